What follows belongs to an exercise in optimizing a design on an open flow for small area, a short achievable clock period and few clock cycles; a production flow would make more cautious choices. Only simulation tests tie the RTL to the original design; equivalence was not proved. Runs are listed by start time; runs that overlapped did not see each other's results, and the first one shown may already differ from the original design. The series may have gaps, and a smaller design here may also do less where the tests do not look. No activity file was given, so power comes from the tool's default toggle rates.

==> flow/design.v <==
`default_nettype none
`timescale 1ns / 1ns
module alu (
  input  wire [31:0] operand1,
  input  wire [31:0] operand2,
  input  wire [ 3:0] operation,
  output reg  [31:0] result,
  output wire        zero
);
  localparam OP_ADD  = 4'b0000;
  localparam OP_SUB  = 4'b0001;
  localparam OP_AND  = 4'b0010;
  localparam OP_OR   = 4'b0011;
  localparam OP_XOR  = 4'b0100;
  localparam OP_SLL  = 4'b0101;
  localparam OP_SRL  = 4'b0110;
  localparam OP_SRA  = 4'b0111;
  localparam OP_SLT  = 4'b1000;
  localparam OP_SLTU = 4'b1001;
  wire signed [31:0] sign_op1;
  wire signed [31:0] sign_op2;
  assign sign_op1 = $signed(operand1);
  assign sign_op2 = $signed(operand2);
  assign zero = (result == 32'd0);
  always @( * )
  begin
    case (operation)
      OP_ADD:
        result =  operand1  +  operand2;
      OP_SUB: 
        result =  sign_op1  -  sign_op2;
      OP_AND: 
        result =  operand1  &  operand2;
      OP_OR: 
        result =  operand1  |  operand2;
      OP_XOR: 
        result =  operand1  ^  operand2;
      OP_SLL:
        result =  operand1 <<  operand2[4:0];
      OP_SRL:
        result =  operand1  >> operand2[4:0];
      OP_SRA:
        result =  sign_op1 >>> operand2[4:0];
      OP_SLT:
        result = (sign_op1  <  sign_op2) ? 32'd1 : 32'd0;
      OP_SLTU:
        result = (operand1  <  operand2) ? 32'd1 : 32'd0;
      default:
        result = 32'd0;
    endcase
  end
endmodule
`default_nettype none
`timescale 1ns / 1ns
module register_file (
  input  wire        clk,
  input  wire        rst_n,
  input  wire        we,
  input  wire [ 4:0] rd,
  input  wire [ 4:0] rs1,
  input  wire [ 4:0] rs2,
  input  wire [31:0] rd_data,
  output wire [31:0] rs1_data,
  output wire [31:0] rs2_data
);
  reg [31:0] registers[31:1];
  assign rs1_data  = (rs1 != 5'd0) ? registers[rs1] : 32'd0;
  assign rs2_data  = (rs2 != 5'd0) ? registers[rs2] : 32'd0;
  always @(posedge clk or negedge rst_n)
  begin
    if (!rst_n)
    begin
      registers[ 1] <= 32'd0;
      registers[ 2] <= 32'd0;
      registers[ 3] <= 32'd0;
      registers[ 4] <= 32'd0;
      registers[ 5] <= 32'd0;
      registers[ 6] <= 32'd0;
      registers[ 7] <= 32'd0;
      registers[ 8] <= 32'd0;
      registers[ 9] <= 32'd0;
      registers[10] <= 32'd0;
      registers[11] <= 32'd0;
      registers[12] <= 32'd0;
      registers[13] <= 32'd0;
      registers[14] <= 32'd0;
      registers[15] <= 32'd0;
      registers[16] <= 32'd0;
      registers[17] <= 32'd0;
      registers[18] <= 32'd0;
      registers[19] <= 32'd0;
      registers[20] <= 32'd0;
      registers[21] <= 32'd0;
      registers[22] <= 32'd0;
      registers[23] <= 32'd0;
      registers[24] <= 32'd0;
      registers[25] <= 32'd0;
      registers[26] <= 32'd0;
      registers[27] <= 32'd0;
      registers[28] <= 32'd0;
      registers[29] <= 32'd0;
      registers[30] <= 32'd0;
      registers[31] <= 32'd0;
    end
    else
    if (we && (rd != 5'd0))
      registers[rd] <= rd_data;
  end
endmodule
`default_nettype none
`timescale 1ns / 1ns
module cpu (
  input  wire        clk,
  input  wire        rst_n,
  output wire [31:0] address,
  output reg  [31:0] write_data,
  input  wire [31:0] read_data,
  output reg         we,
  output reg         re,
  input  wire        mem_busy
);
localparam [3:0]
    FETCH        = 4'd0,
    WAIT         = 4'd1,
    DECODE       = 4'd2,
    EXECUTE      = 4'd3,
    MEMORY       = 4'd4,
    MEMHALT      = 4'd5,
    WRITEBACK    = 4'd6,
    RMW_WAIT     = 4'd7,
    STORE_RMW    = 4'd8;
localparam [3:0]
    OP_ADD       = 4'b0000,
    OP_SUB       = 4'b0001,
    OP_AND       = 4'b0010,
    OP_OR        = 4'b0011,
    OP_XOR       = 4'b0100,
    OP_SLL       = 4'b0101,
    OP_SRL       = 4'b0110,
    OP_SRA       = 4'b0111,
    OP_SLT       = 4'b1000,
    OP_SLTU      = 4'b1001;
localparam [2:0]
    F3_ADD_SUB   = 3'b000,
    F3_SLL       = 3'b001,
    F3_SLT       = 3'b010,
    F3_SLTU      = 3'b011,
    F3_XOR       = 3'b100,
    F3_SRL_SRA   = 3'b101,
    F3_OR        = 3'b110,
    F3_AND       = 3'b111;
localparam [2:0]
    F3_LB        = 3'b000,
    F3_LH        = 3'b001,
    F3_LW        = 3'b010,
    F3_LBU       = 3'b100,
    F3_LHU       = 3'b101;
localparam [2:0]
    F3_SB        = 3'b000,
    F3_SH        = 3'b001,
    F3_SW        = 3'b010;
localparam [2:0]
    F3_BEQ       = 3'b000,
    F3_BNE       = 3'b001,
    F3_BLT       = 3'b100,
    F3_BGE       = 3'b101,
    F3_BLTU      = 3'b110,
    F3_BGEU      = 3'b111;
localparam [6:0]
    F7_ADD       = 7'b0000000,
    F7_SUB       = 7'b0100000,
    F7_SLL       = 7'b0000000,
    F7_SLT       = 7'b0000000,
    F7_SLTU      = 7'b0000000,
    F7_XOR       = 7'b0000000,
    F7_SRL       = 7'b0000000,
    F7_SRA       = 7'b0100000,
    F7_OR        = 7'b0000000,
    F7_AND       = 7'b0000000;
localparam [6:0]
    OPCODE_LUI      = 7'b0110111,
    OPCODE_AUIPC    = 7'b0010111,
    OPCODE_JAL      = 7'b1101111,
    OPCODE_JALR     = 7'b1100111,
    OPCODE_BRANCH   = 7'b1100011,
    OPCODE_LOAD     = 7'b0000011,
    OPCODE_STORE    = 7'b0100011,
    OPCODE_OP_IMM   = 7'b0010011,
    OPCODE_OP       = 7'b0110011;
  reg [31:0] PC;
  reg [31:0] inst;
  reg [31:0] address_reg;
  reg [31:0] reg_w_data;
  reg [31:0] alu_operand1;
  reg [31:0] alu_operand2;
  reg [31:0] imm;
  reg [ 4:0] reg_write_addr;
  reg [ 3:0] alu_op;
  reg [ 3:0] state;
  reg [ 3:0] next_state;
  reg [ 1:0] mem_offset;
  reg        reg_we;
  wire [31:0] rs1_data;
  wire [31:0] rs2_data;
  wire [31:0] alu_result;
  wire [ 6:0] opcode;
  wire [ 6:0] funct7;
  wire [ 4:0] rs1;
  wire [ 4:0] rs2;
  wire [ 4:0] rd;
  wire [ 2:0] funct3;
  wire        alu_zero;
  assign address = address_reg;
  assign opcode = inst[ 6: 0];
  assign funct7 = inst[31:25];
  assign rs1    = inst[19:15];
  assign rs2    = inst[24:20];
  assign rd     = inst[11: 7];
  assign funct3 = inst[14:12];
  register_file reg_file (
    .rst_n     (rst_n),
    .clk       (clk),
    .we        (reg_we),
    .rd        (reg_write_addr),
    .rs1       (rs1),
    .rs2       (rs2),
    .rd_data   (reg_w_data),
    .rs1_data  (rs1_data),
    .rs2_data  (rs2_data)
  );
  alu alu_inst (
    .operand1  (alu_operand1),
    .operand2  (alu_operand2),
    .operation (alu_op),
    .result    (alu_result),
    .zero      (alu_zero)
  );
  always @( * )
  begin
    case (opcode)
      OPCODE_OP_IMM,
      OPCODE_LOAD,
      OPCODE_JALR: 
        imm = {{20{inst[31]}}, inst[31:20]};
      OPCODE_STORE:
        imm = {{20{inst[31]}}, 
                   inst[31:25], 
                   inst[11:7]};
      OPCODE_BRANCH:
        imm = {{20{inst[31]}}, 
                   inst[7], 
                   inst[30:25], 
                   inst[11: 8], 
                   1'b0};
      OPCODE_LUI,
      OPCODE_AUIPC:
        imm = {inst[31: 12], 12'b0};
      OPCODE_JAL:
        imm = {{11{inst[31]}},
                   inst[31],
                   inst[19:12],
                   inst[20],
                   inst[30:21],
                   1'b0};
      default: imm = 32'd0;
    endcase
  end
  always @( * )
  begin
    case (state)
      FETCH:
        next_state = WAIT;
      WAIT:
        next_state = (mem_busy || re) ? WAIT : DECODE;
      DECODE:
        next_state = EXECUTE;
      EXECUTE:
      begin
        if (opcode == OPCODE_LOAD || opcode == OPCODE_STORE)
          next_state = MEMORY;
        else
          next_state = WRITEBACK;
      end
      MEMORY:
      begin
        if (opcode == OPCODE_LOAD)
          next_state = (mem_busy || re) ? MEMORY : MEMHALT;
        else
          if (opcode == OPCODE_STORE)
          begin
            if (funct3 == F3_SW)
              next_state = (mem_busy || re) ? MEMORY : MEMHALT;
            else
              if (funct3 == F3_SB || funct3 == F3_SH)
                next_state = (mem_busy || re) ? MEMORY : RMW_WAIT;
              else
                next_state = (mem_busy || re) ? MEMORY : MEMHALT;
          end
          else
            next_state = WRITEBACK;
      end
      RMW_WAIT:
        next_state = (mem_busy || re || we) ? RMW_WAIT  : STORE_RMW;
      STORE_RMW:
        next_state = (mem_busy || re || we) ? STORE_RMW : MEMHALT;
      MEMHALT:
        next_state = (mem_busy || re || we) ? MEMHALT   : WRITEBACK;
      WRITEBACK:
        next_state = FETCH;
      default:
        next_state = FETCH;
    endcase
  end
  always @(posedge clk or negedge rst_n)
  begin
    if (!rst_n)
    begin
      state       <= FETCH;
      PC          <= 32'h00004000;  
      inst        <= 32'h00000013;
      reg_we      <= 1'b0;
      re          <= 1'b0;
      we          <= 1'b0;
      write_data  <= 32'd0;
      address_reg <= 32'h00004000;
      mem_offset  <= 2'b00;
    end
    else
    begin
      state      <= next_state;
      reg_we     <= 1'b0;   
      write_data <= 32'd0;  
      re         <= 1'b0;
      we         <= 1'b0;
      case (state)
        FETCH:
        begin
          re          <= 1'b1;
          address_reg <= PC;
        end
        WAIT:
        begin
          re   <= 1'b0;
        end
        DECODE:
        begin
          inst <= read_data;
        end
        EXECUTE:
        begin
          case (opcode)
            OPCODE_OP:
            begin
              alu_operand1 <= rs1_data;
              alu_operand2 <= rs2_data;
              case (funct3)
                F3_ADD_SUB:
                  alu_op <= funct7[5] ? OP_SUB : OP_ADD;
                F3_AND:
                  alu_op <= OP_AND;
                F3_OR:
                  alu_op <= OP_OR;
                F3_XOR:
                  alu_op <= OP_XOR;
                F3_SLL:
                  alu_op <= OP_SLL;
                F3_SRL_SRA:
                  alu_op <= funct7[5] ? OP_SRA : OP_SRL;
                F3_SLT:
                  alu_op <= OP_SLT;
                F3_SLTU:
                  alu_op <= OP_SLTU;
                default:
                  alu_op <= 4'b1111;  
              endcase
            end
            OPCODE_OP_IMM:
            begin
              alu_operand1 <= rs1_data;
              if (funct3 == F3_SLL || funct3 == F3_SRL_SRA)
                alu_operand2 <= inst[24: 20];
              else
                alu_operand2 <= imm;
              case (funct3)
                F3_ADD_SUB:
                  alu_op <= OP_ADD;
                F3_AND:
                  alu_op <= OP_AND;
                F3_OR:
                  alu_op <= OP_OR;
                F3_XOR:
                  alu_op <= OP_XOR;
                F3_SLT:
                  alu_op <= OP_SLT;
                F3_SLTU:
                  alu_op <= OP_SLTU;
                F3_SLL:
                  alu_op <= OP_SLL;
                F3_SRL_SRA:
                  alu_op <= (inst[30]) ? OP_SRA : OP_SRL;
                default:
                  alu_op <= 4'b1111;
              endcase
            end
            OPCODE_LOAD:
            begin
              alu_operand1 <= rs1_data;
              alu_operand2 <= imm;
              alu_op       <= OP_ADD;
            end
            OPCODE_STORE:
            begin
              alu_operand1 <= rs1_data;
              alu_operand2 <= imm;
              alu_op       <= OP_ADD;
            end
           OPCODE_JAL:
            begin
              alu_operand1 <= PC;
              alu_operand2 <= imm;
              alu_op       <= OP_ADD;
            end
            OPCODE_JALR:
            begin
              alu_operand1 <= rs1_data;
              alu_operand2 <= imm;
              alu_op       <= OP_ADD;
            end
            OPCODE_BRANCH:
            begin
              alu_operand1 <= rs1_data;
              alu_operand2 <= rs2_data;
              alu_op       <= OP_SUB;
            end
            OPCODE_AUIPC:
            begin
              alu_operand1 <= PC;
              alu_operand2 <= imm;
              alu_op       <= OP_ADD;
            end
            OPCODE_LUI:
            begin
              alu_operand1 <= 32'd0;
              alu_operand2 <= imm;
              alu_op       <= OP_ADD;
            end
            default:
            begin
              alu_operand1 <= 32'd0;
              alu_operand2 <= 32'd0;
              alu_op       <= 4'b1111;
            end
          endcase
        end
        MEMORY:
        begin
          if (opcode == OPCODE_LOAD)
          begin
            re          <= 1'b1;
            address_reg <= alu_result & 32'hFFFFFFFC;
            mem_offset  <= alu_result[1: 0];
          end
          else
            if (opcode == OPCODE_STORE)
            begin
              if (funct3 == F3_SW)
              begin
                write_data  <= rs2_data;
                we          <= 1'b1;
                address_reg <= alu_result;
              end
              else
                if (funct3 == F3_SB || funct3 == F3_SH)
                begin
                  re          <= 1'b1;
                  address_reg <= alu_result & 32'hFFFFFFFC;
                  mem_offset  <= alu_result[1:0];
                end
            end
        end
        RMW_WAIT:
        begin
        end
        STORE_RMW:
        begin
          if (funct3 == F3_SB)
          begin
            case (mem_offset[1: 0])
              2'b00:
                write_data <= {read_data[31:8], rs2_data[7:0]};
              2'b01:
                write_data <= {read_data[31:16], rs2_data[7:0], read_data[7: 0]};
              2'b10:
                write_data <= {read_data[31:24], rs2_data[7:0], read_data[15: 0]};
              2'b11:
                write_data <= {rs2_data[7:0], read_data[23:0]};
              default:
                write_data <= read_data;
            endcase
          end
          else
            if (funct3 == F3_SH)
            begin
              if (mem_offset[1] == 1'b0)
                write_data <= {read_data[31: 16], rs2_data[15: 0]};
              else
                write_data <= {rs2_data[15: 0], read_data[15: 0]};
            end
            else
              write_data <= read_data;
          we <= 1'b1;
        end
        MEMHALT:
        begin
        end
        WRITEBACK:
        begin
          if (opcode == 7'b0000011)
          begin
            case (funct3)
              F3_LB:
              begin
                case (mem_offset[1: 0])
                  2'b00:   reg_w_data <= {{24{read_data[ 7]}}, read_data[ 7: 0]};
                  2'b01:   reg_w_data <= {{24{read_data[15]}}, read_data[15: 8]};
                  2'b10:   reg_w_data <= {{24{read_data[23]}}, read_data[23:16]};
                  2'b11:   reg_w_data <= {{24{read_data[31]}}, read_data[31:24]};
                  default: reg_w_data <= read_data;
                endcase
              end
              F3_LH:
              begin
                if (mem_offset[1] == 1'b0)
                  reg_w_data <= {{16{read_data[15]}}, read_data[15:0]};
                else
                  reg_w_data <= {{16{read_data[31]}}, read_data[31:16]};
              end
              F3_LW:
              begin
                reg_w_data <= read_data;
              end
              F3_LBU:
              begin
                case (mem_offset[1: 0])
                  2'b00:
                    reg_w_data <= {24'd0, read_data[ 7:0]};
                  2'b01:
                    reg_w_data <= {24'd0, read_data[15:8]};
                  2'b10:
                    reg_w_data <= {24'd0, read_data[23:16]};
                  2'b11:
                    reg_w_data <= {24'd0, read_data[31:24]};
                  default:
                    reg_w_data <= read_data;
                endcase
              end
              F3_LHU:
              begin
                if (mem_offset[1] == 1'b0)
                  reg_w_data <= {16'd0, read_data[15: 0]};
                else
                  reg_w_data <= {16'd0, read_data[31:16]};
              end
              default:
                reg_w_data <= read_data;
            endcase
          end
          else if (opcode == OPCODE_JAL || 
                   opcode == OPCODE_JALR)
            reg_w_data <= PC + 4;
          else if (opcode == OPCODE_LUI)
            reg_w_data <= imm;
          else if (opcode == OPCODE_AUIPC)
            reg_w_data <= PC + imm;
          else if (opcode == OPCODE_OP_IMM || 
                   opcode == OPCODE_OP)
            reg_w_data <= alu_result;
          else
            reg_w_data <= 32'd0;
          if (opcode == OPCODE_LOAD  || opcode == OPCODE_JAL    ||
              opcode == OPCODE_JALR  || opcode == OPCODE_LUI    ||
              opcode == OPCODE_AUIPC || opcode == OPCODE_OP_IMM ||
              opcode == OPCODE_OP)
          begin
            reg_write_addr <= rd;
            reg_we <= (rd != 5'd0);
          end
          else
            reg_we <= 1'b0;
          if (opcode == OPCODE_JAL)
            PC <= alu_result;
          else
            if (opcode == OPCODE_JALR)
              PC <= alu_result & ~32'd1;
            else
              if (opcode == OPCODE_BRANCH)
              begin
                case (funct3)
                  F3_BEQ:
                    PC <= (alu_zero) ? (PC + imm) : (PC + 4);
                  F3_BNE:
                    PC <= (!alu_zero) ? (PC + imm) : (PC + 4);
                  F3_BLT:
                    PC <= ($signed(rs1_data) < $signed(rs2_data)) ? (PC + imm) : (PC + 4);
                  F3_BGE:
                    PC <= ($signed(rs1_data) >= $signed(rs2_data)) ? (PC + imm) : (PC + 4);
                  F3_BLTU:
                    PC <= (rs1_data < rs2_data) ? (PC + imm) : (PC + 4);
                  F3_BGEU:
                    PC <= (rs1_data >= rs2_data) ? (PC + imm) : (PC + 4);
                  default: 
                    PC <= PC + 4;
                endcase
              end
              else
                PC <= PC + 4;
        end
        default: ;
      endcase
    end
  end
endmodule
==> flow/run.sh <==
#!/bin/bash
# synth_recipe.tcl (not shown) runs the flow's synth.tcl, then flattens the netlist and writes it again
# the make line also repeats each setting of config.mk as NAME=value (left out here)
make -C /OpenROAD-flow-scripts/flow DESIGN_CONFIG=/design/flow/config.mk WORK_HOME=/design/flow/orfs CLKGATE_MAP_FILE= SYNTH_SCRIPT=/design/flow/synth_recipe.tcl finish
==> flow/config.mk <==
export PLATFORM = sky130hd
export DESIGN_NAME = cpu
export DESIGN_NICKNAME = cpu
export VERILOG_FILES = /design/flow/design.v
export SDC_FILE = /design/flow/constraint.sdc
export NUM_CORES = 8
export LEC_CHECK = 0
export CAP_MARGIN = 20
export CORE_MARGIN = 2
export CORE_UTILIZATION = 40
export SLEW_MARGIN = 20
==> flow/constraint.sdc <==
create_clock -name core_clock -period 10.0 [get_ports {clk}]
set_input_delay 2.0000 -clock core_clock [delete_from_list [all_inputs] [get_ports {clk}]]
set_output_delay 2.0000 -clock core_clock [all_outputs]
set_load 0.01 [all_outputs]
==> flow_summary.yaml, run 1 <==
outcome:
  status: "complete, no violations"
yosys:
  synth-edff-count: 105
  synth_area_sq_mm: 0.07387
  syn_inst: 7005
  synth_flop_cell: "dfrtp_1"
  synth-seq-cells: 1234
  postSynth.asyncResetShare_pct: 91.49
  yosysSeqAreaShare_pct: 42.52
  synth_cell_type_count: 98
  synth_warnings: 4
  syn_avg_cell_area_sq_um: 10.55
sta:
  maxSlewHeadroom_pct: 18.30
  slew_viol_final: 0
  hold_violations: 0
  setup_viol: 0
  rsz0062_at_grt: "no"
  min_period_ns: 7.730
  tightestPinTransition_ns: 1.225
  setup_tns_ns: 0
  fin_skew_ns: 0.09457
  fmax_mhz: 129.4
  period_share_pct: 77.30
clock_network:
  post_cts_buffers: 0
  clk_pin_slew_ns: 0.06
  clkLatencyLatePin_ns: 0.87
  cts-root-buf: "clkbuf_16"
  clock_tree.buffer_depth: 3
  clock_sinks: 1234
  cts_buffers: 139
  htreeDepth: 4
  cts_tree: "yes"
  cts.hold.buffers_added: 0
  cts-resized-gates: 0
floorplanning:
  std_cell_rows: 157
  core_area_sq_mm: 0.1833
  start_util_pct: 40.31
  fp.dieH_microns: 433.8
  io_pins: 101
  die-area_sq_mm: 0.1881
  die_x_microns: 433.8
detailed_routing:
  drtIter0Drc: 14440
  vias_per_cell: 7.504
  first_pass_iters: 15
  postRouteAntennaNets: 0
  wl_mm: 397.7
  drc: 0
  wl_per_cell_microns: 42.09
  vias: 70910
cells_and_area:
  final_common_cell: "dfrtp_1"
  layout_common_cells: "1124 x dfrtp_1, 1053 x mux2_2, 641 x a22oi_1"
  largest_register: "reg_file.registers"
  syn2layout_area_growth_pct: 12.66
  largest_register_ffs: 992
  final_nets: 7054
  n_fill_cell: 17060
  post-route-util_pct: 45.41
  drive_gt1_share_pct: 25.31
worst_setup_path:
  cp.arrival_ns: 8.40
  path_cells: "or3b_2 -> nor2_4 -> buf_4 -> a22o_1 -> a221oi_1 -> nand3_1 -> or3_1 -> inv_1 -> ha_1 -> nor2b_1 -> o21ai_0 -> nand2b_1 -> a21oi_1 -> o221ai_1 -> a21oi_1 -> xor2_1 -> a21bo_2 -> a21boi_1 -> a21o_1 -> mux2i_1 -> o21ai_0"
  timing.critical_path.buf_inv: 2
  crit_family: "compound AO/OA/AOI/OAI gates"
  startpoint: "inst[20]$_DFFE_PN0P_"
  cp_slowest_cell: "a21o_1"
  path_max_fanout: 23
  critPathCaptureType: "flop"
  r2r_start: "inst[20]$_DFFE_PN0P_"
  worstPathRequired_ns: 10.67
  crit_type: "reg2reg"
  start_kind: "flop"
  critical-path-max-stage-delay_ns: 0.89
run:
  maxCapViolCount: 0
power_and_ir_drop:
  p_int_uw: 9897
  p_leak_uw: 0.03711
  pwr-share-clk_pct: 33.4
  power_frac_comb_pct: 31.0
  pwr-share-seq_pct: 35.6
  power_density_mw_per_mm2: 199.9
  swShare_pct: 40.51
  switching_power_uw: 6740
  peakVddDrop_mv: 0.1772
grt:
  overflow: 0
  antenna_found_initial: 21
  grt_max_degree: 174
  grt_pass1_vias: 66550
  grt_pass1_wl_mm: 542.5
  track_usage_pct: 41.03
placement:
  place_hpwl_mm: 260.0
  portBuffers: 100
  place_congestion: 1.039
min_path:
  hold_path_class: "reg2reg"
  hp-start: "address_reg[14]$_DFFE_PN1P_"
## layer usage
layer	part of all wire, %	up-vias	track usage (%)
met4	9.3	25	28.55
met5	0.070	-	0.2862
met3	15	2110	17.01
met2	40	6782	57.93
met1	36	35220	50.51
li1	-	26770	-
## kinds of logic (layout without fill, tap and decap cells)
kind of cell | Yosys count | after routing | share of synthesized area [%]
other | 0 | 16 | 0
and+or+nand+nor | 1398 | 1398 | 9.490
AOI/OAI and AO/OA | 2097 | 2097 | 20.85
DFF | 1234 | 1234 | 42.52
adders and majority gates | 164 | 164 | 2.808
xor gates and xnor gates | 83 | 83 | 0.9840
muxes | 1201 | 1201 | 18.92
buffers and inverters | 828 | 793 | 4.432
## layout make-up
class,instances,area [sq um],share of cell area (%)
Clock inverter,61,913.4,1.097
Timing Repair Buffer,369,3236,3.888
Clock buffer,195,4013,4.821
Antenna cell,16,40.04,0.04811
Multi-Input combinational cell,4943,39900,47.94
Tap cell,2464,3083,3.704
Inverter,168,630.6,0.7577
Sequential cell,1234,31410,37.74
## synth_stat cells (59+ instances only)
| library cell | instances | area, sq um |
|---|---|---|
| or4_1 | 59 | 442.9 |
| mux2i_1 | 96 | 960.9 |
| a221oi_1 | 182 | 1594 |
| nand2_1 | 346 | 1299 |
| edfxtp_1 | 105 | 3153 |
| a21oi_1 | 237 | 1186 |
| dfrtp_1 | 1124 | 28130 |
| a22oi_1 | 641 | 4812 |
| a21o_1 | 61 | 457.9 |
| mux2_2 | 1053 | 11860 |
| o21ai_0 | 226 | 1131 |
| nand4_1 | 124 | 775.7 |
| buf_1 | 84 | 315.3 |
| o22ai_1 | 71 | 444.2 |
| inv_1 | 161 | 604.3 |
| a22o_1 | 224 | 1962 |
| nor2_1 | 299 | 1122 |
| clkbuf_1 | 509 | 1911 |
| a222oi_1 | 71 | 710.7 |
| nand3_1 | 234 | 1171 |
| ha_1 | 161 | 2014 |
## worst reg2reg max path: cells and delay by family (launching register included)
kind                     cells  cell delay (ns)
AO/OA/AOI/OAI               10             3.12
XOR/XNOR                     1             0.25
AND/OR/NAND/NOR              6             2.21
multiplexers                 1             0.30
buffers and inverters        2             0.76
adder cells (fa/ha/maj)      1             0.33
flip-flops                   1             0.56
## power by group through the flow
stage / Clock, uW / Sequential (uW) / Combinational [uW]
4_1_cts: 5560 / 5910 / 4770
2_1_floorplan: 0 / 5690 / 2590
3_5_place_dp: 0 / 6000 / 4750
6_report: 5560 / 5930 / 5150
3_3_place_gp: 0 / 6000 / 4730
5_1_grt: 5770 / 5940 / 5150
## final timing paths
| path | end | slack, ns | cells after the start |
|---|---|---|---|
| min in group asynchronous | reg_file.registers[18][2]$_DFFE_PN0P_ | 1.12 | 1 |
| hold reg to reg | address_reg[14]$_DFFE_PN1P_ | 0.48 | 2 |
| setup / recovery | PC[8]$_DFFE_PN0P_ | 2.27 | 21 |
| max in group asynchronous | reg_file.registers[18][11]$_DFFE_PN0P_ | 5.75 | 4 |
| setup reg to reg | PC[8]$_DFFE_PN0P_ | 2.27 | 21 |
| hold / removal | address_reg[14]$_DFFE_PN1P_ | 0.48 | 2 |
## metrics by stage
stage | power, uW | setup WS, ns | hold WS (ns) | area (sq um) | instances
after floorplan | 8275 | 0.4265 | 0.4563 | 73870 | 7005
after global placement | 10740 | 2.823 | 0.4640 | 78010 | 9163
after detailed placement | 10750 | 2.761 | 0.4694 | 78110 | 9168
after CTS | 16240 | 2.722 | 0.4812 | 83030 | 9424
after global routing | 16850 | 2.138 | 0.4983 | 83190 | 9434
final | 16640 | 2.270 | 0.4783 | 83230 | 9450
Testbench counts, summed over its fixed seeds: cycles 714,085.
==> run 2, diff against run 1 <==
==> flow/design.v (replaced) <==
`default_nettype none
`timescale 1ns / 1ns
module alu (
  input  wire [31:0] operand1,
  input  wire [31:0] operand2,
  input  wire [ 2:0] op_f3,
  input  wire        use_f3,
  input  wire        sub,
  input  wire        sra,
  output reg  [31:0] result,
  output wire [31:0] sum,
  output wire        eq,
  output wire        lt,
  output wire        ltu
);
  wire        do_sub = sub | (use_f3 & (op_f3 == 3'b010 || op_f3 == 3'b011));
  wire [32:0] addr   = {1'b0, operand1} + {1'b0, operand2 ^ {32{do_sub}}} + {32'd0, do_sub};
  assign sum = addr[31:0];
  assign eq  = (operand1 == operand2);
  assign ltu = ~addr[32];
  assign lt  = (operand1[31] == operand2[31]) ? addr[31] : operand1[31];
  wire        left = (op_f3 == 3'b001);
  reg  [31:0] sh_in;
  wire [31:0] sh_out;
  reg  [31:0] sh_rev;
  integer i;
  always @(*) begin
    for (i = 0; i < 32; i = i + 1)
      sh_in[i] = left ? operand1[31 - i] : operand1[i];
  end
  wire [32:0] sh_ext = {sra & operand1[31], sh_in};
  wire [32:0] sh_res = $signed(sh_ext) >>> operand2[4:0];
  assign sh_out = sh_res[31:0];
  always @(*) begin
    for (i = 0; i < 32; i = i + 1)
      sh_rev[i] = sh_out[31 - i];
  end
  always @(*) begin
    if (!use_f3)
      result = sum;
    else
      case (op_f3)
        3'b000: result = sum;
        3'b001: result = sh_rev;
        3'b010: result = {31'd0, lt};
        3'b011: result = {31'd0, ltu};
        3'b100: result = operand1 ^ operand2;
        3'b101: result = sh_out;
        3'b110: result = operand1 | operand2;
        default: result = operand1 & operand2;
      endcase
  end
endmodule
`default_nettype none
`timescale 1ns / 1ns
module register_file (
  input  wire        clk,
  input  wire        rst_n,
  input  wire        we,
  input  wire [ 4:0] rd,
  input  wire [ 4:0] rs1,
  input  wire [ 4:0] rs2,
  input  wire [31:0] rd_data,
  output wire [31:0] rs1_data,
  output wire [31:0] rs2_data
);
  reg [31:0] registers [1:31];
  reg [31:1] valid;
  always @(posedge clk)
    if (we && (rd != 5'd0))
      registers[rd] <= rd_data;
  always @(posedge clk or negedge rst_n)
    if (!rst_n)
      valid <= 31'd0;
    else if (we && (rd != 5'd0))
      valid[rd] <= 1'b1;
  wire v1 = (rs1 != 5'd0) && valid[rs1];
  wire v2 = (rs2 != 5'd0) && valid[rs2];
  assign rs1_data = v1 ? registers[rs1] : 32'd0;
  assign rs2_data = v2 ? registers[rs2] : 32'd0;
endmodule
`default_nettype none
`timescale 1ns / 1ns
module cpu (
  input  wire        clk,
  input  wire        rst_n,
  output wire [31:0] address,
  output reg  [31:0] write_data,
  input  wire [31:0] read_data,
  output wire        we,
  output wire        re,
  input  wire        mem_busy
);
  wire go = ~mem_busy;
  reg        s_data;       
  reg        s_dwr;        
  reg [29:0] fa;           
  reg [31:0] daddr;        
  assign address = s_data ? daddr : {fa, 2'b00};
  assign re      = ~(s_data & s_dwr) & go;
  assign we      = s_data & s_dwr & go;
  wire fetch = ~s_data;
  reg        m_ld, m_sbh;
  reg [ 4:0] m_rd;
  reg [ 2:0] m_f3;
  reg        w_ld, w_sbh;
  reg [ 4:0] w_rd;
  reg [ 2:0] w_f3;
  reg [ 1:0] w_off;
  wire m_rreq = s_data & ~s_dwr;    
  reg        r_v;          
  reg        ir_v;         
  reg [31:0] ir;
  reg [29:0] pc_d;         
  wire        d_v   = ir_v | r_v;
  wire [31:0] inst  = ir_v ? ir : read_data;
  wire [4:0] op     = inst[6:2];
  wire       i_u    = op[2] & op[0];                  
  wire       i_lui  = i_u & op[3];
  wire       i_jal  = op[1];
  wire       i_jalr = op[4] & ~op[1] & op[0];
  wire       i_br   = op[4] & ~op[0];
  wire       i_ld   = ~op[4] & ~op[3] & ~op[2];
  wire       i_st   = ~op[4] & op[3] & ~op[2];
  wire       i_opi  = ~op[4] & ~op[3] & op[2] & ~op[0];
  wire       i_op   = ~op[4] & op[3] & op[2] & ~op[0];
  wire [4:0] rs1 = inst[19:15];
  wire [4:0] rs2 = inst[24:20];
  wire [4:0] rd  = inst[11:7];
  wire [2:0] f3  = inst[14:12];
  wire use1 = ~(i_u | i_jal);
  wire use2 = i_op | i_br | i_st;
  wire wrd  = ~(i_br | i_st) & (rd != 5'd0);
  wire [31:0] imm_i = {{20{inst[31]}}, inst[31:20]};
  wire [31:0] imm_s = {{20{inst[31]}}, inst[31:25], inst[11:7]};
  wire [31:0] imm_u = {inst[31:12], 12'd0};
  wire [29:0] off_b = {{20{inst[31]}}, inst[7], inst[30:25], inst[11:9]};
  wire [29:0] off_j = {{12{inst[31]}}, inst[19:12], inst[20], inst[30:22]};
  wire [29:0] d_tgt  = pc_d + (i_jal ? off_j : off_b);
  wire [29:0] pc_d1  = pc_d + 30'd1;
  wire        d_pred = d_v & (i_jal | (i_br & inst[31]));
  wire [31:0] rf1, rf2;
  reg         w_wen;
  reg  [ 4:0] w_addr;
  reg  [31:0] w_data;
  register_file reg_file (
    .clk      (clk),
    .rst_n    (rst_n),
    .we       (w_wen),
    .rd       (w_addr),
    .rs1      (rs1),
    .rs2      (rs2),
    .rd_data  (w_data),
    .rs1_data (rf1),
    .rs2_data (rf2)
  );
  reg        e_v;
  reg [31:0] e_op1, e_op2, e_aux;
  reg [ 4:0] e_rd;         
  reg [ 2:0] e_f3;
  reg        e_usef3, e_sub, e_sra;
  reg        e_ld, e_sbh, e_sw, e_br, e_jalr, e_link, e_pred;
  wire        e_mem = e_ld | e_sbh | e_sw;
  wire [31:0] alu_res, alu_sum;
  wire        alu_eq, alu_lt, alu_ltu;
  alu alu_inst (
    .operand1 (e_op1),
    .operand2 (e_op2),
    .op_f3    (e_f3),
    .use_f3   (e_usef3),
    .sub      (e_sub),
    .sra      (e_sra),
    .result   (alu_res),
    .sum      (alu_sum),
    .eq       (alu_eq),
    .lt       (alu_lt),
    .ltu      (alu_ltu)
  );
  wire [31:0] e_res = e_link ? e_aux : alu_res;
  wire        e_wr  = (e_rd != 5'd0) & ~e_ld;     
  reg taken;
  always @(*) begin
    case (e_f3)
      3'b000:  taken = alu_eq;
      3'b001:  taken = ~alu_eq;
      3'b100:  taken = alu_lt;
      3'b101:  taken = ~alu_lt;
      3'b110:  taken = alu_ltu;
      default: taken = ~alu_ltu;
    endcase
  end
  wire mem_block = (m_rreq & m_sbh) | w_sbh;
  wire e_hold    = (e_wr & w_ld) | (e_mem & mem_block);
  wire e_adv     = e_v & ~e_hold;
  wire e_redir   = e_adv & ((e_br & (taken ^ e_pred)) | e_jalr);
  wire [29:0] e_tgt = e_jalr ? alu_sum[31:2] : e_aux[31:2];
  wire e_issue   = e_adv & e_mem;
  wire ld_e = e_v & e_ld;
  wire ld_m = m_rreq & m_ld;
  wire hz1  = use1 & (rs1 != 5'd0) &
              ((ld_e & (e_rd == rs1)) | (ld_m & (m_rd == rs1)) | (w_ld & (w_rd == rs1)));
  wire hz2  = use2 & (rs2 != 5'd0) &
              ((ld_e & (e_rd == rs2)) | (ld_m & (m_rd == rs2)) | (w_ld & (w_rd == rs2)));
  wire hz3  = wrd & ((ld_e & (e_rd == rd)) | (ld_m & (m_rd == rd)));
  wire fw1 = e_v & e_wr & (e_rd == rs1);
  wire fw2 = e_v & e_wr & (e_rd == rs2);
  wire [31:0] v1 = fw1 ? e_res : rf1;
  wire [31:0] v2 = fw2 ? e_res : rf2;
  wire e_free = ~e_v | e_adv;
  wire d_adv  = d_v & ~hz1 & ~hz2 & ~hz3 & e_free & ~e_redir;
  reg  [ 7:0] ld_b;
  wire [15:0] ld_h = w_off[1] ? read_data[31:16] : read_data[15:0];
  always @(*) begin
    case (w_off)
      2'b00:   ld_b = read_data[ 7: 0];
      2'b01:   ld_b = read_data[15: 8];
      2'b10:   ld_b = read_data[23:16];
      default: ld_b = read_data[31:24];
    endcase
  end
  wire [31:0] ld_val = w_f3[1] ? read_data :
                       w_f3[0] ? {{16{~w_f3[2] & ld_h[15]}}, ld_h} :
                                 {{24{~w_f3[2] & ld_b[7]}}, ld_b};
  reg [31:0] st_merge;
  always @(*) begin
    st_merge = read_data;
    if (w_f3[0]) begin
      if (w_off[1]) st_merge[31:16] = write_data[15:0];
      else          st_merge[15: 0] = write_data[15:0];
    end else begin
      case (w_off)
        2'b00:   st_merge[ 7: 0] = write_data[7:0];
        2'b01:   st_merge[15: 8] = write_data[7:0];
        2'b10:   st_merge[23:16] = write_data[7:0];
        default: st_merge[31:24] = write_data[7:0];
      endcase
    end
  end
  always @(*) begin
    if (w_ld) begin
      w_wen  = go;
      w_addr = w_rd;
      w_data = ld_val;
    end else begin
      w_wen  = go & e_adv & e_wr;
      w_addr = e_rd;
      w_data = e_res;
    end
  end
  wire drop  = ~d_adv & ir_v & r_v;                
  wire queue = d_adv & ir_v & r_v & ~d_pred;       
  wire kill  = e_redir | d_pred | drop;            
  wire ir_v_n = ~e_redir & (d_adv ? queue : d_v);
  wire ir_ld  = ~e_redir & (queue | (~d_adv & ~ir_v & r_v));
  always @(posedge clk or negedge rst_n) begin
    if (!rst_n) begin
      s_data <= 1'b0;
      s_dwr  <= 1'b0;
      fa     <= 30'h00001000;
      r_v    <= 1'b0;
      ir_v   <= 1'b0;
      e_v    <= 1'b0;
      m_ld   <= 1'b0;
      m_sbh  <= 1'b0;
      w_ld   <= 1'b0;
      w_sbh  <= 1'b0;
    end else if (go) begin
      if (w_sbh) begin
        s_data <= 1'b1;
        s_dwr  <= 1'b1;
      end else if (e_issue) begin
        s_data <= 1'b1;
        s_dwr  <= e_sw;
      end else begin
        s_data <= 1'b0;
        s_dwr  <= 1'b0;
      end
      if (e_issue) begin
        m_ld  <= e_ld;
        m_sbh <= e_sbh;
      end
      w_ld  <= m_rreq & m_ld;
      w_sbh <= m_rreq & m_sbh;
      if (e_redir)
        fa <= e_tgt;
      else if (d_pred)
        fa <= d_tgt;
      else if (drop)
        fa <= pc_d1;
      else if (fetch)
        fa <= fa + 30'd1;
      r_v  <= fetch & ~kill;
      ir_v <= ir_v_n;
      e_v  <= (e_v & e_hold) | d_adv;
    end
  end
  always @(posedge clk) begin
    if (go) begin
      if (e_issue) begin
        daddr      <= alu_sum;
        write_data <= e_aux;
        m_rd       <= e_rd;
        m_f3       <= e_f3;
      end else if (w_sbh) begin
        write_data <= st_merge;
      end
      w_rd  <= m_rd;
      w_f3  <= m_f3;
      w_off <= daddr[1:0];
      if (ir_ld)
        ir <= read_data;
      pc_d <= ir_v_n ? (queue ? pc_d1 : pc_d) : fa;
      if (e_free) begin
        e_op1   <= i_lui ? 32'd0 : (i_u | i_jal) ? {pc_d, 2'b00} : v1;
        e_op2   <= (i_op | i_br) ? v2 : i_u ? imm_u : i_st ? imm_s : imm_i;
        e_aux   <= i_st ? v2 : (i_jal | i_jalr | (i_br & inst[31])) ? {pc_d1, 2'b00} : {d_tgt, 2'b00};
        e_rd    <= wrd ? rd : 5'd0;
        e_f3    <= f3;
        e_usef3 <= i_op | i_opi;
        e_sub   <= (i_op & inst[30] & (f3 == 3'b000)) | i_br;
        e_sra   <= (i_op | i_opi) & inst[30];
        e_ld    <= i_ld;
        e_sbh   <= i_st & (f3[1:0] != 2'b10);
        e_sw    <= i_st & (f3[1:0] == 2'b10);
        e_br    <= i_br;
        e_jalr  <= i_jalr;
        e_link  <= i_jal | i_jalr;
        e_pred  <= inst[31];
      end
    end
  end
endmodule
==> flow_summary.yaml, run 2 <==
yosys:
  yosysSeqAreaShare_pct: 51.44
  synth-seq-cells: 1318
  synth_cell_type_count: 97
  synth_area_sq_mm: 0.07626
  syn_avg_cell_area_sq_um: 9.450
  postSynth.asyncResetShare_pct: 5.311
  synth_warnings: 3
  syn_inst: 8070
  synth-edff-count: 1248
  yosys.area.top_type_share_pct: 49.14
  yosys.area.top_type: "edfxtp_1"
  yosysMostFrequentCell: "nand2_1"
  synth_flop_cell: "edfxtp_1"
  synthTopCellsByArea: "edfxtp_1 49%, nand2_1 11%, nand3_1 6.2%, a311oi_1 3.9%, ha_1 2.3%"
  synthTopCellsByCount: "2250 x nand2_1, 1248 x edfxtp_1, 943 x nand3_1"
power_and_ir_drop:
  switching_power_uw: 13930
  pwr-share-clk_pct: 18.6
  swShare_pct: 47.57
  p_int_uw: 15360
  peakVddDrop_mv: 0.1849
  p_leak_uw: 0.03069
  power_frac_comb_pct: 49.1
  pwr-share-seq_pct: 32.3
  power_density_mw_per_mm2: 344.0
detailed_routing:
  wl_met2_mm: 140.0
  wl_met1_mm: 129.6
  route.met3.wl_mm: 41.07
  wl_mm: 332.8
  vias: 68950
  postRouteAntennaNets: 0
  first_pass_iters: 6
  vias_per_cell: 6.541
  drtIter0Drc: 11650
  routed.top_layer: "met5"
  wl_per_cell_microns: 31.57
  drc: 0
worst_setup_path:
  path_max_fanout: 52
  critPathCaptureType: "flop"
  worstPathRequired_ns: 10.70
  cp_common_cell: "buf_4"
  cp_slowest_cell: "mux2i_4"
  cp.arrival_ns: 7.75
  critical-path-max-stage-delay_ns: 0.91
  start_kind: "primary input"
  crit_type: "in2reg"
  path_cells: "clkdlybuf4s50_1 -> mux2i_4 -> buf_4 -> xnor2_1 -> nor4_1 -> a2bb2oi_1 -> a21oi_1 -> nor4b_4 -> nand4_1 -> o31a_1 -> buf_4 -> o41ai_4 -> buf_4 -> a21oi_1 -> a22o_1"
  r2r_setup_slack_ns: 3.22
  r2r_cells: 17
clock_network:
  cts-resized-gates: 0
  clock_tree.buffer_depth: 3
  clock_sinks: 1318
  clkLatencyLatePin_ns: 0.84
  cts_tree: "yes"
  cts_buffers: 153
  cts-root-buf: "clkbuf_16"
  htreeDepth: 4
  cts.hold.buffers_added: 0
  post_cts_buffers: 0
  clk_pin_slew_ns: 0.06
sta:
  maxSlewHeadroom_pct: 7.421
  tightestPinTransition_ns: 1.374
  min_period_ns: 7.050
  fin_skew_ns: 0.04409
  fmax_mhz: 141.8
  rsz0062_at_grt: "no"
  period_share_pct: 70.50
  setup_tns_ns: 0
  slew_viol_final: 0
  hold_violations: 0
  setup_viol: 0
floorplanning:
  std_cell_rows: 160
  io_pins: 101
  die_x_microns: 440.6
  core_area_sq_mm: 0.1898
  fp.dieH_microns: 440.6
  die-area_sq_mm: 0.1942
  start_util_pct: 40.18
cells_and_area:
  final_nets: 8085
  fin_cells: 10540
  layout_common_cells: "2248 x nand2_1, 1248 x edfxtp_1, 943 x nand3_1"
  syn2layout_area_growth_pct: 11.66
  largest_register: "reg_file.registers"
  drive_gt1_share_pct: 8.303
  final_common_cell: "nand2_1"
  largest_register_ffs: 992
grt:
  grt_max_degree: 161
  overflow: 0
  grt_pass1_vias: 63160
  grt_pass1_wl_mm: 468.9
  track_usage_pct: 33.35
  antenna_found_initial: 17
min_path:
  hold_path_class: "reg2reg"
  whs_path_depth: 0
run:
  maxCapViolCount: 0
outcome:
  status: "complete, no violations"
placement:
  place_hpwl_mm: 211.3
  place_inst: 10260
  place_congestion: 1.033
  portBuffers: 100
==> run 2: critical path, delay by kind of cell <==
family	cells	cell delay [ns]
AO/OA/AOI/OAI	6	1.54
XOR/XNOR	1	0.17
buffers and inverters	4	2.00
multiplexers	1	0.91
AND/OR/NAND/NOR	3	1.06
==> run 2: cells by family (layout without fill, tap and decap cells) <==
kind of cell	count (synthesis)	after routing	share of synthesized area, %
and+or+nand+nor	3907	3907	22.04
AOI/OAI and AO/OA	1490	1490	13.57
DFF	1318	1318	51.44
buffers and inverters	765	716	3.869
muxes	261	261	4.556
xor gates and xnor gates	185	185	2.143
adders and majority gates	144	144	2.382
other	0	9	0
==> run 2: path summary, 6_finish.rpt <==
kind                                        start                                  end
worst max-delay path                read_data[17]                   fa[23]$_DFFE_PN0P_
worst min-delay path            m_f3[1]$_DFFE_PP_                    w_f3[1]$_DFFE_PN_
worst max register to register  e_usef3$_DFFE_PP_  reg_file.registers[8][26]$_DFFE_PP_
worst min register to register  m_f3[1]$_DFFE_PP_                    w_f3[1]$_DFFE_PN_
max in group asynchronous                   rst_n                   s_data$_DFFE_PN0N_
min in group asynchronous                   rst_n                   fa[18]$_DFFE_PN0P_
==> run 2: through the flow <==
| stage | hold slack, ns | cell area [sq um] | setup WS, ns | power, uW | utilization [%] |
|---|---|---|---|---|---|
| 2_1_floorplan | 0.4003 | 76260 | 2.258 | 16840 | - |
| 3_3_place_gp | 0.4033 | 80350 | 2.486 | 23260 | 42.34 |
| 3_5_place_dp | 0.4127 | 80380 | 2.302 | 23330 | 42.36 |
| 4_1_cts | 0.4268 | 85080 | 3.163 | 28740 | 44.83 |
| 5_1_grt | 0.4234 | 85120 | 2.886 | 30160 | 44.85 |
| 6_report | 0.4284 | 85150 | 2.950 | 29290 | 44.87 |
==> run 2: layer usage <==
metal  GRT usage (%)  up-vias
met5               0        -
met4           19.29       10
met3           7.715      963
met2           48.34     4944
met1           45.60    33800
li1                -    29230
==> run 2: final cells by class <==
type                       instances  area [sq um]
antenna                            9         22.52
multi-input combinational       5987         34760
clock buffer                     202          4105
fill                           17760        104600
tap                             2511          3142
sequential                      1318         39230
inverter                         131         521.8
timing repair buffer             315          2770
clock inverter                    68         594.3
==> run 2: power groups by stage <==
stage | registers, uW | clock network, uW | logic (uW)
CTS | 9350 | 5470 | 13900
global route | 9390 | 5670 | 15100
floorplan | 8640 | 0 | 8200
global placement | 9470 | 0 | 13800
finish | 9450 | 5440 | 14400
detailed placement | 9450 | 0 | 13900
Testbench counts for the RTL of run 2, summed over its fixed seeds: cycles 151,969.
==> run 3, diff against run 2 <==
--- a/flow/config.mk
+++ b/flow/config.mk
@@ -10,2 +10,3 @@
 export CORE_UTILIZATION = 40
+export SETUP_SLACK_MARGIN = 5
 export SLEW_MARGIN = 20
==> flow_summary.yaml, run 3 <==
run:
  maxCapViolCount: 0
yosys:
  synth_area_sq_mm: 0.07626
  yosys.area.top_type_share_pct: 49.14
  yosys.area.top_type: "edfxtp_1"
  synth-seq-cells: 1318
  postSynth.asyncResetShare_pct: 5.311
  synth_flop_cell: "edfxtp_1"
  synthTopCellsByArea: "edfxtp_1 49%, nand2_1 11%, nand3_1 6.2%, a311oi_1 3.9%, ha_1 2.3%"
  synthTopCellsByCount: "2250 x nand2_1, 1248 x edfxtp_1, 943 x nand3_1"
  synth_cell_type_count: 97
  synth_warnings: 3
  yosysSeqAreaShare_pct: 51.44
  syn_inst: 8070
  syn_avg_cell_area_sq_um: 9.450
  synth-edff-count: 1248
  yosysMostFrequentCell: "nand2_1"
power_and_ir_drop:
  switching_power_uw: 15590
  pwr-share-seq_pct: 28.7
  swShare_pct: 47.27
  p_leak_uw: 0.03330
  power_density_mw_per_mm2: 360.9
  p_int_uw: 17390
  pwr-share-clk_pct: 16.6
  peakVddDrop_mv: 0.2473
  power_frac_comb_pct: 54.7
worst_setup_path:
  crit_type: "reg2reg"
  crit_family: "compound AO/OA/AOI/OAI gates"
  cp_slowest_cell: "a2111o_1"
  path_cells: "inv_2 -> buf_12 -> a31oi_4 -> buf_12 -> buf_6 -> xnor2_4 -> ha_4 -> and3_4 -> a2111o_1 -> and2_4 -> o311a_4 -> buf_6 -> a31oi_4 -> buf_4 -> o21ai_4 -> a31oi_4 -> xnor2_4 -> a211oi_4 -> a21oi_4 -> nor2_2 -> a21oi_4 -> buf_12 -> bufbuf_16"
  cp.arrival_ns: 5.89
  critical-path-max-stage-delay_ns: 0.44
  worstPathRequired_ns: 10.67
  critPathCaptureType: "flop"
  path_max_fanout: 15
  start_kind: "flop"
  r2r_setup_slack_ns: 4.77
  timing.critical_path.buf_inv: 8
detailed_routing:
  postRouteAntennaNets: 0
  first_pass_iters: 9
  wl_per_cell_microns: 34.03
  wl_mm: 368.8
  vias_per_cell: 6.660
  vias: 72180
  drc: 0
  drtIter0Drc: 12370
clock_network:
  cts-root-buf: "clkbuf_16"
  cts_buffers: 151
  htreeDepth: 4
  clk_pin_slew_ns: 0.06
  clkLatencyLatePin_ns: 0.84
  clock_tree.buffer_depth: 3
  clock_sinks: 1318
  cts_tree: "yes"
  cts.hold.buffers_added: 0
sta:
  hold_violations: 0
  period_share_pct: 52.27
  rsz0062_at_grt: "yes"
  fmax_mhz: 191.3
  maxSlewHeadroom_pct: 24.95
  slew_viol_final: 0
  fin_skew_ns: 0.03841
  setup_tns_ns: 0
  min_period_ns: 5.227
  fin_ws_ns: 4.773
  tightestPinTransition_ns: 1.126
  setup_viol: 0
grt:
  antenna_found_initial: 17
  overflow: 0
  grt_max_degree: 133
  grt_pass1_vias: 65340
  track_usage_pct: 36.63
  grt_pass1_wl_mm: 506.7
placement:
  portBuffers: 100
  place_hpwl_mm: 214.1
  dpl_worst_slack_ns: 2.533
  place_congestion: 1.023
  place_inst: 10260
floorplanning:
  std_cell_rows: 160
  core_area_sq_mm: 0.1898
  io_pins: 101
  die-area_sq_mm: 0.1942
  fp.dieH_microns: 440.6
  start_util_pct: 40.18
  die_x_microns: 440.6
min_path:
  hold_path_class: "reg2reg"
cells_and_area:
  n_fill_cell: 17380
  drive_gt1_share_pct: 15.30
  final_common_cell: "nand2_1"
  largest_register_ffs: 992
  syn2layout_area_growth_pct: 19.84
  final_nets: 8375
  fin_cells: 10840
  layout_common_cells: "2238 x nand2_1, 1248 x edfxtp_1, 941 x nand3_1"
  largest_register: "reg_file.registers"
outcome:
  status: "complete, no violations"
## run 3: worst register-to-register path, cell delays in order, from the launching register on
cell and delay, ns:
edfxtp_1 0.40, inv_2 0.10, buf_12 0.10, a31oi_4 0.13, buf_12 0.17, buf_6 0.14
xnor2_4 0.30, ha_4 0.28, and3_4 0.18, a2111o_1 0.44, and2_4 0.18, o311a_4 0.40
buf_6 0.14, a31oi_4 0.20, buf_4 0.15, o21ai_4 0.09, a31oi_4 0.21, xnor2_4 0.20
a211oi_4 0.14, a21oi_4 0.40, nor2_2 0.10, a21oi_4 0.17, buf_12 0.15, bufbuf_16 0.28
## run 3: stage by stage
step	total power [uW]	cell area (sq um)	utilization, %	hold slack, ns
3_5_place_dp	23730	80800	42.58	0.4065
5_1_grt	33740	91370	48.14	0.4305
6_report	32980	91390	48.16	0.4232
4_1_cts	31210	89700	47.26	0.4206
2_1_floorplan	17130	77130	-	0.4003
3_3_place_gp	23650	80760	42.55	0.4019
## run 3: logic make-up after synthesis
kind of cell / share of synthesized area (%)
adder cells (fa/ha/maj): 2.382
buffers and inverters: 3.869
XOR/XNOR: 2.143
AO/OA/AOI/OAI: 13.57
AND/OR/NAND/NOR: 22.04
flip-flops: 51.44
multiplexers: 4.556
## run 3: layout make-up
class	instances	area, sq um	share of cell area [%]
Sequential cell	1318	39230	42.93
Multi-Input combinational cell	6012	37240	40.75
Timing Repair Buffer	575	6369	6.969
Clock buffer	194	4075	4.459
Tap cell	2511	3142	3.438
Clock inverter	78	671.9	0.7352
Inverter	131	569.3	0.6229
Timing Repair inverter	7	60.06	0.06572
Antenna cell	11	27.53	0.03012
## run 3: path summary, 6_finish.rpt
kind	start	end	cells after the start
worst max-delay path	e_f3[2]$_DFFE_PP_	reg_file.registers[7][29]$_DFFE_PP_	23
worst max register to register	e_f3[2]$_DFFE_PP_	reg_file.registers[7][29]$_DFFE_PP_	23
worst min-delay path	m_f3[2]$_DFFE_PP_	w_f3[2]$_DFFE_PN_	0
max in group asynchronous	rst_n	w_ld$_DFFE_PN0N_	2
worst min register to register	m_f3[2]$_DFFE_PP_	w_f3[2]$_DFFE_PN_	0
min in group asynchronous	rst_n	fa[23]$_DFFE_PN0P_	1
## run 3: what timing repair did
| item | CTS | global route |
|---|---|---|
| setup buffers | 162 | 75 |
| setup endpoints to repair | 1443 | 1036 |
| resized for setup | 371 | 193 |
| cloned | 48 | 8 |
| pin swaps | 72 | 75 |
## run 3: power groups by stage
stage               clock network, uW  logic (uW)  registers [uW]
finish                           5480       18000            9470
global route                     5710       18600            9400
CTS                              5500       16400            9350
detailed placement                  0       14300            9440
global placement                    0       14200            9450
floorplan                           0        8510            8610
## run 3: routing by layer
metal	vias to the layer above	wire [microns]	part of all wire [%]	GRT usage, %
li1	29870	-	-	-
met1	35250	138000	37	49.36
met2	5819	151400	41	51.50
met3	1220	51170	14	10.41
met4	16	28070	7.6	23.35
met5	-	102	0.028	0
==> run 4, diff against run 3 <==
--- a/flow/config.mk
+++ b/flow/config.mk
@@ -10,3 +10,3 @@
 export CORE_UTILIZATION = 40
-export SETUP_SLACK_MARGIN = 5
+export SETUP_SLACK_MARGIN = 3
 export SLEW_MARGIN = 20
==> flow_summary.yaml, run 4 <==
detailed_routing:
  vias: 68810
  first_pass_iters: 6
  drc: 0
  postRouteAntennaNets: 0
  wl_mm: 329.4
  wl_per_cell_microns: 31.22
  drtIter0Drc: 11030
  vias_per_cell: 6.522
grt:
  antenna_found_initial: 19
  overflow: 0
  grt_max_degree: 144
  grt_pass1_wl_mm: 466.6
  grt_pass1_vias: 63420
  track_usage_pct: 33.14
floorplanning:
  die_x_microns: 440.6
  core_area_sq_mm: 0.1898
  io_pins: 101
  start_util_pct: 40.18
  std_cell_rows: 160
  fp.dieH_microns: 440.6
  die-area_sq_mm: 0.1942
clock_network:
  cts-resized-gates: 0
  post_cts_buffers: 0
  clock_tree.buffer_depth: 3
  clkLatencyLatePin_ns: 0.81
  clock_sinks: 1318
  cts_buffers: 150
  cts.hold.buffers_added: 0
  clk_pin_slew_ns: 0.06
  htreeDepth: 4
  cts-root-buf: "clkbuf_16"
  cts_tree: "yes"
yosys:
  yosysMostFrequentCell: "nand2_1"
  synth-seq-cells: 1318
  yosys.area.top_type: "edfxtp_1"
  postSynth.asyncResetShare_pct: 5.311
  synth_area_sq_mm: 0.07626
  synth_flop_cell: "edfxtp_1"
  synth_warnings: 3
  yosysSeqAreaShare_pct: 51.44
  synth_cell_type_count: 97
  syn_inst: 8070
  synth-edff-count: 1248
  syn_avg_cell_area_sq_um: 9.450
  synthTopCellsByArea: "edfxtp_1 49%, nand2_1 11%, nand3_1 6.2%, a311oi_1 3.9%, ha_1 2.3%"
  synthTopCellsByCount: "2250 x nand2_1, 1248 x edfxtp_1, 943 x nand3_1"
  yosys.area.top_type_share_pct: 49.14
cells_and_area:
  drive_gt1_share_pct: 8.548
  finalInstanceArea_sq_mm: 0.08532
  fin_cells: 10550
  post-route-util_pct: 44.96
  register_area_sq_mm: 0.03923
  final_common_cell: "nand2_1"
  n_fill_cell: 17810
  syn2layout_area_growth_pct: 11.88
  largest_register: "reg_file.registers"
  layout_common_cells: "2248 x nand2_1, 1248 x edfxtp_1, 943 x nand3_1"
  final_nets: 8096
  multiInputGateArea_sq_mm: 0.03476
  largest_register_ffs: 992
worst_setup_path:
  r2r-end: "ir[3]$_DFFE_PP_"
  path_cells: "inv_1 -> buf_4 -> a31oi_4 -> buf_4 -> xnor2_1 -> ha_1 -> a21o_1 -> a2111o_1 -> and2_1 -> o311a_1 -> nand3_2 -> nand2_1 -> xnor3_1 -> a21o_1 -> a211oi_4 -> buf_4 -> o2111a_1 -> buf_4"
  crit_family: "compound AO/OA/AOI/OAI gates"
  start_kind: "flop"
  worstPathRequired_ns: 10.46
  r2r_setup_slack_ns: 3.23
  critical-path-max-stage-delay_ns: 0.81
  cp_common_cell: "buf_4"
  cp.arrival_ns: 7.23
  critPathCaptureType: "flop"
  crit_type: "reg2reg"
  path_max_fanout: 31
  timing.critical_path.buf_inv: 5
  cp_slowest_cell: "a211oi_4"
  r2r_start: "e_f3[2]$_DFFE_PP_"
  r2r_cells: 18
min_path:
  hp-start: "m_f3[2]$_DFFE_PP_"
  hold_path_class: "reg2reg"
  hold_end: "w_f3[2]$_DFFE_PN_"
  whs_path_depth: 0
sta:
  timing.hold.ws_ns: 0.4267
  fmax_mhz: 147.7
  min_period_ns: 6.772
  hold_violations: 0
  fin_skew_ns: 0.02739
  rsz0062_at_grt: "no"
  maxSlewHeadroom_pct: 14.93
  setup_tns_ns: 0
  period_share_pct: 67.72
  slew_viol_final: 0
  tightestPinTransition_ns: 1.276
  setup_viol: 0
placement:
  post_dp_cell_area_sq_mm: 0.08046
  portBuffers: 100
  place_inst: 10280
  place_congestion: 1.059
  place_hpwl_mm: 207.8
power_and_ir_drop:
  p_int_uw: 15530
  power_frac_comb_pct: 49.1
  swShare_pct: 47.06
  peakVddDrop_mv: 0.2421
  pwr-share-clk_pct: 18.8
  switching_power_uw: 13800
  power_density_mw_per_mm2: 343.8
  p_leak_uw: 0.03082
  pwr-share-seq_pct: 32.1
run:
  maxCapViolCount: 0
outcome:
  status: "complete, no violations"
==> run 4: cell count changes in the layout (fill, tap and decap cells not counted), sizes merged, moves of 4 or more <==
| cell | delta |
|---|---|
| buf | -237 |
| clkdlybuf4s50 | +22 |
| mux2 | -16 |
| clkinv | -11 |
| bufbuf | -10 |
| diode | -8 |
| dlygate4sd2 | -7 |
| clkinvlp | -5 |
| a21oi | -4 |
| dlymetal6s2s | -4 |
| inv | -4 |
| o21ai | -4 |
==> run 4: area by class of cell <==
| type | count | area share, % |
|---|---|---|
| Clock buffer | 204 | 4.829 |
| Tap cell | 2511 | 3.682 |
| Antenna cell | 3 | 0.008799 |
| Inverter | 131 | 0.6115 |
| Clock inverter | 68 | 0.8212 |
| Timing Repair Buffer | 329 | 3.320 |
| Sequential cell | 1318 | 45.98 |
| Multi-Input combinational cell | 5987 | 40.74 |
==> run 4: logic make-up after synthesis <==
family	share of synthesized area, %
fa+ha+maj	2.382
compound gates	13.57
mux	4.556
buf+inv	3.869
xor+xnor	2.143
simple gates	22.04
flops	51.44
==> run 4: through the flow <==
stage | setup WS [ns] | total power, uW
6_report | 3.228 | 29330
5_1_grt | 3.052 | 30240
4_1_cts | 3.360 | 28790
3_3_place_gp | 2.625 | 23210
3_5_place_dp | 2.567 | 23290
2_1_floorplan | 3.212 | 16840
==> run 4: how the worst max path moves through the flow <==
stage                            startpoint                 endpoint  slack [ns]  cells past startpoint
after floorplan               read_data[21]        pc_d[0]$_DFFE_PP_        3.21                     14
final                     e_f3[2]$_DFFE_PP_          ir[3]$_DFFE_PP_        3.23                     18
after global routing      e_f3[2]$_DFFE_PP_          ir[4]$_DFFE_PP_        3.05                     19
after detailed placement      read_data[16]  e_op1[13]$_SDFFCE_PP0P_        2.57                     15
after global placement        read_data[16]  e_op1[13]$_SDFFCE_PP0P_        2.63                     15
after CTS                 e_f3[2]$_DFFE_PP_          ir[2]$_DFFE_PP_        3.36                     18
==> run 4: worst register-to-register path, stage by stage (launching register included) <==
cell and delay (ns):
edfxtp_1 0.63, inv_1 0.08, buf_4 0.27, a31oi_4 0.17
buf_4 0.45, xnor2_1 0.20, ha_1 0.30, a21o_1 0.21
a2111o_1 0.43, and2_1 0.20, o311a_1 0.44, nand3_2 0.18
nand2_1 0.11, xnor3_1 0.28, a21o_1 0.25, a211oi_4 0.81
buf_4 0.40, o2111a_1 0.52, buf_4 0.46
==> run 4: power groups by stage <==
stage	Sequential [uW]	Clock, uW	Combinational, uW
after floorplan	8640	0	8200
after global placement	9440	0	13800
after detailed placement	9420	0	13900
after CTS	9310	5550	13900
after global routing	9360	5750	15100
final	9410	5520	14400
==> run 4: per-layer routing <==
metal	up-vias	global-route usage (%)	wire length, microns
li1	29230	-	-
met1	33700	45.50	128000
met2	4977	48.14	139500
met3	892	7.948	41690
met4	16	17.98	20130
met5	-	0	108
==> run 5, diff against run 4 <==
--- a/flow/design.v
+++ b/flow/design.v
@@ -7,3 +7,3 @@
   input  wire        use_f3,
-  input  wire        sub,
+  input  wire        sub,       
   input  wire        sra,
@@ -15,3 +15,3 @@
 );
-  wire        do_sub = sub | (use_f3 & (op_f3 == 3'b010 || op_f3 == 3'b011));
+  wire        do_sub = sub;
   wire [32:0] addr   = {1'b0, operand1} + {1'b0, operand2 ^ {32{do_sub}}} + {32'd0, do_sub};
@@ -76,6 +76,22 @@
       valid[rd] <= 1'b1;
-  wire v1 = (rs1 != 5'd0) && valid[rs1];
-  wire v2 = (rs2 != 5'd0) && valid[rs2];
-  assign rs1_data = v1 ? registers[rs1] : 32'd0;
-  assign rs2_data = v2 ? registers[rs2] : 32'd0;
+  wire [31:1] sel1, sel2;
+  genvar g;
+  generate
+    for (g = 1; g < 32; g = g + 1) begin : dec
+      assign sel1[g] = (rs1 == g) & valid[g];
+      assign sel2[g] = (rs2 == g) & valid[g];
+    end
+  endgenerate
+  reg [31:0] r1, r2;
+  integer k;
+  always @(*) begin
+    r1 = 32'd0;
+    r2 = 32'd0;
+    for (k = 1; k < 32; k = k + 1) begin
+      r1 = r1 | ({32{sel1[k]}} & registers[k]);
+      r2 = r2 | ({32{sel2[k]}} & registers[k]);
+    end
+  end
+  assign rs1_data = r1;
+  assign rs2_data = r2;
 endmodule
@@ -319,3 +335,3 @@
         e_usef3 <= i_op | i_opi;
-        e_sub   <= (i_op & inst[30] & (f3 == 3'b000)) | i_br;
+        e_sub   <= (i_op & inst[30] & (f3 == 3'b000)) | i_br | ((i_op | i_opi) & (f3[2:1] == 2'b01));
         e_sra   <= (i_op | i_opi) & inst[30];
--- a/flow/config.mk
+++ b/flow/config.mk
@@ -10,3 +10,3 @@
 export CORE_UTILIZATION = 40
-export SETUP_SLACK_MARGIN = 3
+export SETUP_SLACK_MARGIN = 5
 export SLEW_MARGIN = 20
==> flow_summary.yaml, run 5 <==
worst_setup_path:
  cp.arrival_ns: 5.83
  r2r_cells: 11
  r2r_start: "e_f3[0]$_DFFE_PP_"
  path_max_fanout: 24
  r2r_setup_slack_ns: 4.90
  crit_type: "in2reg"
  critPathCaptureType: "flop"
  start_kind: "primary input"
  worstPathRequired_ns: 10.64
  r2r-end: "reg_file.registers[29][6]$_DFFE_PP_"
detailed_routing:
  drtIter0Drc: 14490
  first_pass_iters: 12
  wl_mm: 365.7
  postRouteAntennaNets: 0
  vias: 61760
  wl_per_cell_microns: 45.47
  vias_per_cell: 7.678
  drc: 0
cells_and_area:
  final_nets: 5874
  syn2layout_area_growth_pct: 16.70
  drive_gt1_share_pct: 17.19
  final_common_cell: "edfxtp_1"
  layout_common_cells: "1248 x edfxtp_1, 345 x nand2_1, 321 x a22oi_1"
  largest_register_ffs: 992
  finalInstanceArea_sq_mm: 0.07986
  n_fill_cell: 15130
  largest_register: "reg_file.registers"
sta:
  rsz0062_at_grt: "yes"
  slew_viol_final: 0
  fmax_mhz: 192.4
  maxSlewHeadroom_pct: 17.19
  min_period_ns: 5.197
  period_share_pct: 51.97
  setup_tns_ns: 0
  tightestPinTransition_ns: 1.229
  hold_violations: 0
  setup_viol: 0
  fin_skew_ns: 0.06534
yosys:
  synth_cell_type_count: 107
  syn_avg_cell_area_sq_um: 12.26
  yosys.area.top_type: "edfxtp_1"
  synthTopCellsByArea: "edfxtp_1 55%, a22o_1 4.0%, a221oi_1 4.0%, a22oi_1 3.5%, dfrtp_1 2.5%"
  synthTopCellsByCount: "1248 x edfxtp_1, 349 x nand2_1, 339 x clkbuf_1"
  yosys.area.top_type_share_pct: 54.76
  synth_flop_cell: "edfxtp_1"
  synth-edff-count: 1248
  yosysSeqAreaShare_pct: 57.32
  postSynth.asyncResetShare_pct: 5.311
  yosysMostFrequentCell: "edfxtp_1"
  syn_inst: 5583
  synth-seq-cells: 1318
  synth_area_sq_mm: 0.06844
  synth_warnings: 3
clock_network:
  cts.hold.buffers_added: 0
  clock_sinks: 1318
  cts_tree: "yes"
  htreeDepth: 4
  clk_pin_slew_ns: 0.06
  cts_buffers: 142
  cts-root-buf: "clkbuf_16"
  clkLatencyLatePin_ns: 0.82
  clock_tree.buffer_depth: 3
floorplanning:
  start_util_pct: 40.34
  core_area_sq_mm: 0.1697
  io_pins: 101
  die-area_sq_mm: 0.1744
  fp.dieH_microns: 417.6
  std_cell_rows: 151
  die_x_microns: 417.6
grt:
  grt_pass1_vias: 57200
  grt_pass1_wl_mm: 486.1
  track_usage_pct: 40.55
  antenna_found_initial: 17
  grt_max_degree: 70
  overflow: 0
outcome:
  status: "complete, no violations"
power_and_ir_drop:
  power_uw: 25730
  power_density_mw_per_mm2: 322.1
  peakVddDrop_mv: 0.2353
  p_leak_uw: 0.02740
placement:
  post_dp_cell_area_sq_mm: 0.07278
  portBuffers: 100
  place_hpwl_mm: 229.9
  place_congestion: 1.014
run:
  maxCapViolCount: 0
min_path:
  hp-start: "m_f3[0]$_DFFE_PP_"
  whs_path_depth: 0
  hold_path_class: "reg2reg"
  hold_end: "w_f3[0]$_DFFE_PN_"
## run 5: changes by cell type after synthesis, sizes merged, moves of 64 or more
cell / previous run / this run
nand2: 2251 / 349
nand3: 944 / 139
a311oi: 341 / 4
a22oi: 22 / 322
a221oi: 19 / 316
a22o: 18 / 315
clkbuf: 473 / 340
nand4: 28 / 150
a21oi: 339 / 234
buf: 161 / 90
and3: 152 / 84
nor2: 342 / 276
a222oi: 1 / 65
## run 5: area by class of cell
class	instances	area, sq um	area share [%]
clock inverters	96	1231	1.542
flip-flops and latches	1318	39240	49.13
repair buffers	400	3610	4.520
diodes	14	35.03	0.04387
clock buffers	161	3666	4.590
multi-input cells	3709	28820	36.08
well taps	2218	2775	3.475
inverters	128	490.5	0.6141
## run 5: critical path, stage by stage
cell and delay, ns:
dlygate4sd2_1 0.51, inv_1 0.28, o32a_1 0.41, nor2_1 0.28
and3_2 0.59, buf_8 0.44, a22o_1 0.22, a221oi_1 0.05
nand4_1 0.16, nor3_1 0.07, buf_4 0.15, nor2_2 0.32
a221o_1 0.26
## run 5: worst max-delay path by stage
| stage | startpoint | slack (ns) | to | cells after the start |
|---|---|---|---|---|
| CTS | e_sub$_DFFE_PP_ | 4.89 | reg_file.registers[15][27]$_DFFE_PP_ | 14 |
| global route | e_f3[0]$_DFFE_PP_ | 4.90 | e_aux[11]$_DFFE_PP_ | 13 |
| finish | read_data[15] | 4.80 | e_op1[27]$_SDFFCE_PP0P_ | 13 |
| global placement | read_data[23] | 2.74 | e_aux[31]$_DFFE_PP_ | 16 |
| detailed placement | read_data[23] | 2.93 | e_aux[31]$_DFFE_PP_ | 16 |
| floorplan | read_data[3] | 4.84 | e_aux[22]$_DFFE_PP_ | 17 |
## run 5: per-layer routing
| metal | routed length [microns] | GRT usage, % | vias up | part of all wire (%) |
|---|---|---|---|---|
| met5 | 311 | 0.2779 | - | 0.085 |
| met4 | 38560 | 32.66 | 25 | 11 |
| met3 | 58660 | 17.12 | 2136 | 16 |
| met2 | 148700 | 57.68 | 6925 | 41 |
| met1 | 119600 | 47.84 | 29800 | 33 |
| li1 | - | - | 22880 | - |
## run 5: logic make-up (layout without fill, tap and decap cells)
family          count (synthesis)  count (layout)  share of synthesized area (%)
compound gates               1881            1885                          20.50
xor+xnor                      190             190                          2.432
fa+ha+maj                     140             140                          2.582
buf+inv                       561             785                          3.362
flops                        1318            1318                          57.32
mux                           261             261                          5.136
other cells                     0              14                              0
simple gates                 1232            1233                          8.664
## run 5: through the flow
stage	hold WS, ns	setup slack (ns)	utilization, %	std cells
global route	0.4248	4.900	47.06	8033
CTS	0.4194	4.887	46.62	8006
global placement	0.4005	2.742	42.87	7692
detailed placement	0.4056	2.934	42.90	7693
floorplan	0.4003	4.841	-	5583
finish	0.4219	4.803	47.07	8044
## run 5: what timing repair did
action | in CTS | in global routing
endpoints found under the setup margin | 914 | 615
buffers inserted | 51 | 22
pin swaps | 22 | 30
gates cloned | 5 | 2
gates resized for setup | 217 | 126
## run 5: where the power goes
group / switching (uW) / internal (uW) / leakage [uW]
registers: 1190 / 8070 / 0.0123
clock network: 2420 / 3170 / 0.00237
logic: 7430 / 3440 / 0.0128
total: 11000 / 14700 / 0.0274
Testbench counts for the RTL of run 5, summed over its fixed seeds: cycles 151,969.
==> run 6, diff against run 5 <==
--- a/flow/design.v
+++ b/flow/design.v
@@ -66,7 +66,17 @@
 );
-  reg [31:0] registers [1:31];
-  reg [31:1] valid;
-  always @(posedge clk)
-    if (we && (rd != 5'd0))
-      registers[rd] <= rd_data;
+  reg  [31:1] valid;
+  wire [31:1] sel1, sel2;
+  wire [31:0] q [1:31];
+  genvar g, b;
+  generate
+    for (g = 1; g < 32; g = g + 1) begin : r
+      reg [31:0] x;
+      always @(posedge clk)
+        if (we && (rd == g))
+          x <= rd_data;
+      assign q[g]    = x;
+      assign sel1[g] = (rs1 == g) & valid[g];
+      assign sel2[g] = (rs2 == g) & valid[g];
+    end
+  endgenerate
   always @(posedge clk or negedge rst_n)
@@ -76,22 +86,34 @@
       valid[rd] <= 1'b1;
-  wire [31:1] sel1, sel2;
-  genvar g;
   generate
-    for (g = 1; g < 32; g = g + 1) begin : dec
-      assign sel1[g] = (rs1 == g) & valid[g];
-      assign sel2[g] = (rs2 == g) & valid[g];
+    for (b = 0; b < 32; b = b + 1) begin : p
+      wire [31:1] col;
+      for (g = 1; g < 32; g = g + 1) begin : c
+        assign col[g] = q[g][b];
+      end
+      rf_rdbit u1 (.s(sel1), .d(col), .q(rs1_data[b]));
+      rf_rdbit u2 (.s(sel2), .d(col), .q(rs2_data[b]));
     end
   endgenerate
-  reg [31:0] r1, r2;
-  integer k;
-  always @(*) begin
-    r1 = 32'd0;
-    r2 = 32'd0;
-    for (k = 1; k < 32; k = k + 1) begin
-      r1 = r1 | ({32{sel1[k]}} & registers[k]);
-      r2 = r2 | ({32{sel2[k]}} & registers[k]);
+endmodule
+module rf_rdbit (
+  input  wire [31:1] s,
+  input  wire [31:1] d,
+  output wire        q
+);
+  wire [10:0] n;
+  genvar i;
+  generate
+    for (i = 0; i < 10; i = i + 1) begin : g
+      rf_aoi3 u (.s0(s[3*i+1]), .d0(d[3*i+1]), .s1(s[3*i+2]), .d1(d[3*i+2]),
+                 .s2(s[3*i+3]), .d2(d[3*i+3]), .y(n[i]));
     end
-  end
-  assign rs1_data = r1;
-  assign rs2_data = r2;
+  endgenerate
+  assign n[10] = ~(s[31] & d[31]);
+  assign q = ~&n;
+endmodule
+module rf_aoi3 (
+  input  wire s0, d0, s1, d1, s2, d2,
+  output wire y
+);
+  assign y = ~((s0 & d0) | (s1 & d1) | (s2 & d2));
 endmodule
--- a/flow/config.mk
+++ b/flow/config.mk
@@ -12 +12,2 @@
 export SLEW_MARGIN = 20
+export SYNTH_HIERARCHICAL = 1
==> flow_summary.yaml, run 6 <==
outcome:
  status: "complete, no violations"
yosys:
  yosys.area.top_type: "edfxtp_1"
  postSynth.asyncResetShare_pct: 5.311
  synth_xor_area_share_pct: 2.531
  synthTopCellsByCount: "1248 x edfxtp_1, 641 x a222oi_1, 367 x nand2_1"
  yosysMostFrequentCell: "edfxtp_1"
  syn_inst: 5123
  synth_top_family_by_area: "compound AO/OA/AOI/OAI gates"
  synthSimpleGateAreaFrac_pct: 9.021
  synth-edff-count: 1248
  synth_flop_cell: "edfxtp_1"
  synth_warnings: 9
  syn_avg_cell_area_sq_um: 12.97
  yosysSeqAreaShare_pct: 59.05
  synth_cell_type_count: 101
  synth_fa_ha_area_share_pct: 2.697
  yosys-mux-area-fraction_pct: 4.989
  synth-seq-cells: 1318
  synthTopCellsByArea: "edfxtp_1 56%, a222oi_1 9.7%, ha_1 2.6%, dfrtp_1 2.6%, mux2i_1 2.3%"
  yosys.area.top_type_share_pct: 56.41
  synth_area_sq_mm: 0.06644
  synth_compound_area_share_pct: 19.50
detailed_routing:
  first_pass_iters: 29
  wl_mm: 314.1
  vias_per_cell: 7.333
  vias: 57600
  drc: 0
  wl_per_cell_microns: 39.99
  postRouteAntennaNets: 0
  drtIter0Drc: 15660
sta:
  setup_tns_ns: 0
  hold_violations: 0
  rsz0062_at_grt: "yes"
  tightestPinTransition_ns: 1.182
  setup_viol: 0
  min_period_ns: 5.224
  period_share_pct: 52.24
  timing.hold.ws_ns: 0.4206
  slew_viol_final: 0
  fin_skew_ns: 0.08451
  fmax_mhz: 191.4
  maxSlewHeadroom_pct: 19.50
placement:
  place_congestion: 1.051
  portBuffers: 100
  place_hpwl_mm: 199.5
clock_network:
  cts_buffers: 142
  clock_sinks: 1318
  clk_pin_slew_ns: 0.06
  cts_tree: "yes"
  clkLatencyLatePin_ns: 0.82
  cts-root-buf: "clkbuf_16"
  htreeDepth: 4
  clock_tree.buffer_depth: 3
cells_and_area:
  largest_register_ffs: 992
  layout_common_cells: "1248 x edfxtp_1, 641 x a222oi_1, 366 x nand2_1"
  final_common_cell: "edfxtp_1"
  largest_register: "reg_file.r.x"
  drive_gt1_share_pct: 18.76
  n_fill_cell: 14480
  final_nets: 5724
  syn2layout_area_growth_pct: 19.63
floorplanning:
  std_cell_rows: 149
  core_area_sq_mm: 0.1650
  die-area_sq_mm: 0.1694
  start_util_pct: 40.27
  die_x_microns: 411.5
  io_pins: 101
  fp.dieH_microns: 411.5
power_and_ir_drop:
  swShare_pct: 41.55
  peakVddDrop_mv: 0.1932
  p_int_uw: 13480
  p_leak_uw: 0.02741
  switching_power_uw: 9580
  power_density_mw_per_mm2: 290.1
  pwr-share-clk_pct: 22.8
  pwr-share-seq_pct: 36.2
  power_frac_comb_pct: 41.0
worst_setup_path:
  start_kind: "primary input"
  crit_type: "in2reg"
  path_max_fanout: 34
  worstPathRequired_ns: 10.55
  cp.arrival_ns: 5.78
  critPathCaptureType: "flop"
  r2r_setup_slack_ns: 4.87
grt:
  antenna_found_initial: 23
  grt_max_degree: 65
  overflow: 0
  track_usage_pct: 35.24
  grt_pass1_vias: 52440
  grt_pass1_wl_mm: 419.3
run:
  maxCapViolCount: 0
min_path:
  hold_path_class: "reg2reg"
==> run 6: changes by cell type in the layout (fill, tap and decap cells not counted), moves of 28 or more <==
cell	change
a22o_1	-304
a222oi_1	+576
a2111o_1	+64
a22oi_1	-297
a21oi_1	+47
a221oi_1	-301
inv_1	+28
nand3_1	-61
o21ai_0	-91
nor2_1	+55
==> run 6: per-layer routing <==
layer | vias to the layer above | global-route usage (%) | share of wire (%)
met2 | 5560 | 52.39 | 42
met5 | - | 0.02826 | 0.024
met4 | 12 | 22.73 | 8.8
met1 | 28060 | 43.51 | 34
li1 | 22670 | - | -
met3 | 1300 | 12.34 | 15
==> run 6: what timing repair did <==
action / in CTS / in global routing
setup endpoints to repair: 1026 / 657
pin swaps: 94 / 90
hold buffers: 0 / 0
gates cloned: 18 / 9
buffers inserted: 99 / 67
resized for setup: 305 / 149
==> run 6: through the flow <==
stage | total power (uW) | cell area (sq um) | cells | setup slack [ns] | util [%]
after global placement | 16430 | 71220 | 7396 | 2.387 | 43.17
after floorplan | 12460 | 66510 | 5123 | 4.476 | -
after CTS | 22230 | 78140 | 7767 | 4.893 | 47.36
after detailed placement | 16460 | 71270 | 7397 | 2.407 | 43.20
after global routing | 23510 | 79460 | 7845 | 4.744 | 48.16
final | 23060 | 79480 | 7855 | 4.776 | 48.17
==> run 6: critical path, cell delays in order <==
cell	delay, ns
clkdlybuf4s50_1	0.69
mux2i_1	0.62
nor2_2	0.09
buf_6	0.22
a211o_1	0.38
a21oi_1	0.40
nor2_4	0.18
nand2_1	0.34
a31o_4	0.27
buf_4	0.20
mux2_2	0.35
==> run 6: per-module statistics from Yosys, one instance, submodules excluded <==
module / flip-flops and latches / copies in the design
cpu: 295 / 1
rf_rdbit: 0 / 64
register_file: 1023 / 1
rf_aoi3: 0 / 640
alu: 0 / 1
==> run 6: final cells by class <==
type | instances | area (sq um) | area share, %
inverters | 157 | 606.8 | 0.7635
multi-input cells | 3461 | 27750 | 34.92
well taps | 2189 | 2739 | 3.446
flip-flops and latches | 1318 | 39230 | 49.36
clock buffers | 174 | 3694 | 4.647
repair buffers | 467 | 4562 | 5.740
clock inverters | 79 | 867.1 | 1.091
diodes | 10 | 25.02 | 0.03148
==> run 6: path summary, 6_finish.rpt <==
check,from,to,cells past startpoint
worst max-delay path,read_data[5],pc_d[8]$_DFFE_PP_,11
worst min-delay path,m_f3[1]$_DFFE_PP_,w_f3[1]$_DFFE_PN_,0
worst max register to register,e_op1[3]$_SDFFCE_PP0P_,fa[25]$_DFFE_PN0P_,23
worst min register to register,m_f3[1]$_DFFE_PP_,w_f3[1]$_DFFE_PN_,0
max in group asynchronous,rst_n,w_ld$_DFFE_PN0N_,2
min in group asynchronous,rst_n,fa[29]$_DFFE_PN0P_,1
==> run 6: kinds of logic after synthesis <==
group,Yosys count
AO/OA/AOI/OAI,1606
flip-flops,1318
AND/OR/NAND/NOR,1233
buffers and inverters,359
multiplexers,276
XOR/XNOR,189
adder cells (fa/ha/maj),142
==> run 6: power by group through the flow <==
stage | clock (uW) | sequential (uW) | combinational (uW)
2_1_floorplan | 0 | 8030 | 4430
3_3_place_gp | 0 | 8400 | 8030
3_5_place_dp | 0 | 8400 | 8060
4_1_cts | 5250 | 8290 | 8690
5_1_grt | 5490 | 8340 | 9680
6_report | 5250 | 8350 | 9450
Testbench counts for the RTL of run 6, summed over its fixed seeds: cycles 151,969.
==> run 7, diff against run 6 <==
--- a/flow/design.v
+++ b/flow/design.v
@@ -5,7 +5,15 @@
   input  wire [31:0] operand2,
-  input  wire [ 2:0] op_f3,
-  input  wire        use_f3,
-  input  wire        sub,       
+  input  wire [31:0] link_data,
+  input  wire        sub,
+  input  wire        left,
   input  wire        sra,
-  output reg  [31:0] result,
+  input  wire        s_add,
+  input  wire        s_sh,
+  input  wire        s_slt,
+  input  wire        s_sltu,
+  input  wire        s_xor,
+  input  wire        s_or,
+  input  wire        s_and,
+  input  wire        s_link,
+  output wire [31:0] result,
   output wire [31:0] sum,
@@ -15,4 +23,3 @@
 );
-  wire        do_sub = sub;
-  wire [32:0] addr   = {1'b0, operand1} + {1'b0, operand2 ^ {32{do_sub}}} + {32'd0, do_sub};
+  wire [32:0] addr = {1'b0, operand1} + {1'b0, operand2 ^ {32{sub}}} + {32'd0, sub};
   assign sum = addr[31:0];
@@ -21,6 +28,3 @@
   assign lt  = (operand1[31] == operand2[31]) ? addr[31] : operand1[31];
-  wire        left = (op_f3 == 3'b001);
-  reg  [31:0] sh_in;
-  wire [31:0] sh_out;
-  reg  [31:0] sh_rev;
+  reg  [31:0] sh_in, sh_rev;
   integer i;
@@ -30,5 +34,4 @@
   end
-  wire [32:0] sh_ext = {sra & operand1[31], sh_in};
-  wire [32:0] sh_res = $signed(sh_ext) >>> operand2[4:0];
-  assign sh_out = sh_res[31:0];
+  wire [32:0] sh_res = $signed({sra & operand1[31], sh_in}) >>> operand2[4:0];
+  wire [31:0] sh_out = sh_res[31:0];
   always @(*) begin
@@ -37,17 +40,10 @@
   end
-  always @(*) begin
-    if (!use_f3)
-      result = sum;
-    else
-      case (op_f3)
-        3'b000: result = sum;
-        3'b001: result = sh_rev;
-        3'b010: result = {31'd0, lt};
-        3'b011: result = {31'd0, ltu};
-        3'b100: result = operand1 ^ operand2;
-        3'b101: result = sh_out;
-        3'b110: result = operand1 | operand2;
-        default: result = operand1 & operand2;
-      endcase
-  end
+  wire [31:0] p = operand1 ^ operand2;
+  wire [31:0] g = operand1 & operand2;
+  assign result = ({32{s_add}} & sum)
+                | ({32{s_sh}} & (left ? sh_rev : sh_out))
+                | {31'd0, (s_slt & lt) | (s_sltu & ltu)}
+                | ({32{s_xor | s_or}} & p)
+                | ({32{s_and | s_or}} & g)
+                | ({32{s_link}} & link_data);
 endmodule
@@ -63,2 +59,5 @@
   input  wire [31:0] rd_data,
+  input  wire        en1,
+  input  wire        x1,
+  input  wire [31:0] x1_data,
   output wire [31:0] rs1_data,
@@ -77,3 +76,3 @@
       assign q[g]    = x;
-      assign sel1[g] = (rs1 == g) & valid[g];
+      assign sel1[g] = (rs1 == g) & valid[g] & en1;
       assign sel2[g] = (rs2 == g) & valid[g];
@@ -92,8 +91,24 @@
       end
-      rf_rdbit u1 (.s(sel1), .d(col), .q(rs1_data[b]));
-      rf_rdbit u2 (.s(sel2), .d(col), .q(rs2_data[b]));
+      rf_rd32 u1 (.s({x1, sel1}), .d({x1_data[b], col}), .q(rs1_data[b]));
+      rf_rd31 u2 (.s(sel2), .d(col), .q(rs2_data[b]));
+    end
+  endgenerate
+endmodule
+module rf_rd32 (
+  input  wire [31:0] s,
+  input  wire [31:0] d,
+  output wire        q
+);
+  wire [10:0] n;
+  genvar i;
+  generate
+    for (i = 0; i < 10; i = i + 1) begin : g
+      rf_aoi3 u (.s0(s[3*i]), .d0(d[3*i]), .s1(s[3*i+1]), .d1(d[3*i+1]),
+                 .s2(s[3*i+2]), .d2(d[3*i+2]), .y(n[i]));
     end
   endgenerate
+  assign n[10] = ~((s[30] & d[30]) | (s[31] & d[31]));
+  assign q = ~&n;
 endmodule
-module rf_rdbit (
+module rf_rd31 (
   input  wire [31:1] s,
@@ -149,10 +164,11 @@
   reg        r_v;          
+  reg [29:0] r_pc;         
   reg        ir_v;         
   reg [31:0] ir;
-  reg [29:0] pc_d;         
+  reg [29:0] ir_pc;
   wire        d_v   = ir_v | r_v;
   wire [31:0] inst  = ir_v ? ir : read_data;
+  wire [29:0] pc_d  = ir_v ? ir_pc : r_pc;
   wire [4:0] op     = inst[6:2];
   wire       i_u    = op[2] & op[0];                  
-  wire       i_lui  = i_u & op[3];
   wire       i_jal  = op[1];
@@ -164,2 +180,4 @@
   wire       i_op   = ~op[4] & op[3] & op[2] & ~op[0];
+  wire       i_alu  = i_op | i_opi;
+  wire       i_link = i_jal | i_jalr;
   wire [4:0] rs1 = inst[19:15];
@@ -179,3 +197,3 @@
   wire        d_pred = d_v & (i_jal | (i_br & inst[31]));
-  wire [31:0] rf1, rf2;
+  wire [31:0] v1, v2;
   reg         w_wen;
@@ -191,29 +209,53 @@
     .rd_data  (w_data),
-    .rs1_data (rf1),
-    .rs2_data (rf2)
+    .en1      (use1),
+    .x1       (i_u & ~op[3]),
+    .x1_data  ({pc_d, 2'b00}),
+    .rs1_data (v1),
+    .rs2_data (v2)
   );
+  wire [4:0] op_r   = ir[6:2];
+  wire       r_u    = op_r[2] & op_r[0];
+  wire       r_jal  = op_r[1];
+  wire       r_br   = op_r[4] & ~op_r[0];
+  wire       r_st   = ~op_r[4] & op_r[3] & ~op_r[2];
+  wire       r_op   = ~op_r[4] & op_r[3] & op_r[2] & ~op_r[0];
+  wire       r_use1 = ~(r_u | r_jal);
+  wire       r_use2 = r_op | r_br | r_st;
+  wire       r_wrd  = ~(r_br | r_st) & (ir[11:7] != 5'd0);
   reg        e_v;
-  reg [31:0] e_op1, e_op2, e_aux;
+  reg [31:0] e_op1, e_op2, e_aux, e_last;
   reg [ 4:0] e_rd;         
   reg [ 2:0] e_f3;
-  reg        e_usef3, e_sub, e_sra;
-  reg        e_ld, e_sbh, e_sw, e_br, e_jalr, e_link, e_pred;
+  reg        e_sub, e_left, e_sra;
+  reg        e_sadd, e_ssh, e_sslt, e_ssltu, e_sxor, e_sor, e_sand, e_slink;
+  reg        e_fw1, e_fw2, e_fwa;
+  reg        e_ld, e_sbh, e_sw, e_br, e_jalr, e_pred;
   wire        e_mem = e_ld | e_sbh | e_sw;
-  wire [31:0] alu_res, alu_sum;
+  wire [31:0] a     = e_fw1 ? e_last : e_op1;
+  wire [31:0] b     = e_fw2 ? e_last : e_op2;
+  wire [31:0] st_d  = e_fwa ? e_last : e_aux;
+  wire [31:0] e_res, alu_sum;
   wire        alu_eq, alu_lt, alu_ltu;
   alu alu_inst (
-    .operand1 (e_op1),
-    .operand2 (e_op2),
-    .op_f3    (e_f3),
-    .use_f3   (e_usef3),
-    .sub      (e_sub),
-    .sra      (e_sra),
-    .result   (alu_res),
-    .sum      (alu_sum),
-    .eq       (alu_eq),
-    .lt       (alu_lt),
-    .ltu      (alu_ltu)
+    .operand1  (a),
+    .operand2  (b),
+    .link_data (e_aux),
+    .sub       (e_sub),
+    .left      (e_left),
+    .sra       (e_sra),
+    .s_add     (e_sadd),
+    .s_sh      (e_ssh),
+    .s_slt     (e_sslt),
+    .s_sltu    (e_ssltu),
+    .s_xor     (e_sxor),
+    .s_or      (e_sor),
+    .s_and     (e_sand),
+    .s_link    (e_slink),
+    .result    (e_res),
+    .sum       (alu_sum),
+    .eq        (alu_eq),
+    .lt        (alu_lt),
+    .ltu       (alu_ltu)
   );
-  wire [31:0] e_res = e_link ? e_aux : alu_res;
-  wire        e_wr  = (e_rd != 5'd0) & ~e_ld;     
+  wire e_wr = (e_rd != 5'd0) & ~e_ld;     
   reg taken;
@@ -235,15 +277,19 @@
   wire e_issue   = e_adv & e_mem;
+  wire e_free    = ~e_v | e_adv;
   wire ld_e = e_v & e_ld;
   wire ld_m = m_rreq & m_ld;
-  wire hz1  = use1 & (rs1 != 5'd0) &
-              ((ld_e & (e_rd == rs1)) | (ld_m & (m_rd == rs1)) | (w_ld & (w_rd == rs1)));
-  wire hz2  = use2 & (rs2 != 5'd0) &
-              ((ld_e & (e_rd == rs2)) | (ld_m & (m_rd == rs2)) | (w_ld & (w_rd == rs2)));
-  wire hz3  = wrd & ((ld_e & (e_rd == rd)) | (ld_m & (m_rd == rd)));
-  wire fw1 = e_v & e_wr & (e_rd == rs1);
-  wire fw2 = e_v & e_wr & (e_rd == rs2);
-  wire [31:0] v1 = fw1 ? e_res : rf1;
-  wire [31:0] v2 = fw2 ? e_res : rf2;
-  wire e_free = ~e_v | e_adv;
-  wire d_adv  = d_v & ~hz1 & ~hz2 & ~hz3 & e_free & ~e_redir;
+  function automatic hit_ld(input [4:0] r);
+    hit_ld = (r != 5'd0) &
+             ((ld_e & (e_rd == r)) | (ld_m & (m_rd == r)) | (w_ld & (w_rd == r)));
+  endfunction
+  function automatic hit_wr(input [4:0] r);
+    hit_wr = (ld_e & (e_rd == r)) | (ld_m & (m_rd == r));
+  endfunction
+  wire hz   = (use1 & hit_ld(rs1)) | (use2 & hit_ld(rs2)) | (wrd & hit_wr(rd));
+  wire hz_r = (r_use1 & hit_ld(ir[19:15])) | (r_use2 & hit_ld(ir[24:20])) |
+              (r_wrd & hit_wr(ir[11:7]));
+  wire d_adv  = d_v & ~hz & e_free & ~e_redir;
+  function automatic fw(input [4:0] r);
+    fw = e_v & e_wr & (e_rd == r);
+  endfunction
   reg  [ 7:0] ld_b;
@@ -291,3 +337,3 @@
   wire ir_v_n = ~e_redir & (d_adv ? queue : d_v);
-  wire ir_ld  = ~e_redir & (queue | (~d_adv & ~ir_v & r_v));
+  wire ir_en  = ~ir_v | (~hz_r & e_free);
   always @(posedge clk or negedge rst_n) begin
@@ -326,3 +372,3 @@
       else if (drop)
-        fa <= pc_d1;
+        fa <= r_pc;
       else if (fetch)
@@ -338,3 +384,3 @@
         daddr      <= alu_sum;
-        write_data <= e_aux;
+        write_data <= st_d;
         m_rd       <= e_rd;
@@ -347,14 +393,29 @@
       w_off <= daddr[1:0];
-      if (ir_ld)
-        ir <= read_data;
-      pc_d <= ir_v_n ? (queue ? pc_d1 : pc_d) : fa;
+      r_pc <= fa;
+      if (ir_en) begin
+        ir    <= read_data;
+        ir_pc <= r_pc;
+      end
+      if (e_adv)
+        e_last <= e_res;
       if (e_free) begin
-        e_op1   <= i_lui ? 32'd0 : (i_u | i_jal) ? {pc_d, 2'b00} : v1;
+        e_op1   <= v1;
         e_op2   <= (i_op | i_br) ? v2 : i_u ? imm_u : i_st ? imm_s : imm_i;
-        e_aux   <= i_st ? v2 : (i_jal | i_jalr | (i_br & inst[31])) ? {pc_d1, 2'b00} : {d_tgt, 2'b00};
+        e_aux   <= i_st ? v2 : (i_link | (i_br & inst[31])) ? {pc_d1, 2'b00} : {d_tgt, 2'b00};
         e_rd    <= wrd ? rd : 5'd0;
         e_f3    <= f3;
-        e_usef3 <= i_op | i_opi;
-        e_sub   <= (i_op & inst[30] & (f3 == 3'b000)) | i_br | ((i_op | i_opi) & (f3[2:1] == 2'b01));
-        e_sra   <= (i_op | i_opi) & inst[30];
+        e_sub   <= (i_op & inst[30] & (f3 == 3'b000)) | i_br | (i_alu & (f3[2:1] == 2'b01));
+        e_left  <= (f3 == 3'b001);
+        e_sra   <= inst[30];
+        e_sadd  <= ~i_link & (~i_alu | (f3 == 3'b000));
+        e_ssh   <= i_alu & (f3[1:0] == 2'b01);
+        e_sslt  <= i_alu & (f3 == 3'b010);
+        e_ssltu <= i_alu & (f3 == 3'b011);
+        e_sxor  <= i_alu & (f3 == 3'b100);
+        e_sor   <= i_alu & (f3 == 3'b110);
+        e_sand  <= i_alu & (f3 == 3'b111);
+        e_slink <= i_link;
+        e_fw1   <= use1 & fw(rs1);
+        e_fw2   <= (i_op | i_br) & fw(rs2);
+        e_fwa   <= i_st & fw(rs2);
         e_ld    <= i_ld;
@@ -364,3 +425,2 @@
         e_jalr  <= i_jalr;
-        e_link  <= i_jal | i_jalr;
         e_pred  <= inst[31];
--- a/flow/config.mk
+++ b/flow/config.mk
@@ -10,2 +10,5 @@
 export CORE_UTILIZATION = 40
+export CTS_BUF_LIST = sky130_fd_sc_hd__clkbuf_16
+export CTS_CLUSTER_DIAMETER = 60
+export CTS_CLUSTER_SIZE = 20
 export SETUP_SLACK_MARGIN = 5
==> flow_summary.yaml, run 7 <==
outcome:
  status: "complete, no violations"
detailed_routing:
  first_pass_iters: 17
  drtIter0Drc: 13290
  vias_per_cell: 7.318
  wl_per_cell_microns: 40.95
  postRouteAntennaNets: 0
  wl_mm: 318.2
  vias: 56870
  drc: 0
sta:
  fmax_mhz: 187.6
  tightestPinTransition_ns: 1.202
  fin_skew_ns: 0.09442
  rsz0062_at_grt: "yes"
  setup_tns_ns: 0
  maxSlewHeadroom_pct: 19.63
  fin_ws_ns: 4.668
  slew_viol_final: 0
  setup_viol: 0
  hold_violations: 0
  min_period_ns: 5.332
  period_share_pct: 53.32
worst_setup_path:
  path_max_fanout: 23
  crit_type: "reg2reg"
  cp_slowest_cell: "a21oi_1"
  cp_common_cell: "buf_4"
  cp.arrival_ns: 5.99
  crit_family: "compound AO/OA/AOI/OAI gates"
  r2r-end: "fa[26]$_DFFE_PN0P_"
  r2r_start: "e_fw2$_DFFE_PP_"
  start_kind: "flop"
  cp.depth: 23
  r2r_setup_slack_ns: 4.67
  startpoint: "e_fw2$_DFFE_PP_"
  cp-endpoint: "fa[26]$_DFFE_PN0P_"
  critPathCaptureType: "flop"
  timing.critical_path.buf_inv: 7
  worstPathRequired_ns: 10.65
  critical-path-max-stage-delay_ns: 0.56
  path_cells: "buf_6 -> buf_12 -> buf_16 -> mux2_4 -> xor2_2 -> ha_4 -> buf_4 -> buf_4 -> o211a_1 -> a211oi_2 -> o211ai_1 -> a21oi_2 -> a21oi_2 -> a31oi_2 -> xor2_1 -> xnor2_1 -> a31o_1 -> o21ai_4 -> buf_4 -> buf_16 -> nand2_2 -> a21oi_1 -> o41ai_4"
  r2r_cells: 23
yosys:
  synthTopCellsByArea: "edfxtp_1 57%, a222oi_1 9.7%, mux2_2 2.7%, dfrtp_1 2.5%, ha_1 1.9%"
  synth_flop_cell: "edfxtp_1"
  yosysMostFrequentCell: "edfxtp_1"
  synth_warnings: 9
  synthSimpleGateAreaFrac_pct: 8.978
  synth_cell_type_count: 112
  synth_top_family_by_area: "compound AO/OA/AOI/OAI gates"
  syn_inst: 5013
  yosys.area.top_type: "edfxtp_1"
  yosys.area.top_type_share_pct: 57.46
  synthTopCellsByCount: "1320 x edfxtp_1, 671 x a222oi_1, 318 x nand2_1"
  postSynth.asyncResetShare_pct: 5.036
  synth_fa_ha_area_share_pct: 1.981
  synth_compound_area_share_pct: 18.43
  yosysSeqAreaShare_pct: 60.00
  yosys-mux-area-fraction_pct: 5.920
  synth-edff-count: 1320
  synth-seq-cells: 1390
  synth_area_sq_mm: 0.06899
  synth_xor_area_share_pct: 2.815
  syn_avg_cell_area_sq_um: 13.76
clock_network:
  cts.hold.buffers_added: 0
  clk_pin_slew_ns: 0.08
  cts_tree: "yes"
  cts_buffers: 110
  htreeDepth: 3
  clock_tree.buffer_depth: 3
  clock_sinks: 1390
  cts-root-buf: "clkbuf_16"
  clkLatencyLatePin_ns: 0.83
cells_and_area:
  final_common_cell: "edfxtp_1"
  largest_register_ffs: 992
  layout_common_cells: "1320 x edfxtp_1, 671 x a222oi_1, 297 x nand2_1"
  post-route-util_pct: 47.36
  final_nets: 5512
  n_fill_cell: 15060
  syn2layout_area_growth_pct: 17.77
  finalInstanceArea_sq_mm: 0.08125
  drive_gt1_share_pct: 20.88
  largest_register: "reg_file.r.x"
floorplanning:
  fp.dieH_microns: 419.3
  std_cell_rows: 152
  io_pins: 101
  die_x_microns: 419.3
  start_util_pct: 40.21
  die-area_sq_mm: 0.1758
  core_area_sq_mm: 0.1715
power_and_ir_drop:
  power_uw: 27150
  power_density_mw_per_mm2: 334.2
  peakVddDrop_mv: 0.2121
  p_leak_uw: 0.02772
min_path:
  hold_path_class: "reg2reg"
placement:
  post_dp_cell_area_sq_mm: 0.07390
  dpl_worst_slack_ns: 3.125
  portBuffers: 100
  place_congestion: 1.075
  place_hpwl_mm: 203.7
run:
  maxCapViolCount: 0
grt:
  overflow: 0
  track_usage_pct: 34.47
  antenna_found_initial: 14
  grt_pass1_vias: 51220
  grt_pass1_wl_mm: 422.3
  grt_max_degree: 71
-- run 7: per-stage QoR --
step / std cells / hold WS (ns)
after floorplan: 5014 / 0.4003
after global placement: 7405 / 0.4045
after detailed placement: 7405 / 0.4208
after CTS: 7702 / 0.4262
after global routing: 7766 / 0.4331
final: 7771 / 0.4263
-- run 7: how the worst min path moves through the flow --
| stage | from | end | slack [ns] | depth (start not counted) |
|---|---|---|---|---|
| 6_report | m_f3[0]$_DFFE_PP_ | w_f3[0]$_DFFE_PN_ | 0.43 | 0 |
| 5_1_grt | m_f3[0]$_DFFE_PP_ | w_f3[0]$_DFFE_PN_ | 0.43 | 0 |
| 3_5_place_dp | m_f3[0]$_DFFE_PP_ | w_f3[0]$_DFFE_PN_ | 0.42 | 0 |
| 3_3_place_gp | m_f3[1]$_DFFE_PP_ | w_f3[1]$_DFFE_PN_ | 0.40 | 0 |
| 2_1_floorplan | m_f3[0]$_DFFE_PP_ | w_f3[0]$_DFFE_PN_ | 0.40 | 0 |
| 4_1_cts | m_f3[0]$_DFFE_PP_ | w_f3[0]$_DFFE_PN_ | 0.43 | 0 |
-- run 7: area by class of cell --
type	count	area [sq um]	area share, %
repair buffers	447	4506	5.546
flip-flops and latches	1390	41400	50.95
well taps	2310	2890	3.557
inverters	92	367.9	0.4528
diodes	5	12.51	0.01540
clock buffers	111	2778	3.419
multi-input cells	3328	28230	34.74
clock inverters	88	1069	1.315
-- run 7: timing repair --
action,in CTS,in global routing
cloned,15,12
gates resized for setup,240,155
pin swaps,92,64
setup endpoints to repair,601,499
buffers inserted,83,51
-- run 7: logic make-up after synthesis --
| group | Yosys count |
|---|---|
| other cells | 1 |
| fa+ha+maj | 108 |
| mux | 318 |
| xor+xnor | 220 |
| flops | 1390 |
| simple gates | 1158 |
| buf+inv | 301 |
| compound gates | 1517 |
-- run 7: report_power, final --
group          leakage, uW  internal (uW)  switching (uW)
Clock              0.00187           2360            2380
Combinational       0.0130           4080            8720
Sequential          0.0129           8800             816
-- run 7: worst register-to-register path: cells and delay by family (launching register included) --
kind,cells,cell delay (ns)
muxes,1,0.33
and+or+nand+nor,1,0.35
adders and majority gates,1,0.23
xor gates and xnor gates,3,0.48
buffers and inverters,7,1.08
DFF,1,0.44
AOI/OAI and AO/OA,10,2.28
-- run 7: per-layer routing --
layer / global-route usage (%) / wire length [microns]
met1: 44.76 / 113100
met2: 52.41 / 137800
met3: 10.50 / 46410
met4: 16.79 / 20850
met5: 0 / 100
-- run 7: modules after synthesis (local to each module, per instance) --
module	flops+latches	cells inside
register_file	1023	1285
cpu	367	2048
alu	0	752
rf_rd32	0	5
rf_rd31	0	4
rf_aoi3	0	1
Testbench counts for the RTL of run 7, summed over its fixed seeds: cycles 151,969.
==> run 8, diff against run 7 <==
--- a/flow/design.v
+++ b/flow/design.v
@@ -23,7 +23,32 @@
 );
-  wire [32:0] addr = {1'b0, operand1} + {1'b0, operand2 ^ {32{sub}}} + {32'd0, sub};
-  assign sum = addr[31:0];
+  wire [31:0] addr = operand1 + (operand2 ^ {32{sub}}) + {31'd0, sub};
+  assign sum = addr;
   assign eq  = (operand1 == operand2);
-  assign ltu = ~addr[32];
-  assign lt  = (operand1[31] == operand2[31]) ? addr[31] : operand1[31];
+  wire [31:0] l0 = ~operand1 & operand2;
+  wire [31:0] e0 = ~(operand1 ^ operand2);
+  wire [15:0] l1, e1;
+  wire [ 7:0] l2, e2;
+  wire [ 3:0] l3, e3;
+  wire [ 1:0] l4, e4;
+  genvar k;
+  generate
+    for (k = 0; k < 16; k = k + 1) begin : c1
+      assign l1[k] = l0[2*k+1] | (e0[2*k+1] & l0[2*k]);
+      assign e1[k] = e0[2*k+1] & e0[2*k];
+    end
+    for (k = 0; k < 8; k = k + 1) begin : c2
+      assign l2[k] = l1[2*k+1] | (e1[2*k+1] & l1[2*k]);
+      assign e2[k] = e1[2*k+1] & e1[2*k];
+    end
+    for (k = 0; k < 4; k = k + 1) begin : c3
+      assign l3[k] = l2[2*k+1] | (e2[2*k+1] & l2[2*k]);
+      assign e3[k] = e2[2*k+1] & e2[2*k];
+    end
+    for (k = 0; k < 2; k = k + 1) begin : c4
+      assign l4[k] = l3[2*k+1] | (e3[2*k+1] & l3[2*k]);
+      assign e4[k] = e3[2*k+1] & e3[2*k];
+    end
+  endgenerate
+  assign ltu = l4[1] | (e4[1] & l4[0]);
+  assign lt  = (operand1[31] ^ operand2[31]) ? operand1[31] : ltu;
   reg  [31:0] sh_in, sh_rev;
@@ -165,8 +190,5 @@
   reg [29:0] r_pc;         
-  reg        ir_v;         
-  reg [31:0] ir;
-  reg [29:0] ir_pc;
-  wire        d_v   = ir_v | r_v;
-  wire [31:0] inst  = ir_v ? ir : read_data;
-  wire [29:0] pc_d  = ir_v ? ir_pc : r_pc;
+  wire        d_v   = r_v;
+  wire [31:0] inst  = read_data;
+  wire [29:0] pc_d  = r_pc;
   wire [4:0] op     = inst[6:2];
@@ -196,3 +218,3 @@
   wire [29:0] pc_d1  = pc_d + 30'd1;
-  wire        d_pred = d_v & (i_jal | (i_br & inst[31]));
+  wire        d_take = i_jal | (i_br & inst[31]);    
   wire [31:0] v1, v2;
@@ -215,11 +237,2 @@
   );
-  wire [4:0] op_r   = ir[6:2];
-  wire       r_u    = op_r[2] & op_r[0];
-  wire       r_jal  = op_r[1];
-  wire       r_br   = op_r[4] & ~op_r[0];
-  wire       r_st   = ~op_r[4] & op_r[3] & ~op_r[2];
-  wire       r_op   = ~op_r[4] & op_r[3] & op_r[2] & ~op_r[0];
-  wire       r_use1 = ~(r_u | r_jal);
-  wire       r_use2 = r_op | r_br | r_st;
-  wire       r_wrd  = ~(r_br | r_st) & (ir[11:7] != 5'd0);
   reg        e_v;
@@ -288,5 +301,4 @@
   wire hz   = (use1 & hit_ld(rs1)) | (use2 & hit_ld(rs2)) | (wrd & hit_wr(rd));
-  wire hz_r = (r_use1 & hit_ld(ir[19:15])) | (r_use2 & hit_ld(ir[24:20])) |
-              (r_wrd & hit_wr(ir[11:7]));
   wire d_adv  = d_v & ~hz & e_free & ~e_redir;
+  wire d_pred = d_adv & d_take;
   function automatic fw(input [4:0] r);
@@ -333,7 +345,4 @@
   end
-  wire drop  = ~d_adv & ir_v & r_v;                
-  wire queue = d_adv & ir_v & r_v & ~d_pred;       
+  wire drop  = d_v & ~d_adv;                       
   wire kill  = e_redir | d_pred | drop;            
-  wire ir_v_n = ~e_redir & (d_adv ? queue : d_v);
-  wire ir_en  = ~ir_v | (~hz_r & e_free);
   always @(posedge clk or negedge rst_n) begin
@@ -344,3 +353,2 @@
       r_v    <= 1'b0;
-      ir_v   <= 1'b0;
       e_v    <= 1'b0;
@@ -369,6 +377,6 @@
         fa <= e_tgt;
-      else if (d_pred)
-        fa <= d_tgt;
       else if (drop)
         fa <= r_pc;
+      else if (d_pred)
+        fa <= d_tgt;
       else if (fetch)
@@ -376,3 +384,2 @@
       r_v  <= fetch & ~kill;
-      ir_v <= ir_v_n;
       e_v  <= (e_v & e_hold) | d_adv;
@@ -394,6 +401,2 @@
       r_pc <= fa;
-      if (ir_en) begin
-        ir    <= read_data;
-        ir_pc <= r_pc;
-      end
       if (e_adv)
@@ -406,3 +409,3 @@
         e_f3    <= f3;
-        e_sub   <= (i_op & inst[30] & (f3 == 3'b000)) | i_br | (i_alu & (f3[2:1] == 2'b01));
+        e_sub   <= i_op & inst[30] & (f3 == 3'b000);
         e_left  <= (f3 == 3'b001);
==> flow_summary.yaml, run 8 <==
grt:
  antenna_found_initial: 17
  grt_pass1_vias: 50170
  grt_max_degree: 67
  track_usage_pct: 35.32
  grt_pass1_wl_mm: 416.7
  overflow: 0
cells_and_area:
  largest_register_ffs: 992
  syn2layout_area_growth_pct: 16.46
  finalInstanceArea_sq_mm: 0.07723
  largest_register: "reg_file.r.x"
  drive_gt1_share_pct: 17.68
  final_nets: 5390
  final_common_cell: "edfxtp_1"
  layout_common_cells: "1260 x edfxtp_1, 641 x a222oi_1, 368 x nand2_1"
detailed_routing:
  wl_met1_mm: 109.6
  wl_per_cell_microns: 41.32
  vias_per_cell: 7.394
  first_pass_iters: 15
  route.met3.wl_mm: 43.94
  routed.top_layer: "met5"
  postRouteAntennaNets: 0
  vias: 55480
  wl_mm: 310.0
  drc: 0
  wl_met2_mm: 134.0
  drtIter0Drc: 13480
floorplanning:
  core_area_sq_mm: 0.1648
  die_x_microns: 411.2
  fp.dieH_microns: 411.2
  die-area_sq_mm: 0.1691
  start_util_pct: 40.24
  std_cell_rows: 149
  io_pins: 101
yosys:
  synthTopCellsByArea: "edfxtp_1 57%, a222oi_1 9.7%, ha_1 2.6%, dfrtp_1 2.6%, mux2_2 2.4%"
  yosysMostFrequentCell: "edfxtp_1"
  synth_top_family_by_area: "compound AO/OA/AOI/OAI gates"
  syn_inst: 4900
  synthTopCellsByCount: "1260 x edfxtp_1, 641 x a222oi_1, 372 x nand2_1"
  synth_compound_area_share_pct: 18.97
  yosys.area.top_type_share_pct: 57.06
  yosys-mux-area-fraction_pct: 5.200
  syn_avg_cell_area_sq_um: 13.53
  synthSimpleGateAreaFrac_pct: 9.128
  synth_flop_cell: "edfxtp_1"
  synth_warnings: 9
  yosysSeqAreaShare_pct: 59.66
  synth-seq-cells: 1329
  synth_area_sq_mm: 0.06631
  postSynth.asyncResetShare_pct: 5.192
  synth_cell_type_count: 116
  yosys.area.top_type: "edfxtp_1"
  synth-edff-count: 1260
  synth_xor_area_share_pct: 2.413
  synth_fa_ha_area_share_pct: 2.645
clock_network:
  clkLatencyLatePin_ns: 0.78
  clk_pin_slew_ns: 0.07
  clock_sinks: 1329
  cts-root-buf: "clkbuf_16"
  clock_tree.buffer_depth: 3
  htreeDepth: 3
  cts_buffers: 110
  cts_tree: "yes"
sta:
  slew_viol_final: 0
  min_period_ns: 5.056
  period_share_pct: 50.56
  rsz0062_at_grt: "yes"
  setup_tns_ns: 0
  maxSlewHeadroom_pct: 19.67
  fmax_mhz: 197.8
  fin_skew_ns: 0.06433
  hold_violations: 0
  setup_viol: 0
  tightestPinTransition_ns: 1.198
power_and_ir_drop:
  power_density_mw_per_mm2: 290.5
  peakVddDrop_mv: 0.1740
  p_leak_uw: 0.02670
  power_uw: 22440
worst_setup_path:
  critPathCaptureType: "flop"
  path_max_fanout: 6
  r2r_cells: 21
  crit_type: "reg2reg"
  worstPathRequired_ns: 10.65
  startpoint: "e_fw2$_DFFE_PP_"
  start_kind: "flop"
  r2r-end: "fa[24]$_DFFE_PN0P_"
  r2r_start: "e_fw2$_DFFE_PP_"
  r2r_setup_slack_ns: 4.94
  cp.arrival_ns: 5.70
min_path:
  hold_path_class: "reg2reg"
  hold_end: "w_f3[2]$_DFFE_PN_"
  hp-start: "m_f3[2]$_DFFE_PP_"
  whs_path_depth: 0
run:
  maxCapViolCount: 0
placement:
  portBuffers: 100
  post_dp_cell_area_sq_mm: 0.07080
  place_congestion: 1.030
  place_hpwl_mm: 198.8
outcome:
  status: "complete, no violations"
## run 8: changes by cell type in the layout (fill, tap and decap cells not counted), sizes merged, moves of 29 or more
| cell | before | now |
|---|---|---|
| a222oi | 671 | 641 |
| a22oi | 8 | 37 |
| buf | 338 | 295 |
| edfxtp | 1320 | 1260 |
| ha | 106 | 137 |
| mux2i | 106 | 71 |
| nand2 | 318 | 373 |
| o21ai | 145 | 206 |
| xnor2 | 121 | 88 |
## run 8: modules after synthesis (local to each module, per instance)
| module | cell area [sq um] | copies in the design | cells | flops+latches |
|---|---|---|---|---|
| register_file | 32370 | 1 | 1285 | 1023 |
| cpu | 18380 | 1 | 1790 | 306 |
| alu | 7119 | 1 | 897 | 0 |
| rf_rd32 | 36.28 | 32 | 5 | 0 |
| rf_rd31 | 27.53 | 32 | 4 | 0 |
| rf_aoi3 | 10.01 | 640 | 1 | 0 |
## run 8: report_power, final
group | total [uW] | internal, uW | switching, uW | leakage (uW)
registers | 8630 | 7920 | 708 | 0.0123
clock network | 4730 | 2460 | 2270 | 0.00191
logic | 9080 | 2910 | 6170 | 0.0125
## run 8: cell families after synthesis
group | count (synthesis)
compound gates | 1530
flops | 1329
simple gates | 1164
buf+inv | 293
mux | 263
xor+xnor | 181
fa+ha+maj | 139
other cells | 1
## run 8: worst max path at each step
stage               slack [ns]                            to  depth (start not counted)
finish                    4.94            fa[24]$_DFFE_PN0P_                         21
floorplan                 4.74  reg_file.r[9].x[0]$_DFFE_PP_                          4
global route              4.86            fa[24]$_DFFE_PN0P_                         21
CTS                       4.83           e_aux[30]$_DFFE_PP_                         14
global placement          3.41            fa[19]$_DFFE_PN0P_                         20
detailed placement        3.27            fa[27]$_DFFE_PN0P_                         20
## run 8: timing repair
action,4_1_cts,5_1_grt
resized for setup,198,107
setup endpoints to repair,932,607
pin swaps,34,60
buffers inserted,72,27
gates cloned,16,3
hold buffers,0,0
## run 8: cell type report
class,count,area [sq um]
fillers,14610,87570
flip-flops and latches,1329,39570
multi-input cells,3288,26800
repair buffers,398,3827
clock buffers,113,2828
well taps,2189,2739
clock inverters,84,1066
inverters,89,369.1
diodes,13,32.53
## run 8: critical path: stages, from the launching register on
cell	delay [ns]
edfxtp_1	0.47
buf_12	0.19
buf_12	0.13
buf_12	0.13
mux2_2	0.34
ha_1	0.35
nand4_1	0.34
nor2_1	0.33
nand4_1	0.20
nand3_2	0.13
mux2_4	0.17
mux2i_4	0.07
mux2_4	0.33
or3_4	0.34
a31o_4	0.25
buf_12	0.14
and4_4	0.22
a21oi_4	0.32
buf_4	0.18
o31ai_1	0.07
a21oi_1	0.16
o31ai_2	0.09
## run 8: layer usage
metal | vias to the layer above | track usage, %
met4 | 12 | 19.05
met3 | 927 | 10.52
met2 | 4910 | 53.55
met5 | - | 0
met1 | 27870 | 45.43
li1 | 21760 | -
## run 8: metrics by stage
step | setup WS (ns) | hold WS (ns) | utilization [%] | std cells
final | 4.944 | 0.4205 | 46.86 | 7503
after global routing | 4.857 | 0.4381 | 46.85 | 7494
after CTS | 4.827 | 0.4210 | 46.39 | 7459
after detailed placement | 3.266 | 0.4098 | 42.96 | 7174
after global placement | 3.411 | 0.4010 | 42.95 | 7174
after floorplan | 4.743 | 0.4003 | - | 4901
Testbench counts for the RTL of run 8, summed over its fixed seeds: cycles 153,005.
==> run 9, diff against run 8 <==
==> flow/flow/run.sh (new file) <==
#!/bin/bash
set -euo pipefail
bash standard.sh finish \
  'BUFFER_PORTS_ARGS=-buffer_cell sky130_fd_sc_hd__buf_4' \
  MATCH_CELL_FOOTPRINT=0 > standard.log 2>&1
==> flow/standard.sh (new file) <==
#!/bin/bash
# synth_recipe.tcl (not shown) runs the flow's synth.tcl, then flattens the netlist and writes it again
# the make line also repeats each setting of config.mk as NAME=value (left out here)
make -C /OpenROAD-flow-scripts/flow DESIGN_CONFIG=/design/flow/config.mk WORK_HOME=/design/flow/orfs CLKGATE_MAP_FILE= SYNTH_SCRIPT=/design/flow/synth_recipe.tcl "${@:-finish}"
removed: flow/run.sh
==> flow_summary.yaml, run 9 <==
outcome:
  status: "complete, no violations"
sta:
  fmax_mhz: 195.3
  setup_tns_ns: 0
  slew_viol_final: 0
  period_share_pct: 51.21
  timing.hold.ws_ns: 0.4293
  hold_violations: 0
  tightestPinTransition_ns: 1.272
  setup_viol: 0
  fin_skew_ns: 0.03393
  min_period_ns: 5.121
  maxSlewHeadroom_pct: 15.18
  rsz0062_at_grt: "yes"
power_and_ir_drop:
  p_leak_uw: 0.02616
  power_density_mw_per_mm2: 289.6
  power_uw: 21980
  peakVddDrop_mv: 0.1639
clock_network:
  clk_pin_slew_ns: 0.07
  cts_tree: "yes"
  clkLatencyLatePin_ns: 0.77
  htreeDepth: 3
  cts_buffers: 109
  cts-root-buf: "clkbuf_16"
  clock_tree.buffer_depth: 3
  clock_sinks: 1329
grt:
  grt_max_degree: 126
  grt_pass1_vias: 49920
  track_usage_pct: 34.32
  overflow: 0
  antenna_found_initial: 17
  grt_pass1_wl_mm: 408.0
worst_setup_path:
  path_cells: "buf_4 -> nor2b_1 -> nor2b_1 -> and3_2 -> buf_4 -> a222oi_1 -> nand4_1 -> a2111o_1 -> a221o_1"
  critical-path-max-stage-delay_ns: 0.65
  cp.arrival_ns: 5.62
  crit_family: "compound AO/OA/AOI/OAI gates"
  crit_type: "in2reg"
  timing.critical_path.buf_inv: 2
  path_max_fanout: 17
  worstPathRequired_ns: 10.50
  start_kind: "primary input"
  cp_slowest_cell: "a2111o_1"
  critPathCaptureType: "flop"
yosys:
  synth_flop_cell: "edfxtp_1"
  syn_inst: 4900
  synth_top_family_by_area: "compound AO/OA/AOI/OAI gates"
  synth_area_sq_mm: 0.06631
  yosysSeqAreaShare_pct: 59.66
  synth_warnings: 9
  yosys-mux-area-fraction_pct: 5.200
  yosys.area.top_type_share_pct: 57.06
  synth-seq-cells: 1329
  synthTopCellsByCount: "1260 x edfxtp_1, 641 x a222oi_1, 372 x nand2_1"
  yosys.area.top_type: "edfxtp_1"
  synthSimpleGateAreaFrac_pct: 9.128
  syn_avg_cell_area_sq_um: 13.53
  postSynth.asyncResetShare_pct: 5.192
  synth_compound_area_share_pct: 18.97
  synth_cell_type_count: 116
  synth_fa_ha_area_share_pct: 2.645
  synth-edff-count: 1260
  yosysMostFrequentCell: "edfxtp_1"
  synthTopCellsByArea: "edfxtp_1 57%, a222oi_1 9.7%, ha_1 2.6%, dfrtp_1 2.6%, mux2_2 2.4%"
  synth_xor_area_share_pct: 2.413
cells_and_area:
  final_nets: 5344
  finalInstanceArea_sq_mm: 0.07590
  largest_register: "reg_file.r.x"
  largest_register_ffs: 992
  layout_common_cells: "1260 x edfxtp_1, 641 x a222oi_1, 370 x nand2_1"
  final_common_cell: "edfxtp_1"
  drive_gt1_share_pct: 18.37
  syn2layout_area_growth_pct: 14.45
  fin_cells: 7450
floorplanning:
  start_util_pct: 40.24
  std_cell_rows: 149
  die_x_microns: 411.2
  core_area_sq_mm: 0.1648
  die-area_sq_mm: 0.1691
  fp.dieH_microns: 411.2
  io_pins: 101
placement:
  place_congestion: 1.031
  place_inst: 7149
  portBuffers: 100
  post_dp_cell_area_sq_mm: 0.07041
  place_hpwl_mm: 198.4
detailed_routing:
  drtIter0Drc: 12850
  vias_per_cell: 7.310
  first_pass_iters: 14
  postRouteAntennaNets: 0
  wl_mm: 300.8
  drc: 0
  vias: 54460
  wl_per_cell_microns: 40.38
run:
  maxCapViolCount: 0
min_path:
  hold_path_class: "reg2reg"
==> run 9: cell count changes in the layout (fill, tap and decap cells not counted), sizes merged, moves of 4 or more <==
cell / delta
buf: +53
bufbuf: -6
bufinv: -7
clkdlybuf4s50: -85
diode: -4
dlygate4sd2: -4
dlymetal6s2s: -5
inv: +5
==> run 9: per-stage QoR <==
stage,utilization [%],worst slack [ns]
finish,46.05,4.879
global route,46.04,4.883
CTS,45.61,5.014
detailed placement,42.73,3.182
global placement,42.71,3.199
floorplan,-,4.743
==> run 9: per-layer routing <==
metal / wire length, microns / global-route usage, % / part of all wire, % / vias to the layer above
met4: 18970 / 17.96 / 6.3 / 8
met5: 57 / 0 / 0.019 / -
met3: 42310 / 9.710 / 14 / 746
met1: 106200 / 43.91 / 35 / 27450
li1: - / - / - / 21680
met2: 133300 / 52.95 / 44 / 4581
==> run 9: path summary, 6_finish.rpt <==
kind                                   startpoint             endpoint  slack, ns  depth (start not counted)
worst min register to register  m_f3[2]$_DFFE_PP_    w_f3[2]$_DFFE_PN_       0.43                          0
worst max register to register    e_fw1$_DFFE_PP_   fa[18]$_DFFE_PN0P_       4.99                         24
worst max-delay path                read_data[20]  e_op2[27]$_DFFE_PP_       4.88                          9
min in group asynchronous                   rst_n   fa[25]$_DFFE_PN0P_       1.16                          1
max in group asynchronous                   rst_n   s_data$_DFFE_PN0N_       7.66                          2
worst min-delay path            m_f3[2]$_DFFE_PP_    w_f3[2]$_DFFE_PN_       0.43                          0
==> run 9: worst register-to-register path: stages (launching register included) <==
cell      delay, ns
edfxtp_1       0.50
buf_12         0.20
buf_6          0.14
mux2_4         0.24
inv_1          0.05
ha_1           0.20
a21o_1         0.16
a21o_1         0.18
a21oi_4        0.21
o21ai_2        0.12
a22oi_2        0.21
nand3_2        0.11
mux2_4         0.27
mux2i_2        0.18
mux2_4         0.34
or3_4          0.35
a31o_4         0.25
buf_12         0.13
and4_4         0.18
buf_6          0.13
a21oi_4        0.23
buf_4          0.16
o21ai_2        0.06
a221oi_2       0.17
o21ai_1        0.10
==> run 9: Yosys stat by module, one instance, submodules excluded <==
module         cells inside  area [sq um]  times used  flops+latches
rf_rd32                   5         36.28          32              0
cpu                    1790         18380           1            306
alu                     897          7119           1              0
register_file          1285         32370           1           1023
rf_rd31                   4         27.53          32              0
rf_aoi3                   1         10.01         640              0
==> run 9: what timing repair did <==
action	4_1_cts	5_1_grt
pin swaps	24	31
setup buffers	49	34
cloned	14	2
resized for setup	110	88
hold buffers	0	0
setup endpoints to repair	777	433
==> run 9: report_power, final <==
group,switching (uW),internal (uW),total [uW]
registers,690,7920,8610
logic,6080,2760,8830
clock network,2300,2240,4540
==> run 9: area by class of cell <==
cell class | instances | area (sq um)
clock inverter | 84 | 945.9
antenna | 9 | 22.52
sequential | 1329 | 39570
fill | 14690 | 88910
multi-input combinational | 3288 | 26570
inverter | 89 | 354.1
tap | 2189 | 2739
clock buffer | 109 | 2728
timing repair buffer | 353 | 2972
==> run 9: kinds of logic (layout without fill, tap and decap cells) <==
kind of cell               after synthesis  in the layout
muxes                                  263            265
xor gates and xnor gates               181            181
DFF                                   1329           1329
AOI/OAI and AO/OA                     1530           1536
adders and majority gates              139            139
buffers and inverters                  293            635
other                                    1             11
and+or+nand+nor                       1164           1165
==> run 10, diff against run 9 <==
==> flow/run.sh (new file) <==
#!/bin/bash
# synth_recipe.tcl (not shown) runs the flow's synth.tcl, then flattens the netlist and writes it again
# the make line also repeats each setting of config.mk as NAME=value (left out here)
make -C /OpenROAD-flow-scripts/flow DESIGN_CONFIG=/design/flow/config.mk WORK_HOME=/design/flow/orfs CLKGATE_MAP_FILE= SYNTH_SCRIPT=/design/flow/synth_recipe.tcl finish
--- a/flow/config.mk
+++ b/flow/config.mk
@@ -11,4 +11,4 @@
 export CTS_BUF_LIST = sky130_fd_sc_hd__clkbuf_16
-export CTS_CLUSTER_DIAMETER = 60
-export CTS_CLUSTER_SIZE = 20
+export CTS_CLUSTER_DIAMETER = 75
+export CTS_CLUSTER_SIZE = 26
 export SETUP_SLACK_MARGIN = 5
removed: flow/flow/run.sh
removed: flow/standard.sh
==> flow_summary.yaml, run 10 <==
worst_setup_path:
  start_kind: "primary input"
  r2r-end: "fa[17]$_DFFE_PN0P_"
  critPathCaptureType: "flop"
  worstPathRequired_ns: 10.44
  r2r_setup_slack_ns: 4.83
  path_cells: "clkdlybuf4s15_2 -> and2_4 -> nor2_1 -> nand2b_1 -> nor2_1 -> and3_1 -> buf_4 -> a222oi_1 -> nand4_1 -> or4_4"
  path_max_fanout: 32
  r2r_cells: 22
  r2r_start: "e_fw2$_DFFE_PP_"
  crit_type: "in2reg"
  cp_common_cell: "nor2_1"
  cp_slowest_cell: "a222oi_1"
  cp.arrival_ns: 5.61
  critical-path-max-stage-delay_ns: 1.11
floorplanning:
  io_pins: 101
  start_util_pct: 40.24
  die-area_sq_mm: 0.1691
  std_cell_rows: 149
  core_area_sq_mm: 0.1648
  die_x_microns: 411.2
  fp.dieH_microns: 411.2
yosys:
  synth-edff-count: 1260
  synthTopCellsByCount: "1260 x edfxtp_1, 641 x a222oi_1, 372 x nand2_1"
  synth_cell_type_count: 116
  synth_compound_area_share_pct: 18.97
  synth_fa_ha_area_share_pct: 2.645
  yosysSeqAreaShare_pct: 59.66
  syn_inst: 4900
  synth-seq-cells: 1329
  synth_xor_area_share_pct: 2.413
  synth_area_sq_mm: 0.06631
  synth_top_family_by_area: "compound AO/OA/AOI/OAI gates"
  yosysMostFrequentCell: "edfxtp_1"
  synth_flop_cell: "edfxtp_1"
  synthTopCellsByArea: "edfxtp_1 57%, a222oi_1 9.7%, ha_1 2.6%, dfrtp_1 2.6%, mux2_2 2.4%"
  yosys.area.top_type: "edfxtp_1"
  synthSimpleGateAreaFrac_pct: 9.128
  postSynth.asyncResetShare_pct: 5.192
  yosys-mux-area-fraction_pct: 5.200
  synth_warnings: 9
  yosys.area.top_type_share_pct: 57.06
  syn_avg_cell_area_sq_um: 13.53
detailed_routing:
  first_pass_iters: 13
  drc: 0
  postRouteAntennaNets: 0
  vias: 54910
  wl_per_cell_microns: 41.28
  wl_mm: 307.4
  vias_per_cell: 7.373
  drtIter0Drc: 12980
clock_network:
  clock_sinks: 1329
  cts_buffers: 88
  cts_tree: "yes"
  cts-root-buf: "clkbuf_16"
  clk_pin_slew_ns: 0.09
  clock_tree.buffer_depth: 3
  htreeDepth: 3
  clkLatencyLatePin_ns: 0.78
sta:
  min_period_ns: 5.176
  maxSlewHeadroom_pct: 16.76
  rsz0062_at_grt: "yes"
  fin_skew_ns: 0.08648
  fmax_mhz: 193.2
  period_share_pct: 51.76
  fin_ws_ns: 4.824
  slew_viol_final: 0
  tightestPinTransition_ns: 1.241
  hold_violations: 0
  setup_viol: 0
  setup_tns_ns: 0
placement:
  place_congestion: 1.030
  portBuffers: 100
  dpl_worst_slack_ns: 3.266
  place_hpwl_mm: 198.8
cells_and_area:
  layout_common_cells: "1260 x edfxtp_1, 641 x a222oi_1, 368 x nand2_1"
  syn2layout_area_growth_pct: 14.92
  n_fill_cell: 14650
  largest_register_ffs: 992
  final_common_cell: "edfxtp_1"
  largest_register: "reg_file.r.x"
  drive_gt1_share_pct: 16.98
  final_nets: 5355
grt:
  track_usage_pct: 35.12
  overflow: 0
  grt_pass1_vias: 49990
  grt_max_degree: 67
  grt_pass1_wl_mm: 413.9
  antenna_found_initial: 17
power_and_ir_drop:
  power_density_mw_per_mm2: 283.6
  peakVddDrop_mv: 0.1490
  p_leak_uw: 0.02617
run:
  maxCapViolCount: 0
min_path:
  hp-start: "m_f3[2]$_DFFE_PP_"
  hold_end: "w_f3[2]$_DFFE_PN_"
  hold_path_class: "reg2reg"
  whs_path_depth: 0
outcome:
  status: "complete, no violations"
==> run 10: cell families after synthesis <==
| logic type | Yosys count |
|---|---|
| mux | 263 |
| xor+xnor | 181 |
| compound gates | 1530 |
| fa+ha+maj | 139 |
| other cells | 1 |
| flops | 1329 |
| simple gates | 1164 |
| buf+inv | 293 |
==> run 10: how the worst max path moves through the flow <==
stage,startpoint,end
after detailed placement,e_fw2$_DFFE_PP_,fa[27]$_DFFE_PN0P_
after global placement,e_fw2$_DFFE_PP_,fa[19]$_DFFE_PN0P_
after floorplan,mem_busy,reg_file.r[9].x[0]$_DFFE_PP_
after CTS,e_fw1$_DFFE_PP_,fa[19]$_DFFE_PN0P_
after global routing,e_fw1$_DFFE_PP_,fa[17]$_DFFE_PN0P_
final,read_data[2],e_op1[29]$_DFFE_PP_
==> run 10: area by class of cell <==
cell class	count	area, sq um	share of cell area (%)
Clock inverter	67	914.6	1.200
Multi-Input combinational cell	3284	26620	34.93
Sequential cell	1329	39570	51.92
Tap cell	2189	2739	3.594
Timing Repair Buffer	389	3750	4.920
Inverter	89	369.1	0.4843
Antenna cell	11	27.53	0.03612
Clock buffer	89	2227	2.922
==> run 10: timing repair <==
action / 4_1_cts / 5_1_grt
gates cloned: 14 / 1
buffers inserted: 71 / 20
setup endpoints to repair: 933 / 524
pin swaps: 46 / 39
gates resized for setup: 207 / 81
hold buffers: 0 / 0
==> run 10: routing by layer <==
layer  up-vias  wire length, microns  track usage, %
met1     27490                108000           44.89
met4        16                 21540           18.81
li1      21700                     -               -
met2      4855                133500           53.35
met5         -                    94               0
met3       849                 44260           10.80
==> run 10: critical path, delay by kind of cell <==
kind / cells / cell delay [ns]
AOI/OAI and AO/OA: 1 / 1.11
buffers and inverters: 2 / 0.68
and+or+nand+nor: 7 / 1.73
==> run 10: stage by stage <==
stage | instances | hold slack [ns] | cell area (sq um) | total power [uW] | utilization [%]
final | 7447 | 0.4280 | 76210 | 21610 | 46.24
after detailed placement | 7174 | 0.4098 | 70800 | 16520 | 42.96
after global routing | 7437 | 0.4409 | 76190 | 22110 | 46.23
after global placement | 7174 | 0.4010 | 70790 | 16500 | 42.95
after CTS | 7415 | 0.4284 | 75690 | 21040 | 45.93
after floorplan | 4901 | 0.4003 | 66380 | 12780 | -
==> run 10: report_power, final <==
part	internal, uW	leakage [uW]	switching [uW]
clock	1810	0.00151	2260
sequential	7920	0.0123	702
combinational	2830	0.0124	6100
==> run 10: per-module statistics from Yosys (local to each module, per instance) <==
module,times used,cells inside
register_file,1,1285
cpu,1,1790
alu,1,897
rf_rd32,32,5
rf_rd31,32,4
rf_aoi3,640,1
==> run 11, diff against run 10 <==
--- a/flow/design.v
+++ b/flow/design.v
@@ -216,3 +216,8 @@
   wire [29:0] off_j = {{12{inst[31]}}, inst[19:12], inst[20], inst[30:22]};
-  wire [29:0] d_tgt  = pc_d + (i_jal ? off_j : off_b);
+  wire [18:0] off_l  = i_jal ? off_j[18:0] : off_b[18:0];
+  wire [19:0] tgt_l  = {1'b0, pc_d[18:0]} + {1'b0, off_l};
+  wire [10:0] pc_hu  = pc_d[29:19] + 11'd1;
+  wire [10:0] pc_hd  = pc_d[29:19] - 11'd1;
+  wire [10:0] tgt_h  = (tgt_l[19] == inst[31]) ? pc_d[29:19] : tgt_l[19] ? pc_hu : pc_hd;
+  wire [29:0] d_tgt  = {tgt_h, tgt_l[18:0]};
   wire [29:0] pc_d1  = pc_d + 30'd1;
--- a/flow/config.mk
+++ b/flow/config.mk
@@ -11,4 +11,4 @@
 export CTS_BUF_LIST = sky130_fd_sc_hd__clkbuf_16
-export CTS_CLUSTER_DIAMETER = 75
-export CTS_CLUSTER_SIZE = 26
+export CTS_CLUSTER_DIAMETER = 60
+export CTS_CLUSTER_SIZE = 20
 export SETUP_SLACK_MARGIN = 5
==> flow_summary.yaml, run 11 <==
cells_and_area:
  final_common_cell: "edfxtp_1"
  syn2layout_area_growth_pct: 16.79
  final_nets: 5406
  largest_register: "reg_file.r.x"
  multiInputGateArea_sq_mm: 0.02704
  drive_gt1_share_pct: 18.89
  largest_register_ffs: 992
  layout_common_cells: "1260 x edfxtp_1, 643 x a222oi_1, 335 x nand2_1"
  n_fill_cell: 14610
  register_area_sq_mm: 0.03957
floorplanning:
  std_cell_rows: 149
  fp.dieH_microns: 411.3
  io_pins: 101
  die-area_sq_mm: 0.1691
  start_util_pct: 40.26
  core_area_sq_mm: 0.1648
  die_x_microns: 411.3
grt:
  grt_max_degree: 66
  grt_pass1_wl_mm: 408.0
  overflow: 0
  track_usage_pct: 34.33
  antenna_found_initial: 14
  grt_pass1_vias: 50360
clock_network:
  clock_sinks: 1329
  cts_buffers: 109
  clock_tree.buffer_depth: 3
  cts_tree: "yes"
  cts-root-buf: "clkbuf_16"
  clk_pin_slew_ns: 0.08
  htreeDepth: 3
  cts.hold.buffers_added: 0
  clkLatencyLatePin_ns: 0.79
detailed_routing:
  drtIter0Drc: 12520
  vias_per_cell: 7.325
  wl_mm: 303.4
  first_pass_iters: 12
  postRouteAntennaNets: 0
  vias: 55020
  drc: 0
  wl_per_cell_microns: 40.40
worst_setup_path:
  cp_common_cell: "a21o_1"
  start_kind: "primary input"
  crit_family: "compound AO/OA/AOI/OAI gates"
  path_cells: "dlygate4sd2_1 -> buf_12 -> nand2_1 -> nand2_2 -> ha_4 -> a21o_1 -> a21o_1 -> a21oi_4 -> o21ai_4 -> nor2_4 -> buf_12 -> buf_12 -> ha_4 -> and3_4 -> a2111o_1 -> a21o_1 -> a21o_1 -> a31oi_2 -> xnor2_1 -> mux2i_1 -> nand2_1 -> a22o_1"
  critical-path-max-stage-delay_ns: 0.38
  cp.arrival_ns: 5.65
  cp_slowest_cell: "a2111o_1"
  timing.critical_path.buf_inv: 4
  r2r_cells: 13
  path_max_fanout: 6
  r2r_start: "e_fw1$_DFFE_PP_"
  r2r_setup_slack_ns: 4.97
  worstPathRequired_ns: 10.51
  critPathCaptureType: "flop"
  r2r-end: "reg_file.r[5].x[5]$_DFFE_PP_"
  crit_type: "in2reg"
yosys:
  yosysMostFrequentCell: "edfxtp_1"
  syn_inst: 4892
  yosysSeqAreaShare_pct: 59.63
  synth-seq-cells: 1329
  postSynth.asyncResetShare_pct: 5.192
  synth_cell_type_count: 111
  yosys.area.top_type_share_pct: 57.03
  syn_avg_cell_area_sq_um: 13.56
  synthTopCellsByArea: "edfxtp_1 57%, a222oi_1 9.7%, dfrtp_1 2.6%, ha_1 2.6%, mux2_2 2.3%"
  synthTopCellsByCount: "1260 x edfxtp_1, 643 x a222oi_1, 350 x nand2_1"
  yosys.area.top_type: "edfxtp_1"
  synth_warnings: 9
  synth_flop_cell: "edfxtp_1"
  synth-edff-count: 1260
  synth_area_sq_mm: 0.06634
sta:
  fmax_mhz: 194.6
  setup_tns_ns: 0
  period_share_pct: 51.39
  slew_viol_final: 3
  maxSlewHeadroom_pct: -18.29
  tightestPinTransition_ns: 1.774
  min_period_ns: 5.139
  fin_skew_ns: 0.06689
  setup_viol: 0
  rsz0062_at_grt: "yes"
  hold_violations: 0
outcome:
  so_faults: "max-slew violations"
  status: "complete, but fails checks"
power_and_ir_drop:
  peakVddDrop_mv: 0.1657
  power_uw: 20070
  power_density_mw_per_mm2: 259.1
  p_leak_uw: 0.02672
min_path:
  hp-start: "m_f3[1]$_DFFE_PP_"
  hold_path_class: "reg2reg"
  whs_path_depth: 0
  hold_end: "w_f3[1]$_DFFE_PN_"
placement:
  portBuffers: 100
  place_hpwl_mm: 197.2
  place_congestion: 1.039
run:
  maxCapViolCount: 1
-- run 11: Yosys stat by module, one instance, submodules excluded --
module	cells inside	copies in the design	cell area, sq um
alu	897	1	7119
register_file	1285	1	32370
rf_aoi3	1	640	10.01
rf_rd32	5	32	36.28
rf_rd31	4	32	27.53
cpu	1782	1	18410
-- run 11: worst max-delay path by stage --
| stage | end | start | cells past startpoint |
|---|---|---|---|
| finish | e_aux[30]$_DFFE_PP_ | read_data[18] | 22 |
| global route | e_aux[31]$_DFFE_PP_ | read_data[24] | 23 |
| CTS | fa[27]$_DFFE_PN0P_ | read_data[23] | 21 |
| detailed placement | e_aux[30]$_DFFE_PP_ | read_data[3] | 19 |
| global placement | e_aux[30]$_DFFE_PP_ | read_data[3] | 19 |
| floorplan | e_aux[30]$_DFFE_PP_ | read_data[3] | 18 |
-- run 11: power by group --
part	switching, uW	internal [uW]	total (uW)
sequential	603	7500	8110
clock	2290	2290	4580
combinational	4980	2410	7390
total	7870	12200	20100
-- run 11: kinds of logic (layout without fill, tap and decap cells) --
family | Yosys count | in the layout | share of synthesized area (%)
other cells | 1 | 10 | 0.005652
buf+inv | 299 | 715 | 2.054
compound gates | 1520 | 1525 | 19.01
fa+ha+maj | 139 | 139 | 2.655
simple gates | 1172 | 1172 | 9.218
mux | 258 | 258 | 5.103
xor+xnor | 174 | 174 | 2.320
flops | 1329 | 1329 | 59.63
-- run 11: through the flow --
stage	setup WS [ns]	utilization (%)	hold slack, ns	cells	cell area [sq um]
after detailed placement	2.435	43.13	0.4161	7174	71090
after CTS	4.754	46.39	0.4304	7446	76450
final	4.861	47.01	0.4330	7511	77480
after floorplan	4.131	-	0.4003	4893	66670
after global placement	2.413	43.12	0.4016	7174	71070
after global routing	4.708	47.00	0.4381	7504	77460
-- run 11: what timing repair did --
| item | 4_1_cts | 5_1_grt |
|---|---|---|
| pin swaps | 60 | 50 |
| buffers inserted | 72 | 49 |
| setup endpoints to repair | 760 | 515 |
| gates cloned | 7 | 5 |
| resized for setup | 290 | 98 |
-- run 11: per-layer routing --
| metal | up-vias | track usage [%] | wire (microns) |
|---|---|---|---|
| met5 | - | 0 | 65 |
| met4 | 12 | 18.93 | 20580 |
| met3 | 895 | 10.69 | 44500 |
| met2 | 4936 | 52.97 | 133900 |
| met1 | 27430 | 42.91 | 104400 |
| li1 | 21740 | - | - |
-- run 11: final cells by class --
class	instances	share of cell area, %
flip-flops and latches	1329	51.07
multi-input cells	3270	34.90
repair buffers	424	5.129
clock buffers	111	3.585
well taps	2189	3.535
clock inverters	82	1.208
inverters	97	0.5313
diodes	8	0.02584
repair inverters	1	0.02099
Testbench counts for the RTL of run 11, summed over its fixed seeds: cycles 153,005.

what the ideal ports hide:
In the flow no input, the clock included, has a driving cell. The finished layouts below were timed again as built, in two steps. Step 1: set_driving_cell puts a clkbuf_16 on clk and a buf_2 on each other input, an assumption about the parent block. Step 2 times the ports against the registers' clock, not the clock port: input delays grow and output delays shrink by t, the midpoint of the rising clock arrivals with the driver on. Slacks: no drivers / after step 1 / after step 2; pairs: no drivers / after step 1.
run	t, ns	slack for setup (ns)	pins driven straight from the clock port
run 1	0.916	2.270 / 2.270 / 2.270	1
run 2	0.901	2.950 / 3.008 / 2.107	1
run 3	0.905	4.773 / 4.773 / 4.030	1
run 4	0.889	3.228 / 3.228 / 2.451	1
run 5	0.877	4.803 / 4.873 / 3.995	1
run 6	0.857	4.776 / 4.831 / 3.974	1
run 7	0.860	4.668 / 4.668 / 3.930	1
run 8	0.836	4.944 / 4.944 / 4.188	1
run 9	0.837	4.879 / 4.924 / 4.087	1
run 10	0.816	4.824 / 4.797 / 3.981	1
run 11	0.847	4.861 / 4.685 / 3.838	1
The setup slack of run 11, which loses most, moves by -0.176 ns with the drivers and by -1.023 ns with both steps.
